From an optimization exercise on the open Yosys and OpenROAD flow, aimed at small area, a short achievable clock period and few clock cycles per item; shortcuts taken in it are not production practice. At most, simulation tests tie the RTL to the original design; equivalence was not proved. Runs are listed by start time; runs that overlapped did not see each other's results, and the first one shown may already differ from the original design. The series may have gaps, and a smaller design here may also do less where the tests do not look. The RTL of run 1 was laid out without a check of its function.

==> flow/design.v <==
`timescale 1ns / 1ps
module systolic_array_matrix_mul #(
    parameter N = 4,             
    parameter DATA_WIDTH = 16    
) (
    input  logic                            clk,
    input  logic                            reset,
    input  logic                            start,
    input  logic [N*N*DATA_WIDTH-1:0]       matrix_a,  
    input  logic [N*N*DATA_WIDTH-1:0]       matrix_b,  
    output logic [N*N*DATA_WIDTH-1:0]       matrix_c,  
    output logic                            done
);
    logic [DATA_WIDTH-1:0] a_in [N];        
    logic [DATA_WIDTH-1:0] b_in [N];        
    logic [DATA_WIDTH-1:0] a_flow [N][N];   
    logic [DATA_WIDTH-1:0] b_flow [N][N];   
    logic [DATA_WIDTH-1:0] c_partial [N][N];  
    typedef enum logic [1:0] {IDLE, COMPUTE, DONE} state_t;
    state_t state;
    logic [$clog2(3*N)-1:0] cycle_count;
    logic clear;
    assign clear = (state == IDLE) && start;
    genvar i, j;
    generate
        for (i = 0; i < N; i++) begin : row_gen
            for (j = 0; j < N; j++) begin : col_gen
                pe #(
                    .DATA_WIDTH(DATA_WIDTH)
                ) pe_inst (
                    .clk(clk),
                    .reset(reset),
                    .clear(clear),
                    .a_in( j == 0 ? a_in[i] : a_flow[i][j-1] ),
                    .b_in( i == 0 ? b_in[j] : b_flow[i-1][j] ),
                    .a_out(a_flow[i][j]),
                    .b_out(b_flow[i][j]),
                    .c_out(c_partial[i][j])
                );
            end
        end
    endgenerate
    always_ff @(posedge clk or posedge reset) begin
        if (reset) begin
            state <= IDLE;
            cycle_count <= 0;
            done <= 0;
            matrix_c <= 0;
        end else begin
            done <= 0;
            case (state)
                IDLE: begin
                    cycle_count <= 0;
                    if (start) state <= COMPUTE;
                end
                COMPUTE: begin
                    cycle_count <= cycle_count + 1;
                    if (cycle_count == 3*N - 3) state <= DONE;
                end
                DONE: begin
                    for (int r = 0; r < N; r++) begin
                        for (int c = 0; c < N; c++) begin
                            matrix_c[(r*N+c)*DATA_WIDTH +: DATA_WIDTH] <= c_partial[r][c];
                        end
                    end
                    done <= 1;
                    state <= IDLE;
                end
                default: state <= IDLE;
            endcase
        end
    end
    always_comb begin
        for (int i = 0; i < N; i++) begin
            a_in[i] = 0;
            for (int k = 0; k < N; k++)
                if (state == COMPUTE && cycle_count == i + k)
                    a_in[i] = matrix_a[(i*N+k)*DATA_WIDTH +: DATA_WIDTH];
        end
        for (int j = 0; j < N; j++) begin
            b_in[j] = 0;
            for (int k = 0; k < N; k++)
                if (state == COMPUTE && cycle_count == j + k)
                    b_in[j] = matrix_b[(k*N+j)*DATA_WIDTH +: DATA_WIDTH];
        end
    end
endmodule
module pe #(
    parameter DATA_WIDTH = 16
) (
    input  logic                  clk,
    input  logic                  reset,
    input  logic                  clear,    
    input  logic [DATA_WIDTH-1:0] a_in,     
    input  logic [DATA_WIDTH-1:0] b_in,     
    output logic [DATA_WIDTH-1:0] a_out,    
    output logic [DATA_WIDTH-1:0] b_out,    
    output logic [DATA_WIDTH-1:0] c_out     
);
    logic [DATA_WIDTH-1:0] c_reg;
    always_ff @(posedge clk or posedge reset) begin
        if (reset) begin
            c_reg <= 0;
            a_out <= 0;
            b_out <= 0;
        end else begin
            if (clear)
                c_reg <= 0;
            else
                c_reg <= c_reg + (a_in * b_in);  
            a_out <= a_in;                   
            b_out <= b_in;                   
        end
    end
    assign c_out = c_reg;
endmodule
==> flow/run.sh <==
#!/bin/bash
# synth_recipe.tcl (not shown) runs the flow's synth.tcl, then flattens the netlist and writes it again
# the make line also repeats each setting of config.mk as NAME=value (left out here)
make -C /OpenROAD-flow-scripts/flow DESIGN_CONFIG=/design/flow/config.mk WORK_HOME=/design/flow/orfs CLKGATE_MAP_FILE= SYNTH_SCRIPT=/design/flow/synth_recipe.tcl finish
==> flow/config.mk <==
export PLATFORM = sky130hd
export DESIGN_NAME = systolic_array_matrix_mul
export DESIGN_NICKNAME = systolic_array_matrix_mul
export VERILOG_FILES = /design/flow/design.v
export SDC_FILE = /design/flow/constraint.sdc
export NUM_CORES = 4
export LEC_CHECK = 0
export CAP_MARGIN = 20
export CORE_MARGIN = 2
export CORE_UTILIZATION = 40
export PLACE_DENSITY = 0.6
export SLEW_MARGIN = 20
==> flow/constraint.sdc <==
create_clock -name core_clock -period 9.0 [get_ports {clk}]
set_input_delay 1.8000 -clock core_clock [delete_from_list [all_inputs] [get_ports {clk}]]
set_output_delay 1.8000 -clock core_clock [all_outputs]
set_load 0.01 [all_outputs]
==> impl_results.md, run 1 <==
- Yosys top cell by area: fa_1
- Worst-skew pair later-pin latency: 0.83 ns
- Pre-antenna DRT Iters: 7
- Post-cts sizing count: 0
- Vias: 73200
- Status: complete, no violations
- Die W: 505 µm
- EDFF count, synth: 0
- Final worst-path cycle share: 0.959
- Final Setup Violations: 0
- Post-DR vias/cell: 5.02
- Root buf cell: clkbuf_16
- First-pass GRT wire length: 514000 µm
- Synth cell count leaders: inv_1, fa_1, nand2_1
- HP Start: row_gen[3].col_gen[0].pe_inst.a_out[15]$_DFF_PP0_
- FF-to-FF End: row_gen[3].col_gen[0].pe_inst.c_reg[15]$_DFF_PP0_
- Total I/O pin count: 772
- Htree depth: 3
- Hold Vio Cnt, Final: 0
- Hpwl dp: 276000 µm
- Final Skew: 0.0688 ns
- Overall Global Routing Usage: 0.269
- Max clock buf depth: 3
- Routed wire length: 337000 µm
- Global route overflow: 0
- Register area share after synthesis: 0.225
- Post-Syn Area: 100000 µm²
- Number of setup buffers added after CTS: 0
- Ys Warns: 9
- Syn avg cell area: 9.61 µm²
- Die area: 255000 µm²
- I/O Buffers: 771
- Share of cells above drive strength 1: 0.0651
- Largest net degree at the start of global routing: 136
- Hold Path Depth: 0
- Fmax: 0.116 GHz
- Worst Max-Slew Pin Slew: 1.23 ns
- Fin area: 117000 µm²
- Crit path time final: 8.63 ns
- Wire per inst: 23.1 µm
- Initial Util: 0.403
- Critical Path AT: 9.32 ns
- Maxcap violations: 0
- DRC viols: 0
- Clock-pin slew on the worst setup and hold paths: 0.07 ns
- Type of element launching the critical path: flop
- Final TNS setup: 0 ns
- Seq cells post-synth: 903
- Vias in the first global route: 81600
- Placement Cell Area: 113000 µm²
- Layout fillers: 23500
- Dominant cells by area after synthesis: fa_1, dfrtp_1, ha_1
- TritonCTS buffer count: 113
- Final Max Tran Viols: 0
- Antenna-violating nets left: 0
- Layout Nets: 14000
- CP Buf/Inv Count: 5
- Most used cell, CP: fa_1
- Slew headroom: 0.175
- Most common cell in the netlist: inv_1
- Setup CP Type: reg -> reg
- CP endpoint kind: flop
- Sinks on the clock net: 903
- Core area: 249000 µm²
- Flop2flop setup slack: 0.37 ns
- Hold buffer count at CTS: 0
- Max incr delay on CP: 0.98 ns
- Post-synth top flop: dfrtp_1
- Synth unique cells: 83
- Initial antenna violation count: 32
- CTS tree: done
- Hold crit path type: reg -> reg
- GPL Wtd Cong: 0.987
- CP max-delay cell: o21ai_0
- RSZ-0062 raised after global routing: false
- Data required time of the worst path: 9.69 ns
- Share of flip-flops with an asynchronous set or reset: 1.00
- DRT iter0 DRCs: 4337
- Synth Instances: 10400
- Family with the most delay on the worst path: adder cells
- Critical R2R Launch: cycle_count[0]$_DFFE_PP0P_
- Top cell type's share of synthesized area: 0.300
- Crit Path Max Fanout: 20
- Hold Path Sink: row_gen[3].col_gen[1].pe_inst.a_out[15]$_DFF_PP0_
- Area growth syn-to-layout: 16.4%
- Die Height: 505 µm
- Core Rows: 183
- R2R cell count: 25
## layer usage
layer  track usage  vias up  part of all wire
li1              -    32500                 -
met1         0.327    37700              0.39
met2         0.464     2349              0.49
met3        0.0381      619             0.055
met4         0.141       10             0.060
met5             0        -           0.00022
## per-stage QoR
| stage | worst slack [ns] | hold WS, ns | util | std cells |
|---|---|---|---|---|
| global placement | 0.275 | 0.365 | 0.452 | 14300 |
| finish | 0.369 | 0.372 | 0.469 | 14600 |
| CTS | 0.475 | 0.378 | 0.469 | 14600 |
| floorplan | -5.22 | 0.352 | - | 10400 |
| global route | 0.0468 | 0.385 | 0.469 | 14600 |
| detailed placement | 0.354 | 0.369 | 0.452 | 14300 |
## cells in the final DEF, fill, tap and decap left out, types with 145 or more instances in the layout
cell type / count
mux2_2: 257
ha_1: 836
nand2_1: 1475
dfrtp_1: 902
xnor2_1: 467
fa_1: 1504
xor2_1: 145
and2_1: 750
inv_1: 2423
nor2_1: 363
clkdlybuf4s50_1: 771
buf_4: 181
## worst register-to-register path, delay by kind of cell (launching register included)
kind | cells | cell delay (ns)
xor+xnor | 8 | 1.82
fa+ha+maj | 7 | 3.43
flops | 1 | 0.44
compound gates | 2 | 1.13
simple gates | 3 | 0.81
buf+inv | 5 | 0.84
## logic make-up (layout without fill, tap and decap cells)
| group | Yosys count | in the layout | share of synthesized area |
|---|---|---|---|
| compound gates | 584 | 584 | 0.0412 |
| xor+xnor | 638 | 638 | 0.0593 |
| mux | 261 | 261 | 0.0293 |
| flops | 903 | 903 | 0.225 |
| other cells | 0 | 26 | 0 |
| simple gates | 2894 | 2894 | 0.134 |
| buf+inv | 2811 | 3605 | 0.106 |
| fa+ha+maj | 2340 | 2340 | 0.405 |
## worst max-delay path by stage
stage	from	to	slack, ns	cells past startpoint
CTS	state[1]$_DFFE_PP0P_	row_gen[3].col_gen[0].pe_inst.c_reg[15]$_DFF_PP0_	0.47	23
finish	cycle_count[0]$_DFFE_PP0P_	row_gen[3].col_gen[0].pe_inst.c_reg[15]$_DFF_PP0_	0.37	25
global placement	matrix_b[115]	row_gen[0].col_gen[3].pe_inst.c_reg[15]$_DFF_PP0_	0.28	23
global route	state[1]$_DFFE_PP0P_	row_gen[3].col_gen[0].pe_inst.c_reg[15]$_DFF_PP0_	0.05	23
detailed placement	matrix_b[50]	row_gen[0].col_gen[3].pe_inst.c_reg[15]$_DFF_PP0_	0.35	23
floorplan	reset	cycle_count[0]$_DFFE_PP0P_	-5.22	1
## area by class of cell
cell class | instances | area [µm²] | area share
Sequential cell | 903 | 22600 | 0.194
Clock inverter | 76 | 1090 | 0.00930
Inverter | 2429 | 9120 | 0.0781
Multi-Input combinational cell | 6717 | 67300 | 0.577
Tap cell | 3330 | 4170 | 0.0357
Clock buffer | 134 | 3020 | 0.0258
Timing Repair Buffer | 966 | 9360 | 0.0802
Antenna cell | 26 | 65.1 | 0.000557
Power of run 1 is not shown: the default activity estimate is doubtful for this run.
==> inputs of run 2 (changes only) <==
==> flow/design.v (replaced) <==
`timescale 1ns / 1ps
module mm_part (
    input  logic [7:0] s10,
    input  logic [7:0] s20,
    input  logic [7:0] s30,
    input  logic [15:0] b0,
    input  logic [15:0] t0,
    input  logic [7:0] s11,
    input  logic [7:0] s21,
    input  logic [7:0] s31,
    input  logic [15:0] b1,
    input  logic [15:0] t1,
    input  logic [7:0] s12,
    input  logic [7:0] s22,
    input  logic [7:0] s32,
    input  logic [15:0] b2,
    input  logic [15:0] t2,
    input  logic [7:0] s13,
    input  logic [7:0] s23,
    input  logic [7:0] s33,
    input  logic [15:0] b3,
    input  logic [15:0] t3,
    output logic [48:0] s
);
  wire n1, n2, n3, n4, n5, n6, n7, n8, n9, n10, n11, n12, n13, n14, n15, n16, n17, n18, n19, n20, n21, n22, n23, n24, n25, n26, n27, n28, n29, n30, n31, n32, n33, n34, n35, n36, n37, n38, n39, n40, n41, n42, n43, n44, n45, n46, n47, n48, n49, n50, n51, n52, n53, n54, n55, n56, n57, n58, n59, n60, n61, n62, n63, n64, n65, n66, n67, n68, n69, n70, n71, n72, n73, n74, n75, n76, n77, n78, n79, n80, n81, n82, n83, n84, n85, n86, n87, n88, n89, n90, n91, n92, n93, n94, n95, n96, n97, n98, n99, n100, n101, n102, n103, n104, n105, n106, n107, n108, n109, n110, n111, n112, n113, n114, n115, n116, n117, n118, n119, n120, n121, n122, n123, n124, n125, n126, n127, n128, n129, n130, n131, n132, n133, n134, n135, n136, n137, n138, n139, n140, n141, n142, n143, n144, n145, n146, n147, n148, n149, n150, n151, n152, n153, n154, n155, n156, n157, n158, n159, n160, n161, n162, n163, n164, n165, n166, n167, n168, n169, n170, n171, n172, n173, n174, n175, n176, n177, n178, n179, n180, n181, n182, n183, n184, n185, n186, n187, n188, n189, n190, n191, n192, n193, n194, n195, n196, n197, n198, n199, n200, n201, n202, n203, n204, n205, n206, n207, n208, n209, n210, n211, n212, n213, n214, n215, n216, n217, n218, n219, n220, n221, n222, n223, n224, n225, n226, n227, n228, n229, n230, n231, n232, n233, n234, n235, n236, n237, n238, n239, n240, n241, n242, n243, n244, n245, n246, n247, n248, n249, n250, n251, n252, n253, n254, n255, n256, n257, n258, n259, n260, n261, n262, n263, n264, n265, n266, n267, n268, n269, n270, n271, n272, n273, n274, n275, n276, n277, n278, n279, n280, n281, n282, n283, n284, n285, n286, n287, n288, n289, n290, n291, n292, n293, n294, n295, n296, n297, n298, n299, n300, n301, n302, n303, n304, n305, n306, n307, n308, n309, n310, n311, n312, n313, n314, n315, n316, n317, n318, n319, n320, n321, n322, n323, n324, n325, n326, n327, n328, n329, n330, n331, n332, n333, n334, n335, n336, n337, n338, n339, n340, n341, n342, n343, n344, n345, n346, n347, n348, n349, n350, n351, n352, n353, n354, n355, n356, n357, n358, n359, n360, n361, n362, n363, n364, n365, n366, n367, n368, n369, n370, n371, n372, n373, n374, n375, n376, n377, n378, n379, n380, n381, n382, n383, n384, n385, n386, n387, n388, n389, n390, n391, n392, n393, n394, n395, n396, n397, n398, n399, n400, n401, n402, n403, n404, n405, n406, n407, n408, n409, n410, n411, n412, n413, n414, n415, n416, n417, n418, n419, n420, n421, n422, n423, n424, n425, n426, n427, n428, n429, n430, n431, n432, n433, n434, n435, n436, n437, n438, n439, n440, n441, n442, n443, n444, n445, n446, n447, n448, n449, n450, n451, n452, n453, n454, n455, n456, n457, n458, n459, n460, n461, n462, n463, n464, n465, n466, n467, n468, n469, n470, n471, n472, n473, n474, n475, n476, n477, n478, n479, n480, n481, n482, n483, n484, n485, n486, n487, n488, n489, n490, n491, n492, n493, n494, n495, n496, n497, n498, n499, n500, n501, n502, n503, n504, n505, n506, n507, n508, n509, n510, n511, n512, n513, n514, n515, n516, n517, n518, n519, n520, n521, n522, n523, n524, n525, n526, n527, n528, n529, n530, n531, n532, n533, n534, n535, n536, n537, n538, n539, n540, n541, n542, n543, n544, n545, n546, n547, n548, n549, n550, n551, n552, n553, n554, n555, n556, n557, n558, n559, n560, n561, n562, n563, n564, n565, n566, n567, n568, n569, n570, n571, n572, n573, n574, n575, n576, n577, n578, n579, n580, n581, n582, n583, n584, n585, n586, n587, n588, n589, n590, n591, n592, n593, n594, n595, n596, n597, n598, n599, n600, n601, n602, n603, n604, n605, n606, n607, n608, n609, n610, n611, n612, n613, n614, n615, n616, n617, n618, n619, n620, n621, n622, n623, n624, n625, n626, n627, n628, n629, n630, n631, n632, n633, n634, n635, n636, n637, n638, n639, n640, n641, n642, n643, n644, n645, n646, n647, n648, n649, n650, n651, n652, n653, n654, n655, n656, n657, n658, n659, n660, n661, n662, n663, n664, n665, n666, n667, n668, n669, n670, n671, n672, n673, n674, n675, n676, n677, n678, n679, n680, n681, n682, n683, n684, n685, n686, n687, n688, n689, n690, n691;
  assign n1 = ~((b0[0] & s10[0]) | (t0[0] & s30[0]));
  assign n2 = ~((b0[1] & s10[0]) | (b0[0] & s20[0]) | (t0[1] & s30[0]));
  assign n3 = ~((b0[2] & s10[0]) | (b0[1] & s20[0]) | (t0[2] & s30[0]));
  assign n4 = ~((b0[3] & s10[0]) | (b0[2] & s20[0]) | (t0[3] & s30[0]));
  assign n5 = ~((b0[4] & s10[0]) | (b0[3] & s20[0]) | (t0[4] & s30[0]));
  assign n6 = ~((b0[5] & s10[0]) | (b0[4] & s20[0]) | (t0[5] & s30[0]));
  assign n7 = ~((b0[6] & s10[0]) | (b0[5] & s20[0]) | (t0[6] & s30[0]));
  assign n8 = ~((b0[7] & s10[0]) | (b0[6] & s20[0]) | (t0[7] & s30[0]));
  assign n9 = ~((b0[8] & s10[0]) | (b0[7] & s20[0]) | (t0[8] & s30[0]));
  assign n10 = ~((b0[9] & s10[0]) | (b0[8] & s20[0]) | (t0[9] & s30[0]));
  assign n11 = ~((b0[10] & s10[0]) | (b0[9] & s20[0]) | (t0[10] & s30[0]));
  assign n12 = ~((b0[11] & s10[0]) | (b0[10] & s20[0]) | (t0[11] & s30[0]));
  assign n13 = ~((b0[12] & s10[0]) | (b0[11] & s20[0]) | (t0[12] & s30[0]));
  assign n14 = ~((b0[13] & s10[0]) | (b0[12] & s20[0]) | (t0[13] & s30[0]));
  assign n15 = ~((b0[14] & s10[0]) | (b0[13] & s20[0]) | (t0[14] & s30[0]));
  assign n16 = ~((b0[15] & s10[0]) | (b0[14] & s20[0]) | (t0[15] & s30[0]));
  assign n17 = ~((b0[0] & s10[1]) | (t0[0] & s30[1]));
  assign n18 = ~((b0[1] & s10[1]) | (b0[0] & s20[1]) | (t0[1] & s30[1]));
  assign n19 = ~((b0[2] & s10[1]) | (b0[1] & s20[1]) | (t0[2] & s30[1]));
  assign n20 = ~((b0[3] & s10[1]) | (b0[2] & s20[1]) | (t0[3] & s30[1]));
  assign n21 = ~((b0[4] & s10[1]) | (b0[3] & s20[1]) | (t0[4] & s30[1]));
  assign n22 = ~((b0[5] & s10[1]) | (b0[4] & s20[1]) | (t0[5] & s30[1]));
  assign n23 = ~((b0[6] & s10[1]) | (b0[5] & s20[1]) | (t0[6] & s30[1]));
  assign n24 = ~((b0[7] & s10[1]) | (b0[6] & s20[1]) | (t0[7] & s30[1]));
  assign n25 = ~((b0[8] & s10[1]) | (b0[7] & s20[1]) | (t0[8] & s30[1]));
  assign n26 = ~((b0[9] & s10[1]) | (b0[8] & s20[1]) | (t0[9] & s30[1]));
  assign n27 = ~((b0[10] & s10[1]) | (b0[9] & s20[1]) | (t0[10] & s30[1]));
  assign n28 = ~((b0[11] & s10[1]) | (b0[10] & s20[1]) | (t0[11] & s30[1]));
  assign n29 = ~((b0[12] & s10[1]) | (b0[11] & s20[1]) | (t0[12] & s30[1]));
  assign n30 = ~((b0[13] & s10[1]) | (b0[12] & s20[1]) | (t0[13] & s30[1]));
  assign n31 = ~((b0[0] & s10[2]) | (t0[0] & s30[2]));
  assign n32 = ~((b0[1] & s10[2]) | (b0[0] & s20[2]) | (t0[1] & s30[2]));
  assign n33 = ~((b0[2] & s10[2]) | (b0[1] & s20[2]) | (t0[2] & s30[2]));
  assign n34 = ~((b0[3] & s10[2]) | (b0[2] & s20[2]) | (t0[3] & s30[2]));
  assign n35 = ~((b0[4] & s10[2]) | (b0[3] & s20[2]) | (t0[4] & s30[2]));
  assign n36 = ~((b0[5] & s10[2]) | (b0[4] & s20[2]) | (t0[5] & s30[2]));
  assign n37 = ~((b0[6] & s10[2]) | (b0[5] & s20[2]) | (t0[6] & s30[2]));
  assign n38 = ~((b0[7] & s10[2]) | (b0[6] & s20[2]) | (t0[7] & s30[2]));
  assign n39 = ~((b0[8] & s10[2]) | (b0[7] & s20[2]) | (t0[8] & s30[2]));
  assign n40 = ~((b0[9] & s10[2]) | (b0[8] & s20[2]) | (t0[9] & s30[2]));
  assign n41 = ~((b0[10] & s10[2]) | (b0[9] & s20[2]) | (t0[10] & s30[2]));
  assign n42 = ~((b0[11] & s10[2]) | (b0[10] & s20[2]) | (t0[11] & s30[2]));
  assign n43 = ~((b0[0] & s10[3]) | (t0[0] & s30[3]));
  assign n44 = ~((b0[1] & s10[3]) | (b0[0] & s20[3]) | (t0[1] & s30[3]));
  assign n45 = ~((b0[2] & s10[3]) | (b0[1] & s20[3]) | (t0[2] & s30[3]));
  assign n46 = ~((b0[3] & s10[3]) | (b0[2] & s20[3]) | (t0[3] & s30[3]));
  assign n47 = ~((b0[4] & s10[3]) | (b0[3] & s20[3]) | (t0[4] & s30[3]));
  assign n48 = ~((b0[5] & s10[3]) | (b0[4] & s20[3]) | (t0[5] & s30[3]));
  assign n49 = ~((b0[6] & s10[3]) | (b0[5] & s20[3]) | (t0[6] & s30[3]));
  assign n50 = ~((b0[7] & s10[3]) | (b0[6] & s20[3]) | (t0[7] & s30[3]));
  assign n51 = ~((b0[8] & s10[3]) | (b0[7] & s20[3]) | (t0[8] & s30[3]));
  assign n52 = ~((b0[9] & s10[3]) | (b0[8] & s20[3]) | (t0[9] & s30[3]));
  assign n53 = ~((b0[0] & s10[4]) | (t0[0] & s30[4]));
  assign n54 = ~((b0[1] & s10[4]) | (b0[0] & s20[4]) | (t0[1] & s30[4]));
  assign n55 = ~((b0[2] & s10[4]) | (b0[1] & s20[4]) | (t0[2] & s30[4]));
  assign n56 = ~((b0[3] & s10[4]) | (b0[2] & s20[4]) | (t0[3] & s30[4]));
  assign n57 = ~((b0[4] & s10[4]) | (b0[3] & s20[4]) | (t0[4] & s30[4]));
  assign n58 = ~((b0[5] & s10[4]) | (b0[4] & s20[4]) | (t0[5] & s30[4]));
  assign n59 = ~((b0[6] & s10[4]) | (b0[5] & s20[4]) | (t0[6] & s30[4]));
  assign n60 = ~((b0[7] & s10[4]) | (b0[6] & s20[4]) | (t0[7] & s30[4]));
  assign n61 = ~((b0[0] & s10[5]) | (t0[0] & s30[5]));
  assign n62 = ~((b0[1] & s10[5]) | (b0[0] & s20[5]) | (t0[1] & s30[5]));
  assign n63 = ~((b0[2] & s10[5]) | (b0[1] & s20[5]) | (t0[2] & s30[5]));
  assign n64 = ~((b0[3] & s10[5]) | (b0[2] & s20[5]) | (t0[3] & s30[5]));
  assign n65 = ~((b0[4] & s10[5]) | (b0[3] & s20[5]) | (t0[4] & s30[5]));
  assign n66 = ~((b0[5] & s10[5]) | (b0[4] & s20[5]) | (t0[5] & s30[5]));
  assign n67 = ~((b0[0] & s10[6]) | (t0[0] & s30[6]));
  assign n68 = ~((b0[1] & s10[6]) | (b0[0] & s20[6]) | (t0[1] & s30[6]));
  assign n69 = ~((b0[2] & s10[6]) | (b0[1] & s20[6]) | (t0[2] & s30[6]));
  assign n70 = ~((b0[3] & s10[6]) | (b0[2] & s20[6]) | (t0[3] & s30[6]));
  assign n71 = ~((b0[0] & s10[7]) | (t0[0] & s30[7]));
  assign n72 = ~((b0[1] & s10[7]) | (b0[0] & s20[7]) | (t0[1] & s30[7]));
  assign n73 = ~((b1[0] & s11[0]) | (t1[0] & s31[0]));
  assign n74 = ~((b1[1] & s11[0]) | (b1[0] & s21[0]) | (t1[1] & s31[0]));
  assign n75 = ~((b1[2] & s11[0]) | (b1[1] & s21[0]) | (t1[2] & s31[0]));
  assign n76 = ~((b1[3] & s11[0]) | (b1[2] & s21[0]) | (t1[3] & s31[0]));
  assign n77 = ~((b1[4] & s11[0]) | (b1[3] & s21[0]) | (t1[4] & s31[0]));
  assign n78 = ~((b1[5] & s11[0]) | (b1[4] & s21[0]) | (t1[5] & s31[0]));
  assign n79 = ~((b1[6] & s11[0]) | (b1[5] & s21[0]) | (t1[6] & s31[0]));
  assign n80 = ~((b1[7] & s11[0]) | (b1[6] & s21[0]) | (t1[7] & s31[0]));
  assign n81 = ~((b1[8] & s11[0]) | (b1[7] & s21[0]) | (t1[8] & s31[0]));
  assign n82 = ~((b1[9] & s11[0]) | (b1[8] & s21[0]) | (t1[9] & s31[0]));
  assign n83 = ~((b1[10] & s11[0]) | (b1[9] & s21[0]) | (t1[10] & s31[0]));
  assign n84 = ~((b1[11] & s11[0]) | (b1[10] & s21[0]) | (t1[11] & s31[0]));
  assign n85 = ~((b1[12] & s11[0]) | (b1[11] & s21[0]) | (t1[12] & s31[0]));
  assign n86 = ~((b1[13] & s11[0]) | (b1[12] & s21[0]) | (t1[13] & s31[0]));
  assign n87 = ~((b1[14] & s11[0]) | (b1[13] & s21[0]) | (t1[14] & s31[0]));
  assign n88 = ~((b1[15] & s11[0]) | (b1[14] & s21[0]) | (t1[15] & s31[0]));
  assign n89 = ~((b1[0] & s11[1]) | (t1[0] & s31[1]));
  assign n90 = ~((b1[1] & s11[1]) | (b1[0] & s21[1]) | (t1[1] & s31[1]));
  assign n91 = ~((b1[2] & s11[1]) | (b1[1] & s21[1]) | (t1[2] & s31[1]));
  assign n92 = ~((b1[3] & s11[1]) | (b1[2] & s21[1]) | (t1[3] & s31[1]));
  assign n93 = ~((b1[4] & s11[1]) | (b1[3] & s21[1]) | (t1[4] & s31[1]));
  assign n94 = ~((b1[5] & s11[1]) | (b1[4] & s21[1]) | (t1[5] & s31[1]));
  assign n95 = ~((b1[6] & s11[1]) | (b1[5] & s21[1]) | (t1[6] & s31[1]));
  assign n96 = ~((b1[7] & s11[1]) | (b1[6] & s21[1]) | (t1[7] & s31[1]));
  assign n97 = ~((b1[8] & s11[1]) | (b1[7] & s21[1]) | (t1[8] & s31[1]));
  assign n98 = ~((b1[9] & s11[1]) | (b1[8] & s21[1]) | (t1[9] & s31[1]));
  assign n99 = ~((b1[10] & s11[1]) | (b1[9] & s21[1]) | (t1[10] & s31[1]));
  assign n100 = ~((b1[11] & s11[1]) | (b1[10] & s21[1]) | (t1[11] & s31[1]));
  assign n101 = ~((b1[12] & s11[1]) | (b1[11] & s21[1]) | (t1[12] & s31[1]));
  assign n102 = ~((b1[13] & s11[1]) | (b1[12] & s21[1]) | (t1[13] & s31[1]));
  assign n103 = ~((b1[0] & s11[2]) | (t1[0] & s31[2]));
  assign n104 = ~((b1[1] & s11[2]) | (b1[0] & s21[2]) | (t1[1] & s31[2]));
  assign n105 = ~((b1[2] & s11[2]) | (b1[1] & s21[2]) | (t1[2] & s31[2]));
  assign n106 = ~((b1[3] & s11[2]) | (b1[2] & s21[2]) | (t1[3] & s31[2]));
  assign n107 = ~((b1[4] & s11[2]) | (b1[3] & s21[2]) | (t1[4] & s31[2]));
  assign n108 = ~((b1[5] & s11[2]) | (b1[4] & s21[2]) | (t1[5] & s31[2]));
  assign n109 = ~((b1[6] & s11[2]) | (b1[5] & s21[2]) | (t1[6] & s31[2]));
  assign n110 = ~((b1[7] & s11[2]) | (b1[6] & s21[2]) | (t1[7] & s31[2]));
  assign n111 = ~((b1[8] & s11[2]) | (b1[7] & s21[2]) | (t1[8] & s31[2]));
  assign n112 = ~((b1[9] & s11[2]) | (b1[8] & s21[2]) | (t1[9] & s31[2]));
  assign n113 = ~((b1[10] & s11[2]) | (b1[9] & s21[2]) | (t1[10] & s31[2]));
  assign n114 = ~((b1[11] & s11[2]) | (b1[10] & s21[2]) | (t1[11] & s31[2]));
  assign n115 = ~((b1[0] & s11[3]) | (t1[0] & s31[3]));
  assign n116 = ~((b1[1] & s11[3]) | (b1[0] & s21[3]) | (t1[1] & s31[3]));
  assign n117 = ~((b1[2] & s11[3]) | (b1[1] & s21[3]) | (t1[2] & s31[3]));
  assign n118 = ~((b1[3] & s11[3]) | (b1[2] & s21[3]) | (t1[3] & s31[3]));
  assign n119 = ~((b1[4] & s11[3]) | (b1[3] & s21[3]) | (t1[4] & s31[3]));
  assign n120 = ~((b1[5] & s11[3]) | (b1[4] & s21[3]) | (t1[5] & s31[3]));
  assign n121 = ~((b1[6] & s11[3]) | (b1[5] & s21[3]) | (t1[6] & s31[3]));
  assign n122 = ~((b1[7] & s11[3]) | (b1[6] & s21[3]) | (t1[7] & s31[3]));
  assign n123 = ~((b1[8] & s11[3]) | (b1[7] & s21[3]) | (t1[8] & s31[3]));
  assign n124 = ~((b1[9] & s11[3]) | (b1[8] & s21[3]) | (t1[9] & s31[3]));
  assign n125 = ~((b1[0] & s11[4]) | (t1[0] & s31[4]));
  assign n126 = ~((b1[1] & s11[4]) | (b1[0] & s21[4]) | (t1[1] & s31[4]));
  assign n127 = ~((b1[2] & s11[4]) | (b1[1] & s21[4]) | (t1[2] & s31[4]));
  assign n128 = ~((b1[3] & s11[4]) | (b1[2] & s21[4]) | (t1[3] & s31[4]));
  assign n129 = ~((b1[4] & s11[4]) | (b1[3] & s21[4]) | (t1[4] & s31[4]));
  assign n130 = ~((b1[5] & s11[4]) | (b1[4] & s21[4]) | (t1[5] & s31[4]));
  assign n131 = ~((b1[6] & s11[4]) | (b1[5] & s21[4]) | (t1[6] & s31[4]));
  assign n132 = ~((b1[7] & s11[4]) | (b1[6] & s21[4]) | (t1[7] & s31[4]));
  assign n133 = ~((b1[0] & s11[5]) | (t1[0] & s31[5]));
  assign n134 = ~((b1[1] & s11[5]) | (b1[0] & s21[5]) | (t1[1] & s31[5]));
  assign n135 = ~((b1[2] & s11[5]) | (b1[1] & s21[5]) | (t1[2] & s31[5]));
  assign n136 = ~((b1[3] & s11[5]) | (b1[2] & s21[5]) | (t1[3] & s31[5]));
  assign n137 = ~((b1[4] & s11[5]) | (b1[3] & s21[5]) | (t1[4] & s31[5]));
  assign n138 = ~((b1[5] & s11[5]) | (b1[4] & s21[5]) | (t1[5] & s31[5]));
  assign n139 = ~((b1[0] & s11[6]) | (t1[0] & s31[6]));
  assign n140 = ~((b1[1] & s11[6]) | (b1[0] & s21[6]) | (t1[1] & s31[6]));
  assign n141 = ~((b1[2] & s11[6]) | (b1[1] & s21[6]) | (t1[2] & s31[6]));
  assign n142 = ~((b1[3] & s11[6]) | (b1[2] & s21[6]) | (t1[3] & s31[6]));
  assign n143 = ~((b1[0] & s11[7]) | (t1[0] & s31[7]));
  assign n144 = ~((b1[1] & s11[7]) | (b1[0] & s21[7]) | (t1[1] & s31[7]));
  assign n145 = ~((b2[0] & s12[0]) | (t2[0] & s32[0]));
  assign n146 = ~((b2[1] & s12[0]) | (b2[0] & s22[0]) | (t2[1] & s32[0]));
  assign n147 = ~((b2[2] & s12[0]) | (b2[1] & s22[0]) | (t2[2] & s32[0]));
  assign n148 = ~((b2[3] & s12[0]) | (b2[2] & s22[0]) | (t2[3] & s32[0]));
  assign n149 = ~((b2[4] & s12[0]) | (b2[3] & s22[0]) | (t2[4] & s32[0]));
  assign n150 = ~((b2[5] & s12[0]) | (b2[4] & s22[0]) | (t2[5] & s32[0]));
  assign n151 = ~((b2[6] & s12[0]) | (b2[5] & s22[0]) | (t2[6] & s32[0]));
  assign n152 = ~((b2[7] & s12[0]) | (b2[6] & s22[0]) | (t2[7] & s32[0]));
  assign n153 = ~((b2[8] & s12[0]) | (b2[7] & s22[0]) | (t2[8] & s32[0]));
  assign n154 = ~((b2[9] & s12[0]) | (b2[8] & s22[0]) | (t2[9] & s32[0]));
  assign n155 = ~((b2[10] & s12[0]) | (b2[9] & s22[0]) | (t2[10] & s32[0]));
  assign n156 = ~((b2[11] & s12[0]) | (b2[10] & s22[0]) | (t2[11] & s32[0]));
  assign n157 = ~((b2[12] & s12[0]) | (b2[11] & s22[0]) | (t2[12] & s32[0]));
  assign n158 = ~((b2[13] & s12[0]) | (b2[12] & s22[0]) | (t2[13] & s32[0]));
  assign n159 = ~((b2[14] & s12[0]) | (b2[13] & s22[0]) | (t2[14] & s32[0]));
  assign n160 = ~((b2[15] & s12[0]) | (b2[14] & s22[0]) | (t2[15] & s32[0]));
  assign n161 = ~((b2[0] & s12[1]) | (t2[0] & s32[1]));
  assign n162 = ~((b2[1] & s12[1]) | (b2[0] & s22[1]) | (t2[1] & s32[1]));
  assign n163 = ~((b2[2] & s12[1]) | (b2[1] & s22[1]) | (t2[2] & s32[1]));
  assign n164 = ~((b2[3] & s12[1]) | (b2[2] & s22[1]) | (t2[3] & s32[1]));
  assign n165 = ~((b2[4] & s12[1]) | (b2[3] & s22[1]) | (t2[4] & s32[1]));
  assign n166 = ~((b2[5] & s12[1]) | (b2[4] & s22[1]) | (t2[5] & s32[1]));
  assign n167 = ~((b2[6] & s12[1]) | (b2[5] & s22[1]) | (t2[6] & s32[1]));
  assign n168 = ~((b2[7] & s12[1]) | (b2[6] & s22[1]) | (t2[7] & s32[1]));
  assign n169 = ~((b2[8] & s12[1]) | (b2[7] & s22[1]) | (t2[8] & s32[1]));
  assign n170 = ~((b2[9] & s12[1]) | (b2[8] & s22[1]) | (t2[9] & s32[1]));
  assign n171 = ~((b2[10] & s12[1]) | (b2[9] & s22[1]) | (t2[10] & s32[1]));
  assign n172 = ~((b2[11] & s12[1]) | (b2[10] & s22[1]) | (t2[11] & s32[1]));
  assign n173 = ~((b2[12] & s12[1]) | (b2[11] & s22[1]) | (t2[12] & s32[1]));
  assign n174 = ~((b2[13] & s12[1]) | (b2[12] & s22[1]) | (t2[13] & s32[1]));
  assign n175 = ~((b2[0] & s12[2]) | (t2[0] & s32[2]));
  assign n176 = ~((b2[1] & s12[2]) | (b2[0] & s22[2]) | (t2[1] & s32[2]));
  assign n177 = ~((b2[2] & s12[2]) | (b2[1] & s22[2]) | (t2[2] & s32[2]));
  assign n178 = ~((b2[3] & s12[2]) | (b2[2] & s22[2]) | (t2[3] & s32[2]));
  assign n179 = ~((b2[4] & s12[2]) | (b2[3] & s22[2]) | (t2[4] & s32[2]));
  assign n180 = ~((b2[5] & s12[2]) | (b2[4] & s22[2]) | (t2[5] & s32[2]));
  assign n181 = ~((b2[6] & s12[2]) | (b2[5] & s22[2]) | (t2[6] & s32[2]));
  assign n182 = ~((b2[7] & s12[2]) | (b2[6] & s22[2]) | (t2[7] & s32[2]));
  assign n183 = ~((b2[8] & s12[2]) | (b2[7] & s22[2]) | (t2[8] & s32[2]));
  assign n184 = ~((b2[9] & s12[2]) | (b2[8] & s22[2]) | (t2[9] & s32[2]));
  assign n185 = ~((b2[10] & s12[2]) | (b2[9] & s22[2]) | (t2[10] & s32[2]));
  assign n186 = ~((b2[11] & s12[2]) | (b2[10] & s22[2]) | (t2[11] & s32[2]));
  assign n187 = ~((b2[0] & s12[3]) | (t2[0] & s32[3]));
  assign n188 = ~((b2[1] & s12[3]) | (b2[0] & s22[3]) | (t2[1] & s32[3]));
  assign n189 = ~((b2[2] & s12[3]) | (b2[1] & s22[3]) | (t2[2] & s32[3]));
  assign n190 = ~((b2[3] & s12[3]) | (b2[2] & s22[3]) | (t2[3] & s32[3]));
  assign n191 = ~((b2[4] & s12[3]) | (b2[3] & s22[3]) | (t2[4] & s32[3]));
  assign n192 = ~((b2[5] & s12[3]) | (b2[4] & s22[3]) | (t2[5] & s32[3]));
  assign n193 = ~((b2[6] & s12[3]) | (b2[5] & s22[3]) | (t2[6] & s32[3]));
  assign n194 = ~((b2[7] & s12[3]) | (b2[6] & s22[3]) | (t2[7] & s32[3]));
  assign n195 = ~((b2[8] & s12[3]) | (b2[7] & s22[3]) | (t2[8] & s32[3]));
  assign n196 = ~((b2[9] & s12[3]) | (b2[8] & s22[3]) | (t2[9] & s32[3]));
  assign n197 = ~((b2[0] & s12[4]) | (t2[0] & s32[4]));
  assign n198 = ~((b2[1] & s12[4]) | (b2[0] & s22[4]) | (t2[1] & s32[4]));
  assign n199 = ~((b2[2] & s12[4]) | (b2[1] & s22[4]) | (t2[2] & s32[4]));
  assign n200 = ~((b2[3] & s12[4]) | (b2[2] & s22[4]) | (t2[3] & s32[4]));
  assign n201 = ~((b2[4] & s12[4]) | (b2[3] & s22[4]) | (t2[4] & s32[4]));
  assign n202 = ~((b2[5] & s12[4]) | (b2[4] & s22[4]) | (t2[5] & s32[4]));
  assign n203 = ~((b2[6] & s12[4]) | (b2[5] & s22[4]) | (t2[6] & s32[4]));
  assign n204 = ~((b2[7] & s12[4]) | (b2[6] & s22[4]) | (t2[7] & s32[4]));
  assign n205 = ~((b2[0] & s12[5]) | (t2[0] & s32[5]));
  assign n206 = ~((b2[1] & s12[5]) | (b2[0] & s22[5]) | (t2[1] & s32[5]));
  assign n207 = ~((b2[2] & s12[5]) | (b2[1] & s22[5]) | (t2[2] & s32[5]));
  assign n208 = ~((b2[3] & s12[5]) | (b2[2] & s22[5]) | (t2[3] & s32[5]));
  assign n209 = ~((b2[4] & s12[5]) | (b2[3] & s22[5]) | (t2[4] & s32[5]));
  assign n210 = ~((b2[5] & s12[5]) | (b2[4] & s22[5]) | (t2[5] & s32[5]));
  assign n211 = ~((b2[0] & s12[6]) | (t2[0] & s32[6]));
  assign n212 = ~((b2[1] & s12[6]) | (b2[0] & s22[6]) | (t2[1] & s32[6]));
  assign n213 = ~((b2[2] & s12[6]) | (b2[1] & s22[6]) | (t2[2] & s32[6]));
  assign n214 = ~((b2[3] & s12[6]) | (b2[2] & s22[6]) | (t2[3] & s32[6]));
  assign n215 = ~((b2[0] & s12[7]) | (t2[0] & s32[7]));
  assign n216 = ~((b2[1] & s12[7]) | (b2[0] & s22[7]) | (t2[1] & s32[7]));
  assign n217 = ~((b3[0] & s13[0]) | (t3[0] & s33[0]));
  assign n218 = ~((b3[1] & s13[0]) | (b3[0] & s23[0]) | (t3[1] & s33[0]));
  assign n219 = ~((b3[2] & s13[0]) | (b3[1] & s23[0]) | (t3[2] & s33[0]));
  assign n220 = ~((b3[3] & s13[0]) | (b3[2] & s23[0]) | (t3[3] & s33[0]));
  assign n221 = ~((b3[4] & s13[0]) | (b3[3] & s23[0]) | (t3[4] & s33[0]));
  assign n222 = ~((b3[5] & s13[0]) | (b3[4] & s23[0]) | (t3[5] & s33[0]));
  assign n223 = ~((b3[6] & s13[0]) | (b3[5] & s23[0]) | (t3[6] & s33[0]));
  assign n224 = ~((b3[7] & s13[0]) | (b3[6] & s23[0]) | (t3[7] & s33[0]));
  assign n225 = ~((b3[8] & s13[0]) | (b3[7] & s23[0]) | (t3[8] & s33[0]));
  assign n226 = ~((b3[9] & s13[0]) | (b3[8] & s23[0]) | (t3[9] & s33[0]));
  assign n227 = ~((b3[10] & s13[0]) | (b3[9] & s23[0]) | (t3[10] & s33[0]));
  assign n228 = ~((b3[11] & s13[0]) | (b3[10] & s23[0]) | (t3[11] & s33[0]));
  assign n229 = ~((b3[12] & s13[0]) | (b3[11] & s23[0]) | (t3[12] & s33[0]));
  assign n230 = ~((b3[13] & s13[0]) | (b3[12] & s23[0]) | (t3[13] & s33[0]));
  assign n231 = ~((b3[14] & s13[0]) | (b3[13] & s23[0]) | (t3[14] & s33[0]));
  assign n232 = ~((b3[15] & s13[0]) | (b3[14] & s23[0]) | (t3[15] & s33[0]));
  assign n233 = ~((b3[0] & s13[1]) | (t3[0] & s33[1]));
  assign n234 = ~((b3[1] & s13[1]) | (b3[0] & s23[1]) | (t3[1] & s33[1]));
  assign n235 = ~((b3[2] & s13[1]) | (b3[1] & s23[1]) | (t3[2] & s33[1]));
  assign n236 = ~((b3[3] & s13[1]) | (b3[2] & s23[1]) | (t3[3] & s33[1]));
  assign n237 = ~((b3[4] & s13[1]) | (b3[3] & s23[1]) | (t3[4] & s33[1]));
  assign n238 = ~((b3[5] & s13[1]) | (b3[4] & s23[1]) | (t3[5] & s33[1]));
  assign n239 = ~((b3[6] & s13[1]) | (b3[5] & s23[1]) | (t3[6] & s33[1]));
  assign n240 = ~((b3[7] & s13[1]) | (b3[6] & s23[1]) | (t3[7] & s33[1]));
  assign n241 = ~((b3[8] & s13[1]) | (b3[7] & s23[1]) | (t3[8] & s33[1]));
  assign n242 = ~((b3[9] & s13[1]) | (b3[8] & s23[1]) | (t3[9] & s33[1]));
  assign n243 = ~((b3[10] & s13[1]) | (b3[9] & s23[1]) | (t3[10] & s33[1]));
  assign n244 = ~((b3[11] & s13[1]) | (b3[10] & s23[1]) | (t3[11] & s33[1]));
  assign n245 = ~((b3[12] & s13[1]) | (b3[11] & s23[1]) | (t3[12] & s33[1]));
  assign n246 = ~((b3[13] & s13[1]) | (b3[12] & s23[1]) | (t3[13] & s33[1]));
  assign n247 = ~((b3[0] & s13[2]) | (t3[0] & s33[2]));
  assign n248 = ~((b3[1] & s13[2]) | (b3[0] & s23[2]) | (t3[1] & s33[2]));
  assign n249 = ~((b3[2] & s13[2]) | (b3[1] & s23[2]) | (t3[2] & s33[2]));
  assign n250 = ~((b3[3] & s13[2]) | (b3[2] & s23[2]) | (t3[3] & s33[2]));
  assign n251 = ~((b3[4] & s13[2]) | (b3[3] & s23[2]) | (t3[4] & s33[2]));
  assign n252 = ~((b3[5] & s13[2]) | (b3[4] & s23[2]) | (t3[5] & s33[2]));
  assign n253 = ~((b3[6] & s13[2]) | (b3[5] & s23[2]) | (t3[6] & s33[2]));
  assign n254 = ~((b3[7] & s13[2]) | (b3[6] & s23[2]) | (t3[7] & s33[2]));
  assign n255 = ~((b3[8] & s13[2]) | (b3[7] & s23[2]) | (t3[8] & s33[2]));
  assign n256 = ~((b3[9] & s13[2]) | (b3[8] & s23[2]) | (t3[9] & s33[2]));
  assign n257 = ~((b3[10] & s13[2]) | (b3[9] & s23[2]) | (t3[10] & s33[2]));
  assign n258 = ~((b3[11] & s13[2]) | (b3[10] & s23[2]) | (t3[11] & s33[2]));
  assign n259 = ~((b3[0] & s13[3]) | (t3[0] & s33[3]));
  assign n260 = ~((b3[1] & s13[3]) | (b3[0] & s23[3]) | (t3[1] & s33[3]));
  assign n261 = ~((b3[2] & s13[3]) | (b3[1] & s23[3]) | (t3[2] & s33[3]));
  assign n262 = ~((b3[3] & s13[3]) | (b3[2] & s23[3]) | (t3[3] & s33[3]));
  assign n263 = ~((b3[4] & s13[3]) | (b3[3] & s23[3]) | (t3[4] & s33[3]));
  assign n264 = ~((b3[5] & s13[3]) | (b3[4] & s23[3]) | (t3[5] & s33[3]));
  assign n265 = ~((b3[6] & s13[3]) | (b3[5] & s23[3]) | (t3[6] & s33[3]));
  assign n266 = ~((b3[7] & s13[3]) | (b3[6] & s23[3]) | (t3[7] & s33[3]));
  assign n267 = ~((b3[8] & s13[3]) | (b3[7] & s23[3]) | (t3[8] & s33[3]));
  assign n268 = ~((b3[9] & s13[3]) | (b3[8] & s23[3]) | (t3[9] & s33[3]));
  assign n269 = ~((b3[0] & s13[4]) | (t3[0] & s33[4]));
  assign n270 = ~((b3[1] & s13[4]) | (b3[0] & s23[4]) | (t3[1] & s33[4]));
  assign n271 = ~((b3[2] & s13[4]) | (b3[1] & s23[4]) | (t3[2] & s33[4]));
  assign n272 = ~((b3[3] & s13[4]) | (b3[2] & s23[4]) | (t3[3] & s33[4]));
  assign n273 = ~((b3[4] & s13[4]) | (b3[3] & s23[4]) | (t3[4] & s33[4]));
  assign n274 = ~((b3[5] & s13[4]) | (b3[4] & s23[4]) | (t3[5] & s33[4]));
  assign n275 = ~((b3[6] & s13[4]) | (b3[5] & s23[4]) | (t3[6] & s33[4]));
  assign n276 = ~((b3[7] & s13[4]) | (b3[6] & s23[4]) | (t3[7] & s33[4]));
  assign n277 = ~((b3[0] & s13[5]) | (t3[0] & s33[5]));
  assign n278 = ~((b3[1] & s13[5]) | (b3[0] & s23[5]) | (t3[1] & s33[5]));
  assign n279 = ~((b3[2] & s13[5]) | (b3[1] & s23[5]) | (t3[2] & s33[5]));
  assign n280 = ~((b3[3] & s13[5]) | (b3[2] & s23[5]) | (t3[3] & s33[5]));
  assign n281 = ~((b3[4] & s13[5]) | (b3[3] & s23[5]) | (t3[4] & s33[5]));
  assign n282 = ~((b3[5] & s13[5]) | (b3[4] & s23[5]) | (t3[5] & s33[5]));
  assign n283 = ~((b3[0] & s13[6]) | (t3[0] & s33[6]));
  assign n284 = ~((b3[1] & s13[6]) | (b3[0] & s23[6]) | (t3[1] & s33[6]));
  assign n285 = ~((b3[2] & s13[6]) | (b3[1] & s23[6]) | (t3[2] & s33[6]));
  assign n286 = ~((b3[3] & s13[6]) | (b3[2] & s23[6]) | (t3[3] & s33[6]));
  assign n287 = ~((b3[0] & s13[7]) | (t3[0] & s33[7]));
  assign n288 = ~((b3[1] & s13[7]) | (b3[0] & s23[7]) | (t3[1] & s33[7]));
  mm_fa f0 (.x(n1), .y(n145), .z(n217), .s(n289), .c(n290));
  mm_fa h0 (.x(n73), .y(n289), .z(1'b1), .s(n291), .c(n292));
  mm_fa f1 (.x(n146), .y(n2), .z(n218), .s(n293), .c(n294));
  mm_fa f2 (.x(n74), .y(n290), .z(n293), .s(n295), .c(n296));
  mm_fa h1 (.x(n292), .y(n295), .z(1'b1), .s(n297), .c(n298));
  mm_fa f3 (.x(n147), .y(n161), .z(n17), .s(n299), .c(n300));
  mm_fa f4 (.x(n219), .y(n233), .z(n3), .s(n301), .c(n302));
  mm_fa f5 (.x(n75), .y(n89), .z(n294), .s(n303), .c(n304));
  mm_fa h2 (.x(n299), .y(n301), .z(1'b1), .s(n305), .c(n306));
  mm_fa f6 (.x(n305), .y(n296), .z(n303), .s(n307), .c(n308));
  mm_fa h3 (.x(n298), .y(n307), .z(1'b1), .s(n309), .c(n310));
  mm_fa f7 (.x(n148), .y(n162), .z(n18), .s(n311), .c(n312));
  mm_fa f8 (.x(n220), .y(n234), .z(n4), .s(n313), .c(n314));
  mm_fa f9 (.x(n76), .y(n90), .z(n300), .s(n315), .c(n316));
  mm_fa f10 (.x(n302), .y(n311), .z(n313), .s(n317), .c(n318));
  mm_fa f11 (.x(n306), .y(n304), .z(n315), .s(n319), .c(n320));
  mm_fa f12 (.x(n317), .y(n308), .z(n319), .s(n321), .c(n322));
  mm_fa h4 (.x(n310), .y(n321), .z(1'b1), .s(n323), .c(n324));
  mm_fa f13 (.x(n103), .y(n149), .z(n163), .s(n325), .c(n326));
  mm_fa f14 (.x(n175), .y(n19), .z(n221), .s(n327), .c(n328));
  mm_fa f15 (.x(n235), .y(n247), .z(n31), .s(n329), .c(n330));
  mm_fa f16 (.x(n5), .y(n77), .z(n91), .s(n331), .c(n332));
  mm_fa f17 (.x(n312), .y(n314), .z(n325), .s(n333), .c(n334));
  mm_fa f18 (.x(n327), .y(n329), .z(n331), .s(n335), .c(n336));
  mm_fa f19 (.x(n316), .y(n318), .z(n333), .s(n337), .c(n338));
  mm_fa h5 (.x(n335), .y(n320), .z(1'b1), .s(n339), .c(n340));
  mm_fa f20 (.x(n337), .y(n339), .z(n322), .s(n341), .c(n342));
  mm_fa f21 (.x(n104), .y(n150), .z(n164), .s(n343), .c(n344));
  mm_fa f22 (.x(n176), .y(n20), .z(n222), .s(n345), .c(n346));
  mm_fa f23 (.x(n236), .y(n248), .z(n32), .s(n347), .c(n348));
  mm_fa f24 (.x(n6), .y(n78), .z(n92), .s(n349), .c(n350));
  mm_fa f25 (.x(n326), .y(n328), .z(n330), .s(n351), .c(n352));
  mm_fa f26 (.x(n332), .y(n343), .z(n345), .s(n353), .c(n354));
  mm_fa f27 (.x(n347), .y(n349), .z(n334), .s(n355), .c(n356));
  mm_fa f28 (.x(n336), .y(n351), .z(n353), .s(n357), .c(n358));
  mm_fa h6 (.x(n338), .y(n355), .z(1'b1), .s(n359), .c(n360));
  mm_fa f29 (.x(n357), .y(n340), .z(n359), .s(n361), .c(n362));
  mm_fa f30 (.x(n105), .y(n115), .z(n151), .s(n363), .c(n364));
  mm_fa f31 (.x(n165), .y(n177), .z(n187), .s(n365), .c(n366));
  mm_fa f32 (.x(n21), .y(n223), .z(n237), .s(n367), .c(n368));
  mm_fa f33 (.x(n249), .y(n259), .z(n33), .s(n369), .c(n370));
  mm_fa f34 (.x(n43), .y(n7), .z(n79), .s(n371), .c(n372));
  mm_fa f35 (.x(n93), .y(n344), .z(n346), .s(n373), .c(n374));
  mm_fa f36 (.x(n348), .y(n350), .z(n363), .s(n375), .c(n376));
  mm_fa f37 (.x(n365), .y(n367), .z(n369), .s(n377), .c(n378));
  mm_fa f38 (.x(n371), .y(n352), .z(n354), .s(n379), .c(n380));
  mm_fa f39 (.x(n373), .y(n375), .z(n377), .s(n381), .c(n382));
  mm_fa f40 (.x(n356), .y(n358), .z(n379), .s(n383), .c(n384));
  mm_fa f41 (.x(n381), .y(n360), .z(n383), .s(n385), .c(n386));
  mm_fa f42 (.x(n106), .y(n116), .z(n152), .s(n387), .c(n388));
  mm_fa f43 (.x(n166), .y(n178), .z(n188), .s(n389), .c(n390));
  mm_fa f44 (.x(n22), .y(n224), .z(n238), .s(n391), .c(n392));
  mm_fa f45 (.x(n250), .y(n260), .z(n34), .s(n393), .c(n394));
  mm_fa f46 (.x(n44), .y(n8), .z(n80), .s(n395), .c(n396));
  mm_fa f47 (.x(n94), .y(n364), .z(n366), .s(n397), .c(n398));
  mm_fa f48 (.x(n368), .y(n370), .z(n372), .s(n399), .c(n400));
  mm_fa f49 (.x(n387), .y(n389), .z(n391), .s(n401), .c(n402));
  mm_fa f50 (.x(n393), .y(n395), .z(n374), .s(n403), .c(n404));
  mm_fa f51 (.x(n376), .y(n378), .z(n397), .s(n405), .c(n406));
  mm_fa f52 (.x(n399), .y(n401), .z(n380), .s(n407), .c(n408));
  mm_fa f53 (.x(n403), .y(n382), .z(n405), .s(n409), .c(n410));
  mm_fa f54 (.x(n384), .y(n407), .z(n409), .s(n411), .c(n412));
  mm_fa f55 (.x(n107), .y(n117), .z(n125), .s(n413), .c(n414));
  mm_fa f56 (.x(n153), .y(n167), .z(n179), .s(n415), .c(n416));
  mm_fa f57 (.x(n189), .y(n197), .z(n225), .s(n417), .c(n418));
  mm_fa f58 (.x(n23), .y(n239), .z(n251), .s(n419), .c(n420));
  mm_fa f59 (.x(n261), .y(n269), .z(n35), .s(n421), .c(n422));
  mm_fa f60 (.x(n45), .y(n53), .z(n81), .s(n423), .c(n424));
  mm_fa f61 (.x(n9), .y(n95), .z(n388), .s(n425), .c(n426));
  mm_fa f62 (.x(n390), .y(n392), .z(n394), .s(n427), .c(n428));
  mm_fa f63 (.x(n396), .y(n413), .z(n415), .s(n429), .c(n430));
  mm_fa f64 (.x(n417), .y(n419), .z(n421), .s(n431), .c(n432));
  mm_fa f65 (.x(n423), .y(n398), .z(n400), .s(n433), .c(n434));
  mm_fa f66 (.x(n402), .y(n425), .z(n427), .s(n435), .c(n436));
  mm_fa f67 (.x(n429), .y(n431), .z(n404), .s(n437), .c(n438));
  mm_fa f68 (.x(n406), .y(n433), .z(n435), .s(n439), .c(n440));
  mm_fa h7 (.x(n408), .y(n437), .z(1'b1), .s(n441), .c(n442));
  mm_fa f69 (.x(n10), .y(n108), .z(n118), .s(n443), .c(n444));
  mm_fa f70 (.x(n126), .y(n154), .z(n168), .s(n445), .c(n446));
  mm_fa f71 (.x(n180), .y(n190), .z(n198), .s(n447), .c(n448));
  mm_fa f72 (.x(n226), .y(n24), .z(n240), .s(n449), .c(n450));
  mm_fa f73 (.x(n252), .y(n262), .z(n270), .s(n451), .c(n452));
  mm_fa f74 (.x(n36), .y(n46), .z(n54), .s(n453), .c(n454));
  mm_fa f75 (.x(n82), .y(n96), .z(n414), .s(n455), .c(n456));
  mm_fa f76 (.x(n416), .y(n418), .z(n420), .s(n457), .c(n458));
  mm_fa f77 (.x(n422), .y(n424), .z(n443), .s(n459), .c(n460));
  mm_fa f78 (.x(n445), .y(n447), .z(n449), .s(n461), .c(n462));
  mm_fa f79 (.x(n451), .y(n453), .z(n426), .s(n463), .c(n464));
  mm_fa f80 (.x(n428), .y(n430), .z(n432), .s(n465), .c(n466));
  mm_fa f81 (.x(n455), .y(n457), .z(n459), .s(n467), .c(n468));
  mm_fa f82 (.x(n461), .y(n434), .z(n436), .s(n469), .c(n470));
  mm_fa f83 (.x(n463), .y(n465), .z(n467), .s(n471), .c(n472));
  mm_fa h8 (.x(n438), .y(n440), .z(1'b1), .s(n473), .c(n474));
  mm_fa f84 (.x(n109), .y(n11), .z(n119), .s(n475), .c(n476));
  mm_fa f85 (.x(n127), .y(n133), .z(n155), .s(n477), .c(n478));
  mm_fa f86 (.x(n169), .y(n181), .z(n191), .s(n479), .c(n480));
  mm_fa f87 (.x(n199), .y(n205), .z(n227), .s(n481), .c(n482));
  mm_fa f88 (.x(n241), .y(n25), .z(n253), .s(n483), .c(n484));
  mm_fa f89 (.x(n263), .y(n271), .z(n277), .s(n485), .c(n486));
  mm_fa f90 (.x(n37), .y(n47), .z(n55), .s(n487), .c(n488));
  mm_fa f91 (.x(n61), .y(n83), .z(n97), .s(n489), .c(n490));
  mm_fa f92 (.x(n444), .y(n446), .z(n448), .s(n491), .c(n492));
  mm_fa f93 (.x(n450), .y(n452), .z(n454), .s(n493), .c(n494));
  mm_fa f94 (.x(n475), .y(n477), .z(n479), .s(n495), .c(n496));
  mm_fa f95 (.x(n481), .y(n483), .z(n485), .s(n497), .c(n498));
  mm_fa f96 (.x(n487), .y(n489), .z(n456), .s(n499), .c(n500));
  mm_fa f97 (.x(n458), .y(n460), .z(n462), .s(n501), .c(n502));
  mm_fa f98 (.x(n491), .y(n493), .z(n495), .s(n503), .c(n504));
  mm_fa f99 (.x(n497), .y(n464), .z(n466), .s(n505), .c(n506));
  mm_fa f100 (.x(n499), .y(n468), .z(n501), .s(n507), .c(n508));
  mm_fa f101 (.x(n503), .y(n470), .z(n505), .s(n509), .c(n510));
  mm_fa f102 (.x(n110), .y(n12), .z(n120), .s(n511), .c(n512));
  mm_fa f103 (.x(n128), .y(n134), .z(n156), .s(n513), .c(n514));
  mm_fa f104 (.x(n170), .y(n182), .z(n192), .s(n515), .c(n516));
  mm_fa f105 (.x(n200), .y(n206), .z(n228), .s(n517), .c(n518));
  mm_fa f106 (.x(n242), .y(n254), .z(n26), .s(n519), .c(n520));
  mm_fa f107 (.x(n264), .y(n272), .z(n278), .s(n521), .c(n522));
  mm_fa f108 (.x(n38), .y(n48), .z(n56), .s(n523), .c(n524));
  mm_fa f109 (.x(n62), .y(n84), .z(n98), .s(n525), .c(n526));
  mm_fa f110 (.x(n476), .y(n478), .z(n480), .s(n527), .c(n528));
  mm_fa f111 (.x(n482), .y(n484), .z(n486), .s(n529), .c(n530));
  mm_fa f112 (.x(n488), .y(n490), .z(n511), .s(n531), .c(n532));
  mm_fa f113 (.x(n513), .y(n515), .z(n517), .s(n533), .c(n534));
  mm_fa f114 (.x(n519), .y(n521), .z(n523), .s(n535), .c(n536));
  mm_fa f115 (.x(n525), .y(n492), .z(n494), .s(n537), .c(n538));
  mm_fa f116 (.x(n496), .y(n498), .z(n527), .s(n539), .c(n540));
  mm_fa f117 (.x(n529), .y(n531), .z(n533), .s(n541), .c(n542));
  mm_fa f118 (.x(n535), .y(n500), .z(n502), .s(n543), .c(n544));
  mm_fa f119 (.x(n537), .y(n504), .z(n539), .s(n545), .c(n546));
  mm_fa f120 (.x(n541), .y(n506), .z(n508), .s(n547), .c(n548));
  mm_fa f121 (.x(n111), .y(n121), .z(n129), .s(n549), .c(n550));
  mm_fa f122 (.x(n13), .y(n135), .z(n139), .s(n551), .c(n552));
  mm_fa f123 (.x(n157), .y(n171), .z(n183), .s(n553), .c(n554));
  mm_fa f124 (.x(n193), .y(n201), .z(n207), .s(n555), .c(n556));
  mm_fa f125 (.x(n211), .y(n229), .z(n243), .s(n557), .c(n558));
  mm_fa f126 (.x(n255), .y(n265), .z(n27), .s(n559), .c(n560));
  mm_fa f127 (.x(n273), .y(n279), .z(n283), .s(n561), .c(n562));
  mm_fa f128 (.x(n39), .y(n49), .z(n57), .s(n563), .c(n564));
  mm_fa f129 (.x(n63), .y(n67), .z(n85), .s(n565), .c(n566));
  mm_fa f130 (.x(n99), .y(n512), .z(n514), .s(n567), .c(n568));
  mm_fa f131 (.x(n516), .y(n518), .z(n520), .s(n569), .c(n570));
  mm_fa f132 (.x(n522), .y(n524), .z(n526), .s(n571), .c(n572));
  mm_fa f133 (.x(n549), .y(n551), .z(n553), .s(n573), .c(n574));
  mm_fa f134 (.x(n555), .y(n557), .z(n559), .s(n575), .c(n576));
  mm_fa f135 (.x(n561), .y(n563), .z(n565), .s(n577), .c(n578));
  mm_fa f136 (.x(n528), .y(n530), .z(n532), .s(n579), .c(n580));
  mm_fa f137 (.x(n534), .y(n536), .z(n567), .s(n581), .c(n582));
  mm_fa f138 (.x(n569), .y(n571), .z(n573), .s(n583), .c(n584));
  mm_fa f139 (.x(n575), .y(n577), .z(n538), .s(n585), .c(n586));
  mm_fa f140 (.x(n540), .y(n542), .z(n579), .s(n587), .c(n588));
  mm_fa f141 (.x(n581), .y(n583), .z(n544), .s(n589), .c(n590));
  mm_fa h9 (.x(n585), .y(n546), .z(1'b1), .s(n591), .c(n592));
  mm_fa f142 (.x(n100), .y(n112), .z(n122), .s(n593), .c(n594));
  mm_fa f143 (.x(n130), .y(n136), .z(n14), .s(n595), .c(n596));
  mm_fa f144 (.x(n140), .y(n158), .z(n172), .s(n597), .c(n598));
  mm_fa f145 (.x(n184), .y(n194), .z(n202), .s(n599), .c(n600));
  mm_fa f146 (.x(n208), .y(n212), .z(n230), .s(n601), .c(n602));
  mm_fa f147 (.x(n244), .y(n256), .z(n266), .s(n603), .c(n604));
  mm_fa f148 (.x(n274), .y(n28), .z(n280), .s(n605), .c(n606));
  mm_fa f149 (.x(n284), .y(n40), .z(n50), .s(n607), .c(n608));
  mm_fa f150 (.x(n58), .y(n64), .z(n68), .s(n609), .c(n610));
  mm_fa f151 (.x(n86), .y(n550), .z(n552), .s(n611), .c(n612));
  mm_fa f152 (.x(n554), .y(n556), .z(n558), .s(n613), .c(n614));
  mm_fa f153 (.x(n560), .y(n562), .z(n564), .s(n615), .c(n616));
  mm_fa f154 (.x(n566), .y(n593), .z(n595), .s(n617), .c(n618));
  mm_fa f155 (.x(n597), .y(n599), .z(n601), .s(n619), .c(n620));
  mm_fa f156 (.x(n603), .y(n605), .z(n607), .s(n621), .c(n622));
  mm_fa f157 (.x(n609), .y(n568), .z(n570), .s(n623), .c(n624));
  mm_fa f158 (.x(n572), .y(n574), .z(n576), .s(n625), .c(n626));
  mm_fa f159 (.x(n578), .y(n611), .z(n613), .s(n627), .c(n628));
  mm_fa f160 (.x(n615), .y(n617), .z(n619), .s(n629), .c(n630));
  mm_fa f161 (.x(n621), .y(n580), .z(n582), .s(n631), .c(n632));
  mm_fa f162 (.x(n623), .y(n584), .z(n625), .s(n633), .c(n634));
  mm_fa f163 (.x(n627), .y(n629), .z(n586), .s(n635), .c(n636));
  mm_fa f164 (.x(n588), .y(n631), .z(n633), .s(n637), .c(n638));
  mm_fa f165 (.x(n101), .y(n113), .z(n123), .s(n639), .c(n640));
  mm_fa f166 (.x(n131), .y(n137), .z(n141), .s(n641), .c(n642));
  mm_fa f167 (.x(n143), .y(n15), .z(n159), .s(n643), .c(n644));
  mm_fa f168 (.x(n173), .y(n185), .z(n195), .s(n645), .c(n646));
  mm_fa f169 (.x(n203), .y(n209), .z(n213), .s(n647), .c(n648));
  mm_fa f170 (.x(n215), .y(n231), .z(n245), .s(n649), .c(n650));
  mm_fa f171 (.x(n257), .y(n267), .z(n275), .s(n651), .c(n652));
  mm_fa f172 (.x(n281), .y(n285), .z(n287), .s(n653), .c(n654));
  mm_fa f173 (.x(n29), .y(n41), .z(n51), .s(n655), .c(n656));
  mm_fa f174 (.x(n59), .y(n65), .z(n69), .s(n657), .c(n658));
  mm_fa f175 (.x(n71), .y(n87), .z(n594), .s(n659), .c(n660));
  mm_fa f176 (.x(n596), .y(n598), .z(n600), .s(n661), .c(n662));
  mm_fa f177 (.x(n602), .y(n604), .z(n606), .s(n663), .c(n664));
  mm_fa f178 (.x(n608), .y(n610), .z(n639), .s(n665), .c(n666));
  mm_fa f179 (.x(n641), .y(n643), .z(n645), .s(n667), .c(n668));
  mm_fa f180 (.x(n647), .y(n649), .z(n651), .s(n669), .c(n670));
  mm_fa f181 (.x(n653), .y(n655), .z(n657), .s(n671), .c(n672));
  mm_fa f182 (.x(n612), .y(n614), .z(n616), .s(n673), .c(n674));
  mm_fa f183 (.x(n618), .y(n620), .z(n622), .s(n675), .c(n676));
  mm_fa f184 (.x(n659), .y(n661), .z(n663), .s(n677), .c(n678));
  mm_fa f185 (.x(n665), .y(n667), .z(n669), .s(n679), .c(n680));
  mm_fa f186 (.x(n671), .y(n624), .z(n626), .s(n681), .c(n682));
  mm_fa f187 (.x(n628), .y(n673), .z(n630), .s(n683), .c(n684));
  mm_fa f188 (.x(n675), .y(n677), .z(n679), .s(n685), .c(n686));
  mm_fa f189 (.x(n632), .y(n634), .z(n681), .s(n687), .c(n688));
  mm_fa h10 (.x(n683), .y(n685), .z(1'b1), .s(n689), .c(n690));
  assign n691 = ~(n102 ^ n114 ^ n124 ^ n132 ^ n138 ^ n142 ^ n144 ^ n16 ^ n160 ^ n174 ^ n186 ^ n196 ^ n204 ^ n210 ^ n214 ^ n216 ^ n232 ^ n246 ^ n258 ^ n268 ^ n276 ^ n282 ^ n286 ^ n288 ^ n30 ^ n42 ^ n52 ^ n60 ^ n66 ^ n70 ^ n72 ^ n88 ^ n640 ^ n642 ^ n644 ^ n646 ^ n648 ^ n650 ^ n652 ^ n654 ^ n656 ^ n658 ^ n660 ^ n662 ^ n664 ^ n666 ^ n668 ^ n670 ^ n672 ^ n674);
  assign s[0] = n291;   
  assign s[1] = n297;   
  assign s[2] = n309;   
  assign s[3] = n323;   
  assign s[4] = n324;   
  assign s[5] = n341;   
  assign s[6] = n342;   
  assign s[7] = n361;   
  assign s[8] = n362;   
  assign s[9] = n385;   
  assign s[10] = n386;   
  assign s[11] = n411;   
  assign s[12] = n410;   
  assign s[13] = n439;   
  assign s[14] = n441;   
  assign s[15] = n412;   
  assign s[16] = n469;   
  assign s[17] = n442;   
  assign s[18] = n471;   
  assign s[19] = n473;   
  assign s[20] = n472;   
  assign s[21] = n507;   
  assign s[22] = n474;   
  assign s[23] = n509;   
  assign s[24] = n543;   
  assign s[25] = n545;   
  assign s[26] = n510;   
  assign s[27] = n547;   
  assign s[28] = n587;   
  assign s[29] = n591;   
  assign s[30] = n548;   
  assign s[31] = n589;   
  assign s[32] = n592;   
  assign s[33] = n590;   
  assign s[34] = n635;   
  assign s[35] = n637;   
  assign s[36] = n636;   
  assign s[37] = n687;   
  assign s[38] = n638;   
  assign s[39] = n689;   
  assign s[40] = n676;   
  assign s[41] = n678;   
  assign s[42] = n680;   
  assign s[43] = n682;   
  assign s[44] = n684;   
  assign s[45] = n686;   
  assign s[46] = n688;   
  assign s[47] = n690;   
  assign s[48] = n691;   
endmodule
module mm_fa (input logic x, y, z, output logic s, c);
  assign s = x ^ y ^ z;
  assign c = (x & y) | (x & z) | (y & z);
endmodule
module mm_final (
    input  logic [48:0] s,
    output logic [15:0] y
);
  wire n1, n2, n3, n4, n5, n6, n7, n8, n9, n10, n11, n12, n13, n14, n15, n16, n17, n18, n19, n20, n21, n22, n23, n24, n25, n26, n27;
  mm_fa f0 (.x(s[12]), .y(s[13]), .z(s[14]), .s(n1), .c(n2));
  mm_fa f1 (.x(s[16]), .y(s[17]), .z(s[18]), .s(n3), .c(n4));
  mm_fa h0 (.x(s[19]), .y(n2), .z(1'b1), .s(n5), .c(n6));
  mm_fa f2 (.x(s[20]), .y(s[21]), .z(s[22]), .s(n7), .c(n8));
  mm_fa f3 (.x(s[23]), .y(n4), .z(n7), .s(n9), .c(n10));
  mm_fa f4 (.x(s[24]), .y(s[25]), .z(s[26]), .s(n11), .c(n12));
  mm_fa f5 (.x(s[27]), .y(n8), .z(n11), .s(n13), .c(n14));
  mm_fa f6 (.x(s[28]), .y(s[29]), .z(s[30]), .s(n15), .c(n16));
  mm_fa f7 (.x(s[31]), .y(n12), .z(n15), .s(n17), .c(n18));
  mm_fa f8 (.x(s[32]), .y(s[33]), .z(s[34]), .s(n19), .c(n20));
  mm_fa f9 (.x(s[35]), .y(n16), .z(n19), .s(n21), .c(n22));
  mm_fa f10 (.x(s[36]), .y(s[37]), .z(s[38]), .s(n23), .c(n24));
  mm_fa f11 (.x(s[39]), .y(n20), .z(n23), .s(n25), .c(n26));
  assign n27 = ~(s[40] ^ s[41] ^ s[42] ^ s[43] ^ s[44] ^ s[45] ^ s[46] ^ s[47] ^ s[48] ^ n24);
  wire [15:0] x0 = {n26, n22, n18, n14, n10, n6, n3, s[15], s[10], s[8], s[6], s[4], s[3], s[2], s[1], s[0]};
  wire [15:0] x1 = {n27, n25, n21, n17, n13, n9, n5, n1, s[11], s[9], s[7], s[5], 1'b1, 1'b1, 1'b1, 1'b1};
  assign y = ~(x0 + x1 + 16'd1);
endmodule
module systolic_array_matrix_mul #(
    parameter N = 4,
    parameter DATA_WIDTH = 16
) (
    input  logic                            clk,
    input  logic                            reset,
    input  logic                            start,
    input  logic [N*N*DATA_WIDTH-1:0]       matrix_a,
    input  logic [N*N*DATA_WIDTH-1:0]       matrix_b,
    output logic [N*N*DATA_WIDTH-1:0]       matrix_c,
    output logic                            done
);
    logic [7:0] s1 [16];
    logic [7:0] s2 [16];
    logic [7:0] s3 [16];
    logic [15:0] b3 [16];
    genvar e, d;
    generate
        for (e = 0; e < 16; e++) begin : enc
            wire [15:0] ae = matrix_a[e*16 +: 16];
            wire [15:0] be = matrix_b[e*16 +: 16];
            assign b3[e] = be + {be[14:0], 1'b0};
            for (d = 0; d < 8; d++) begin : dig
                assign s1[e][d] = ~ae[2*d+1] &  ae[2*d];
                assign s2[e][d] =  ae[2*d+1] & ~ae[2*d];
                assign s3[e][d] =  ae[2*d+1] &  ae[2*d];
            end
        end
    endgenerate
    logic [48:0] cs   [16];
    logic [48:0] cs_q [16];
    genvar r, c;
    generate
        for (r = 0; r < 4; r++) begin : row
            for (c = 0; c < 4; c++) begin : col
                mm_part u_part (
                    .s10(s1[r*4+0]),
                    .s20(s2[r*4+0]),
                    .s30(s3[r*4+0]),
                    .t0(b3[0*4+c]),
                    .b0(matrix_b[(0*4+c)*16 +: 16]),
                    .s11(s1[r*4+1]),
                    .s21(s2[r*4+1]),
                    .s31(s3[r*4+1]),
                    .t1(b3[1*4+c]),
                    .b1(matrix_b[(1*4+c)*16 +: 16]),
                    .s12(s1[r*4+2]),
                    .s22(s2[r*4+2]),
                    .s32(s3[r*4+2]),
                    .t2(b3[2*4+c]),
                    .b2(matrix_b[(2*4+c)*16 +: 16]),
                    .s13(s1[r*4+3]),
                    .s23(s2[r*4+3]),
                    .s33(s3[r*4+3]),
                    .t3(b3[3*4+c]),
                    .b3(matrix_b[(3*4+c)*16 +: 16]),
                    .s(cs[r*4+c])
                );
                mm_final u_final (
                    .s(cs_q[r*4+c]),
                    .y(matrix_c[(r*4+c)*16 +: 16])
                );
            end
        end
    endgenerate
    always_ff @(posedge clk) begin
        for (int i = 0; i < 16; i++)
            cs_q[i] <= cs[i];
    end
    always_ff @(posedge clk or posedge reset) begin
        if (reset)
            done <= 1'b0;
        else
            done <= start;
    end
endmodule
==> flow/flow/run.sh (new file) <==
#!/bin/bash
# The standard layout (standard.sh), with two changes:
# - the buffers that placement puts on every input and output port are buf_2
#   cells, which the resizer may then size, instead of the slow delay-buffer
#   cell buffer_ports picks by default;
# - before detailed routing, flow/pre_drt.tcl repairs antennas on the global
#   routes with a margin (see there).
# Each tool's output goes to a log in this folder.
set -euo pipefail
bash standard.sh BUFFER_PORTS_ARGS="-buffer_cell sky130_fd_sc_hd__buf_2" \
    PRE_DETAIL_ROUTE_TCL="$PWD/flow/pre_drt.tcl" > layout.log 2>&1
==> flow/flow/pre_drt.tcl (new file) <==
# Run before detailed routing: repair antennas once more on the global routes,
# with a 30% margin on the antenna ratios, so that the check after detailed
# routing finds none left and no second detailed route is needed.
repair_antennas -iterations 3 -ratio_margin 30
check_placement -verbose
==> flow/standard.sh (new file) <==
#!/bin/bash
# synth_recipe.tcl (not shown) runs the flow's synth.tcl, then flattens the netlist and writes it again
# the make line also repeats each setting of config.mk as NAME=value (left out here)
make -C /OpenROAD-flow-scripts/flow DESIGN_CONFIG=/design/flow/config.mk WORK_HOME=/design/flow/orfs CLKGATE_MAP_FILE= SYNTH_SCRIPT=/design/flow/synth_recipe.tcl "${@:-finish}"
--- a/flow/config.mk
+++ b/flow/config.mk
@@ -7,6 +7,8 @@
 export LEC_CHECK = 0
 export CAP_MARGIN = 20
 export CORE_MARGIN = 2
-export CORE_UTILIZATION = 40
-export PLACE_DENSITY = 0.6
+export CORE_UTILIZATION = 28
+export PLACE_DENSITY = 0.4
+export SETUP_SLACK_MARGIN = 3.5
 export SLEW_MARGIN = 20
+export SYNTH_HIERARCHICAL = 1
removed: flow/run.sh
==> run 2 against run 1 <==
Synthesized cell count rose by 44%. Global-route usage increased by 24 points. Area after synthesis grew 70%. The flow now stops in 5_2_route.
==> impl_results.md, run 2 <==
- Vias in the first global route: 199000 (+140%)
- Yosys top cell by area: fa_1
- Failed at: 5_2_route
- WEP type: output port
- Register area share after synthesis: 0.0922 (-0.133)
- Syn avg cell area: 11.3 µm² (+18%)
- First-pass GRT wire length: 2080000 µm (+300%)
- TritonCTS buffer count: 117 (+3.5%)
- Initial antenna violation count: 398 (+1100%)
- Synth Instances: 15100 (+44%)
- Top cell type's share of synthesized area: 0.406 (+0.105)
- Global route overflow: 0 (unchanged)
- Hold buffer count at CTS: 0 (unchanged)
- Root buf cell: clkbuf_16
- I/O Buffers: 771 (unchanged)
- Error: [ERROR GRT-0232] Routing congestion too high. Check the congestion heatmap in the GUI.
- Seq cells post-synth: 785 (-13%)
- Initial Util: 0.281 (-0.122)
- Worst_ep grt: matrix_c[95]
- Largest net degree at the start of global routing: 68 (-50%)
- Hpwl dp: 1040000 µm (+280%)
- Core Rows: 286 (+56%)
- Total I/O pin count: 772 (unchanged)
- Synth cell count leaders: a222oi_1, fa_1, clkbuf_1
- Most common cell in the netlist: a222oi_1
- Ys Warns: 18 (+9)
- Overall Global Routing Usage: 0.513 (+0.244)
- Post-synth top flop: dfxtp_1
- Htree depth: 3 (unchanged)
- Die W: 784 µm (+55%)
- Post-Syn Area: 170000 µm² (+70%)
- Synth unique cells: 67 (-19%)
- Share of flip-flops with an asynchronous set or reset: 0.00127 (-0.999)
- Sinks on the clock net: 785 (-13%)
- Max clock buf depth: 4 (+1)
- GPL Wtd Cong: 1.10 (+11%)
- Dominant cells by area after synthesis: fa_1, a222oi_1, dfxtp_1
- EDFF count, synth: 0 (unchanged)
- Status: stopped before the end
- Die Height: 784 µm (+55%)
==> run 2: changes by cell type after synthesis, sizes merged, moves of 902 or more <==
cell,delta
a222oi,+4091
fa,+1952
nand2,-1248
inv,-2208
dfrtp,-902
clkbuf,+1200
==> run 2: per-stage QoR <==
| step | area [µm²] | std cells | hold WS [ns] | worst slack, ns |
|---|---|---|---|---|
| 3_5_place_dp | 190000 | 22700 | 1.63 | 1.31 |
| 4_1_cts | 206000 | 23500 | 0.591 | 2.83 |
| 5_1_grt | 213000 | 24100 | 0.614 | 2.82 |
| 3_3_place_gp | 190000 | 22700 | 1.63 | 1.23 |
| 2_1_floorplan | 178000 | 15200 | 1.53 | 2.82 |
==> run 2: cells by family after synthesis <==
| group | share of synthesized area |
|---|---|
| AND/OR/NAND/NOR | 0.0338 |
| AO/OA/AOI/OAI | 0.296 |
| buffers and inverters | 0.0756 |
| flip-flops | 0.0922 |
| other | 0.000705 |
| XOR/XNOR | 0.0669 |
| adder cells (fa/ha/maj) | 0.435 |
==> run 2: layer usage <==
layer	track usage
met1	0.531
met2	0.610
met3	0.433
met4	0.457
met5	0.212
==> run 2: worst max-delay path by stage <==
stage / from / slack (ns) / endpoint
2_1_floorplan: matrix_b[224] / 2.82 / cs_q[10][39]$_DFF_P_
3_3_place_gp: matrix_b[240] / 1.23 / cs_q[15][39]$_DFF_P_
3_5_place_dp: matrix_b[147] / 1.31 / cs_q[1][35]$_DFF_P_
4_1_cts: cs_q[5][22]$_DFF_P_ / 2.83 / matrix_c[95]
5_1_grt: cs_q[5][21]$_DFF_P_ / 2.82 / matrix_c[95]
==> run 2: Yosys stat by module (local to each module, per instance) <==
module                     times used  cells inside
mm_fa                            3424             1
mm_final                           16            86
systolic_array_matrix_mul           1          2494
mm_part                            16           485
==> run 2: timing repair <==
action                     in CTS  in global routing
cloned                         41                  8
pin swaps                    1159                922
buffers inserted              495                259
setup endpoints to repair     706                521
gates resized for setup      1269                617
Testbench counts for the RTL of run 2, summed over its fixed seeds: cycles 328, items 320.
==> inputs of run 3 (changes only) <==
==> flow/design.v (replaced) <==
`timescale 1ns / 1ps
module systolic_array_matrix_mul #(
    parameter N = 4,
    parameter DATA_WIDTH = 16
) (
    input  logic                            clk,
    input  logic                            reset,
    input  logic                            start,
    input  logic [N*N*DATA_WIDTH-1:0]       matrix_a,
    input  logic [N*N*DATA_WIDTH-1:0]       matrix_b,
    output logic [N*N*DATA_WIDTH-1:0]       matrix_c,
    output logic                            done
);
    logic       busy;
    logic [1:0] k;           
    logic [DATA_WIDTH-1:0] a_sel [N];
    logic [DATA_WIDTH-1:0] b_sel [N];
    always_comb begin
        for (int i = 0; i < N; i++) begin
            a_sel[i] = matrix_a[(i*N+k)*DATA_WIDTH +: DATA_WIDTH];
            b_sel[i] = matrix_b[(k*N+i)*DATA_WIDTH +: DATA_WIDTH];
        end
    end
    always_ff @(posedge clk or posedge reset) begin
        if (reset) begin
            busy <= 1'b0;
            k    <= 2'd0;
            done <= 1'b0;
        end else begin
            done <= busy && (k == 2'd3);
            if (!busy) begin
                if (start) begin
                    busy <= 1'b1;
                    k    <= 2'd1;
                end else begin
                    k    <= 2'd0;
                end
            end else begin
                k <= k + 2'd1;
                if (k == 2'd3) begin
                    busy <= 1'b0;
                    k    <= 2'd0;
                end
            end
        end
    end
    always_ff @(posedge clk) begin
        for (int r = 0; r < N; r++)
            for (int c = 0; c < N; c++)
                if (!busy)
                    matrix_c[(r*N+c)*DATA_WIDTH +: DATA_WIDTH] <= a_sel[r] * b_sel[c];
                else
                    matrix_c[(r*N+c)*DATA_WIDTH +: DATA_WIDTH] <=
                        matrix_c[(r*N+c)*DATA_WIDTH +: DATA_WIDTH] + a_sel[r] * b_sel[c];
    end
endmodule
==> flow/run.sh (new file) <==
#!/bin/bash
# synth_recipe.tcl (not shown) runs the flow's synth.tcl, then flattens the netlist and writes it again
# the make line also repeats each setting of config.mk as NAME=value (left out here)
make -C /OpenROAD-flow-scripts/flow DESIGN_CONFIG=/design/flow/config.mk WORK_HOME=/design/flow/orfs CLKGATE_MAP_FILE= SYNTH_SCRIPT=/design/flow/synth_recipe.tcl finish
--- a/flow/config.mk
+++ b/flow/config.mk
@@ -7,8 +7,6 @@
 export LEC_CHECK = 0
 export CAP_MARGIN = 20
 export CORE_MARGIN = 2
-export CORE_UTILIZATION = 28
-export PLACE_DENSITY = 0.4
-export SETUP_SLACK_MARGIN = 3.5
+export CORE_UTILIZATION = 40
+export PLACE_DENSITY = 0.6
 export SLEW_MARGIN = 20
-export SYNTH_HIERARCHICAL = 1
removed: flow/flow/run.sh
removed: flow/flow/pre_drt.tcl
removed: flow/standard.sh
==> run 3 against run 2 <==
Now clean on timing, DRC and antenna. Area after synthesis shrank 51%. Global-route usage shrank 19 points. Synthesized cell count shrank 34%.
==> impl_results.md, run 3 <==
- Worst-skew pair later-pin latency: 0.67 ns
- Dominant cells by area after synthesis: fa_1, ha_1, inv_1
- EDFF count, synth: 0 (unchanged)
- DRC viols: 0
- Final Setup Violations: 0
- GPL Wtd Cong: 0.967 (-12%)
- Vias in the first global route: 78000 (-61%)
- Worst Max-Slew Pin Slew: 1.11 ns
- Layout Nets: 14200
- Data required time of the worst path: 9.58 ns
- Fmax: 0.115 GHz
- Register area share after synthesis: 0.0628 (-0.0295)
- TritonCTS buffer count: 40 (-66%)
- Final worst-path cycle share: 0.967
- Seq cells post-synth: 260 (-67%)
- Final Skew: 0.0250 ns
- Die W: 460 µm (-41%)
- Maxcap violations: 0
- Setup CP Type: in -> reg
- Final TNS setup: 0 ns
- Most used cell, CP: fa_1
- CTS tree: done
- Initial antenna violation count: 23 (-94%)
- Core Rows: 167 (-42%)
- Type of element launching the critical path: input pin
- Root buf cell: clkbuf_16
- I/O Buffers: 771 (unchanged)
- Initial Util: 0.402 (+0.121)
- Clock-pin slew on the worst setup and hold paths: 0.05 ns
- Antenna-violating nets left: 0
- Max clock buf depth: 3 (-1)
- Syn avg cell area: 8.35 µm² (-26%)
- Largest reg by FF count: matrix_c
- Number of setup buffers added after CTS: 0 (-100%)
- Global route overflow: 0 (unchanged)
- Max incr delay on CP: 0.68 ns
- Status: complete, no violations
- Routed wire length: 345000 µm
- Post-synth top flop: dfxtp_1
- Synth Instances: 9968 (-34%)
- Area growth syn-to-layout: 24.0%
- Layout fillers: 19800
- Hold buffer count at CTS: 0 (unchanged)
- First-pass GRT wire length: 509000 µm (-76%)
- Share of cells above drive strength 1: 0.122
- DRT iter0 DRCs: 5325
- Die Height: 460 µm (-41%)
- Total I/O pin count: 772 (unchanged)
- CP max-delay cell: mux2i_2
- Max FFs per register: 256
- Core area: 207000 µm²
- Final Max Tran Viols: 0
- Yosys top cell by area: fa_1
- CP endpoint kind: flop
- Hold Vio Cnt, Final: 0
- Hold crit path type: reg -> reg
- Overall Global Routing Usage: 0.327 (-0.186)
- Commonest non-fill, non-tap cells in the layout: inv_1, nor2_1, fa_1, ha_1, nand2_1
- Post-cts sizing count: 0 (-100%)
- Ys Warns: 3 (-15)
- Die area: 212000 µm²
- Slew headroom: 0.241
- Post-DR vias/cell: 5.18
- Vias: 73500
- Htree depth: 2 (-1)
- Share of flip-flops with an asynchronous set or reset: 0.0154 (+0.0141)
- Pre-antenna DRT Iters: 5
- Top cell type's share of synthesized area: 0.312 (-0.0942)
- Critical Path AT: 9.29 ns
- Hpwl dp: 285000 µm (-73%)
- Crit path time final: 8.71 ns
- RSZ-0062 raised after global routing: false
- Sinks on the clock net: 260 (-67%)
- Commonest non-fill, non-tap cell in the layout: inv_1
- Synth cell count leaders: inv_1, nor2_1, fa_1
- Synth unique cells: 62 (-7.5%)
- Most common cell in the netlist: inv_1
- Largest net degree at the start of global routing: 84 (+24%)
- Crit Path Max Fanout: 6
- Wire per inst: 24.3 µm
- Post-Syn Area: 83300 µm² (-51%)
[run 3: changes by cell type after synthesis, sizes merged, moves of 514 or more]
cell    change
a222oi   -4096
fa       -2160
inv      +1683
nor2     +1358
clkbuf   -1230
buf       -716
nand2     +669
ha        +641
dfxtp     -528
a22oi     -514
[run 3: area by class of cell]
class | instances | area, µm² | share of cell area
repair buffers | 1768 | 16700 | 0.162
diodes | 19 | 47.5 | 0.000461
multi-input cells | 7366 | 69200 | 0.671
clock inverters | 18 | 211 | 0.00205
clock buffers | 53 | 1130 | 0.0110
flip-flops and latches | 260 | 5240 | 0.0507
inverters | 1902 | 7140 | 0.0692
well taps | 2788 | 3490 | 0.0338
[run 3: metal layers]
layer | track usage | vias up | wire, µm
met5 | 0 | - | 101
met4 | 0.183 | 14 | 23200
met3 | 0.0573 | 686 | 26200
met2 | 0.530 | 2792 | 157000
met1 | 0.412 | 36700 | 138000
li1 | - | 33300 | -
[run 3: through the flow]
stage	hold WS (ns)	worst slack (ns)	instance area [µm²]	utilization	instances
2_1_floorplan	0.605	0.543	83300	-	9968
3_3_place_gp	0.561	-0.212	102000	0.492	14100
3_5_place_dp	0.576	-0.268	102000	0.492	14100
4_1_cts	0.592	0.407	103000	0.498	14200
5_1_grt	0.614	0.0354	103000	0.498	14200
6_report	0.595	0.293	103000	0.498	14200
[run 3: kinds of logic (layout without fill, tap and decap cells)]
group / Yosys count / count (layout) / share of synthesized area
muxes: 523 / 523 / 0.0710
other: 0 / 19 / 0
DFF: 260 / 260 / 0.0628
AOI/OAI and AO/OA: 875 / 875 / 0.0664
buffers and inverters: 2342 / 3741 / 0.109
adders and majority gates: 2337 / 2337 / 0.468
and+or+nand+nor: 2777 / 2777 / 0.133
xor gates and xnor gates: 854 / 854 / 0.0898
[run 3: critical path: cells and delay by family]
kind                       cells  cell delay [ns]
buffers and inverters          5             0.88
and+or+nand+nor                4             0.93
muxes                          3             1.04
AOI/OAI and AO/OA              5             1.09
adders and majority gates      8             3.22
xor gates and xnor gates       2             0.29
[run 3: worst paths after layout]
| kind | from | to | slack (ns) | cells past startpoint |
|---|---|---|---|---|
| setup / recovery | matrix_a[178] | matrix_c[175]$_DFF_P_ | 0.29 | 27 |
| hold / removal | matrix_c[64]$_DFF_P_ | matrix_c[64]$_DFF_P_ | 0.59 | 3 |
| setup reg to reg | k[1]$_DFF_PP0_ | matrix_c[175]$_DFF_P_ | 0.72 | 27 |
| hold reg to reg | matrix_c[64]$_DFF_P_ | matrix_c[64]$_DFF_P_ | 0.59 | 3 |
| max in group asynchronous | reset | k[1]$_DFF_PP0_ | 7.51 | 2 |
| min in group asynchronous | reset | busy$_DFF_PP0_ | 1.32 | 2 |
Testbench counts for the RTL of run 3, summed over its fixed seeds: cycles 1,288, items 320.
Power of run 3 is not shown: default switching activity piles up to over one toggle a cycle in this logic, so the estimate is an artifact.
==> inputs of run 4 (changes only) <==
==> flow/flow/run.sh (new file) <==
#!/bin/bash
# The standard layout (standard.sh), with one change: the buffers that
# placement puts on every input and output port are buf_2 cells, which the
# resizer may then size, instead of the slow delay-buffer cell buffer_ports
# picks by default.  Each tool's output goes to a log in this folder.
set -euo pipefail
bash standard.sh BUFFER_PORTS_ARGS="-buffer_cell sky130_fd_sc_hd__buf_2" > layout.log 2>&1
==> flow/standard.sh (new file) <==
#!/bin/bash
# synth_recipe.tcl (not shown) runs the flow's synth.tcl, then flattens the netlist and writes it again
# the make line also repeats each setting of config.mk as NAME=value (left out here)
make -C /OpenROAD-flow-scripts/flow DESIGN_CONFIG=/design/flow/config.mk WORK_HOME=/design/flow/orfs CLKGATE_MAP_FILE= SYNTH_SCRIPT=/design/flow/synth_recipe.tcl "${@:-finish}"
removed: flow/run.sh
==> run 4 against run 3 <==
Sequential share of layout area is 0.43 points higher. Register-to-register slack worse by 0.32 ns. Sequential cell count stayed put. Die area stayed put. Utilization is 3.9 points lower. Hold slack worse by 0.012 ns. Final cell count is 3.2% lower. First-iteration DRC count is 1.6% lower. Fmax is 1.2% higher. Routed wire length is 0.54% lower.
==> impl_results.md, run 4 <==
- Critical Path AT: 9.14 ns (-0.15 ns)
- Hold Path Depth: 3 (unchanged)
- CP startpoint: k[1]$_DFF_PP0_
- Yosys top cell by area: fa_1
- Synth Instances: 9968 (unchanged)
- Post-Syn Area: 83300 µm² (unchanged)
- Most used cell, CP: fa_1
- Data required time of the worst path: 9.53 ns (-0.05 ns)
- Post-DR vias/cell: 5.27 (+1.7%)
- I/O Buffers: 771 (unchanged)
- Fin area: 95100 µm² (-7.8%)
- Area growth syn-to-layout: 14.2%
- RSZ-0062 raised after global routing: false
- Layout Nets: 13700 (-3.3%)
- Overall Global Routing Usage: 0.324 (-0.00304)
- Status: complete, no violations
- Worst-skew pair later-pin latency: 0.66 ns (about the same)
- TritonCTS buffer count: 40 (unchanged)
- Antenna-violating nets left: 0 (unchanged)
- GPL Wtd Cong: 1.00 (+3.8%)
- CTS tree: done
- Clock-pin slew on the worst setup and hold paths: 0.06 ns (about the same)
- Slew headroom: 0.191 (-0.0501)
- Largest net degree at the start of global routing: 66 (-21%)
- Sinks on the clock net: 260 (unchanged)
- Post-cts sizing count: 0 (unchanged)
- Final Setup Violations: 0 (unchanged)
- Final worst-path cycle share: 0.956 (-0.0114)
- Setup CP Type: reg -> reg
- DRT iter0 DRCs: 5241 (-1.6%)
- GR met1 Demand/Resource: 0.408 (-0.00371)
- Crit Path Max Fanout: 33 (+27)
- Max FFs per register: 256 (unchanged)
- CP endpoint kind: flop
- Root buf cell: clkbuf_16
- Crit path depth: 28 (+3.7%)
- Share of flip-flops with an asynchronous set or reset: 0.0154 (unchanged)
- Commonest non-fill, non-tap cells in the layout: inv_1, nor2_1, fa_1, ha_1, nand2_1
- Critical Path End: matrix_c[223]$_DFF_P_
- Hold Vio Cnt, Final: 0 (unchanged)
- Type of element launching the critical path: flop
- DRC viols: 0 (unchanged)
- Vias: 72300 (-1.6%)
- Most common cell in the netlist: inv_1
- Number of setup buffers added after CTS: 0 (unchanged)
- Maxcap violations: 0 (unchanged)
- Critical R2R Launch: k[1]$_DFF_PP0_
- Core area: 207000 µm² (unchanged)
- Met3 Use GR: 0.0650 (+0.00764)
- Synth unique cells: 62 (unchanged)
- Family with the most delay on the worst path: adder cells
- FF-to-FF End: matrix_c[223]$_DFF_P_
- Final Max Tran Viols: 0 (unchanged)
- Met2 Use GR: 0.510 (-0.0195)
- Pre-antenna DRT Iters: 6 (+1)
- R2R cell count: 28 (+3.7%)
- Htree depth: 2 (unchanged)
- Crit path time final: 8.60 ns (-0.103 ns)
- Largest reg by FF count: matrix_c
- First-pass GRT wire length: 502000 µm (-1.3%)
- Initial Util: 0.402 (unchanged)
- Wire per inst: 25.0 µm (+2.7%)
- Placement Cell Area: 93700 µm² (-8.0%)
- Post-synth top flop: dfxtp_1
- CP max-delay cell: dfrtp_4
- Hold buffer count at CTS: 0 (unchanged)
- Final Skew: 0.0289 ns (+0.00388 ns)
- Routed wire length: 343000 µm (-0.54%)
- Hpwl dp: 279000 µm (-2.0%)
- Top cell type's share of synthesized area: 0.312 (unchanged)
- Hold crit path type: reg -> reg
- GR peak layer: met2
- Fmax: 0.116 GHz (+1.2%)
- EDFF count, synth: 0 (unchanged)
- Worst Max-Slew Pin Slew: 1.18 ns (+0.0731 ns)
- CP Buf/Inv Count: 6 (+1)
- Max incr delay on CP: 0.88 ns (+0.20 ns)
- Ys Warns: 3 (unchanged)
- Vias in the first global route: 75900 (-2.6%)
- Synth cell count leaders: inv_1, nor2_1, fa_1
- Die W: 460 µm (unchanged)
- Share of cells above drive strength 1: 0.155 (+0.0331)
- Die area: 212000 µm² (unchanged)
- Max clock buf depth: 3 (unchanged)
- Dominant cells by area after synthesis: fa_1, ha_1, inv_1
- Commonest non-fill, non-tap cell in the layout: inv_1
- Layout fillers: 20500 (+3.8%)
- Global route overflow: 0 (unchanged)
- Die Height: 460 µm (unchanged)
- Syn avg cell area: 8.35 µm² (unchanged)
- Total I/O pin count: 772 (unchanged)
- Core Rows: 167 (unchanged)
- Seq cells post-synth: 260 (unchanged)
- Flop2flop setup slack: 0.40 ns (-0.32 ns)
- Initial antenna violation count: 20 (-13%)
- Register area share after synthesis: 0.0628 (unchanged)
## run 4: layout make-up
type | count | area, µm² | share of cell area
multi-input combinational | 7366 | 69200 | 0.728
timing repair buffer | 1302 | 8610 | 0.0905
inverter | 1902 | 7140 | 0.0751
sequential | 260 | 5240 | 0.0551
tap | 2788 | 3490 | 0.0367
clock buffer | 60 | 1200 | 0.0126
clock inverter | 11 | 149 | 0.00157
antenna | 33 | 82.6 | 0.000868
## run 4: worst min-delay path by stage
stage | start | slack [ns] | endpoint
global route | matrix_c[32]$_DFF_P_ | 0.62 | matrix_c[32]$_DFF_P_
finish | matrix_c[32]$_DFF_P_ | 0.58 | matrix_c[32]$_DFF_P_
CTS | matrix_c[32]$_DFF_P_ | 0.59 | matrix_c[32]$_DFF_P_
detailed placement | matrix_c[32]$_DFF_P_ | 0.57 | matrix_c[32]$_DFF_P_
global placement | matrix_c[32]$_DFF_P_ | 0.56 | matrix_c[32]$_DFF_P_
floorplan | k[0]$_DFF_PP0_ | 0.61 | k[1]$_DFF_PP0_
## run 4: cell families (layout without fill, tap and decap cells)
kind of cell,Yosys count,in the layout,share of synthesized area
DFF,260,260,0.0628
and+or+nand+nor,2777,2777,0.133
xor gates and xnor gates,854,854,0.0898
other,0,33,0
muxes,523,523,0.0710
AOI/OAI and AO/OA,875,875,0.0664
buffers and inverters,2342,3275,0.109
adders and majority gates,2337,2337,0.468
## run 4: worst register-to-register path, delay by kind of cell, from the launching register on
| family | cells | cell delay [ns] |
|---|---|---|
| flip-flops | 1 | 0.88 |
| multiplexers | 2 | 1.14 |
| XOR/XNOR | 3 | 0.55 |
| AO/OA/AOI/OAI | 5 | 0.93 |
| AND/OR/NAND/NOR | 4 | 0.29 |
| buffers and inverters | 6 | 1.12 |
| adder cells (fa/ha/maj) | 8 | 3.59 |
## run 4: per-layer routing
| metal | vias up | wire (µm) |
|---|---|---|
| li1 | 32400 | - |
| met1 | 36100 | 137000 |
| met2 | 3021 | 152000 |
| met3 | 744 | 27900 |
| met4 | 6 | 25800 |
| met5 | - | 41 |
## run 4: through the flow
| stage | setup WS (ns) | TNS [ns] | utilization | instances | hold WS (ns) |
|---|---|---|---|---|---|
| 2_1_floorplan | 0.543 | 0 | - | 9968 | 0.605 |
| 3_3_place_gp | -0.0878 | -0.187 | 0.452 | 13600 | 0.561 |
| 3_5_place_dp | -0.0978 | -0.259 | 0.452 | 13600 | 0.570 |
| 4_1_cts | 0.462 | 0 | 0.459 | 13700 | 0.586 |
| 5_1_grt | 0.0890 | 0 | 0.459 | 13700 | 0.619 |
| 6_report | 0.396 | 0 | 0.459 | 13700 | 0.583 |
Power of run 4 is left out for the same reason.
==> inputs of run 5 (changes only) <==
--- a/flow/config.mk
+++ b/flow/config.mk
@@ -9,4 +9,5 @@
 export CORE_MARGIN = 2
 export CORE_UTILIZATION = 40
 export PLACE_DENSITY = 0.6
+export SETUP_SLACK_MARGIN = 1.5
 export SLEW_MARGIN = 20
==> run 5 against run 4 <==
Fmax rose by 8.7%. Still clean. Routed wire length rose by 6.4%. Count of clock-buffer cells in the layout fell by 2. Area after synthesis did not move. Clock skew rose by 0.0021 ns. Final cell count rose by 3.5%. Sequential share of layout area fell by 0.58 points. Via count rose by 5.8%. Sequential cell count did not move. Synthesized cell count did not move. Critical endpoint is now matrix_c[159]$_DFF_P_. First-iteration DRC count rose by 31%. Global-route usage rose by 1.1 points.
==> impl_results.md, run 5 <==
- Status: complete, no violations
- RSZ-0062 raised after global routing: true
- Register area share after synthesis: 0.0628 (unchanged)
- Dpl cells: 13500 (-0.61%)
- DRC viols: 0 (unchanged)
- Worst Max-Slew Pin Slew: 1.23 ns (+0.0529 ns)
- GPL Wtd Cong: 1.01 (+0.66%)
- Die area: 212000 µm² (unchanged)
- CP Buf/Inv Count: 6 (unchanged)
- Max incr delay on CP: 0.54 ns (-0.34 ns)
- Slew headroom: 0.155 (-0.0363)
- Core area: 207000 µm² (unchanged)
- Post-Syn Area: 83300 µm² (unchanged)
- Vias: 76600 (+5.8%)
- DRT iter0 DRCs: 6848 (+31%)
- Area growth syn-to-layout: 27.6%
- Final Skew: 0.0310 ns (+0.00208 ns)
- Most used cell, CP: fa_1
- Max clock buf depth: 3 (unchanged)
- Data required time of the worst path: 9.52 ns (about the same)
- Global route overflow: 0 (unchanged)
- FF-to-FF End: matrix_c[159]$_DFF_P_
- Htree depth: 2 (unchanged)
- HP Start: matrix_c[64]$_DFF_P_
- Largest net degree at the start of global routing: 70 (+6.1%)
- Commonest non-fill, non-tap cell in the layout: inv_1
- Initial antenna violation count: 27 (+35%)
- CP endpoint kind: flop
- Most common cell in the netlist: inv_1
- Top cell type's share of synthesized area: 0.312 (unchanged)
- Yosys top cell by area: fa_1
- EDFF count, synth: 0 (unchanged)
- Share of cells above drive strength 1: 0.260 (+0.105)
- R2R cell count: 29 (+3.6%)
- Pre-CTS setup slack: -0.0358 ns (+0.0621 ns)
- Flop2flop setup slack: 1.20 ns (+0.80 ns)
- TritonCTS buffer count: 39 (-2.5%)
- Clock-pin slew on the worst setup and hold paths: 0.06 ns (about the same)
- Hpwl dp: 268000 µm (-3.7%)
- CTS tree: done
- Total I/O pin count: 772 (unchanged)
- Layout Nets: 14200 (+3.5%)
- Commonest non-fill, non-tap cells in the layout: inv_1, nor2_1, fa_1, ha_1, nand2_1
- Type of element launching the critical path: input pin
- Critical Path AT: 8.43 ns (-0.71 ns)
- Fmax: 0.126 GHz (+8.7%)
- Largest reg by FF count: matrix_c
- Hold crit path type: reg -> reg
- Wire per inst: 25.7 µm (+2.8%)
- Hold Path Depth: 3 (unchanged)
- Hold Path Sink: matrix_c[64]$_DFF_P_
- Hold Vio Cnt, Final: 0 (unchanged)
- Setup CP Type: in -> reg
- Synth unique cells: 62 (unchanged)
- Die W: 460 µm (unchanged)
- Non-filler cells, final: 14200 (+3.5%)
- I/O Buffers: 771 (unchanged)
- Family with the most delay on the worst path: adder cells
- Antenna-violating nets left: 0 (unchanged)
- Initial Util: 0.402 (unchanged)
- Hold buffer count at CTS: 0 (unchanged)
- Ys Warns: 3 (unchanged)
- Final Setup Violations: 0 (unchanged)
- Post-DR vias/cell: 5.39 (+2.3%)
- First-pass GRT wire length: 518000 µm (+3.2%)
- Vias in the first global route: 78300 (+3.1%)
- Dominant cells by area after synthesis: fa_1, ha_1, inv_1
- Post-synth top flop: dfxtp_1
- Post-layout worst setup margin: 1.09 ns (+0.691 ns)
- Worst-skew pair later-pin latency: 0.66 ns (about the same)
- Final TNS setup: 0 ns (unchanged)
- Final Max Tran Viols: 0 (unchanged)
- Routed wire length: 365000 µm (+6.4%)
- Root buf cell: clkbuf_16
- Max FFs per register: 256 (unchanged)
- Share of flip-flops with an asynchronous set or reset: 0.0154 (unchanged)
- Syn avg cell area: 8.35 µm² (unchanged)
- Maxcap violations: 0 (unchanged)
- Final worst-path cycle share: 0.879 (-0.0768)
- Critical R2R Launch: k[1]$_DFF_PP0_
- Pre-antenna DRT Iters: 6 (unchanged)
- Crit Path Max Fanout: 6 (-82%)
- Die Height: 460 µm (unchanged)
- CP max-delay cell: fa_1
- Core Rows: 167 (unchanged)
- Synth cell count leaders: inv_1, nor2_1, fa_1
- Overall Global Routing Usage: 0.335 (+0.0113)
- Synth Instances: 9968 (unchanged)
- Crit path time final: 7.91 ns (-0.691 ns)
- Sinks on the clock net: 260 (unchanged)
- Seq cells post-synth: 260 (unchanged)
-- run 5: logic make-up after synthesis --
logic type / after synthesis / share of synthesized area
xor+xnor: 854 / 0.0898
buf+inv: 2342 / 0.109
flops: 260 / 0.0628
fa+ha+maj: 2337 / 0.468
mux: 523 / 0.0710
compound gates: 875 / 0.0664
simple gates: 2777 / 0.133
-- run 5: per-stage QoR --
| stage | hold slack, ns | util | cell area, µm² |
|---|---|---|---|
| 6_report | 0.573 | 0.513 | 106000 |
| 5_1_grt | 0.593 | 0.513 | 106000 |
| 4_1_cts | 0.577 | 0.493 | 102000 |
| 3_5_place_dp | 0.562 | 0.456 | 94300 |
| 3_3_place_gp | 0.557 | 0.456 | 94300 |
| 2_1_floorplan | 0.605 | - | 85700 |
-- run 5: how the worst max path moves through the flow --
stage | from | end | slack (ns) | cells after the start
finish | matrix_b[22] | matrix_c[159]$_DFF_P_ | 1.09 | 27
global route | matrix_b[214] | matrix_c[159]$_DFF_P_ | 0.97 | 27
CTS | matrix_b[209] | matrix_c[159]$_DFF_P_ | 1.22 | 28
detailed placement | matrix_b[211] | matrix_c[223]$_DFF_P_ | -0.04 | 28
global placement | matrix_b[211] | matrix_c[223]$_DFF_P_ | -0.007 | 28
floorplan | matrix_a[117] | matrix_c[127]$_DFF_P_ | 1.00 | 27
-- run 5: repair_timing --
action	in CTS	in global routing
setup buffers	371	170
gates cloned	26	5
pin swaps	227	429
setup endpoints to repair	81	71
resized for setup	413	576
-- run 5: cell type report --
cell class                      instances  area (µm²)
Fill cell                           19200      101000
Multi-Input combinational cell       7379       74500
Timing Repair Buffer                 1777       14600
Inverter                             1902        7140
Sequential cell                       260        5240
Tap cell                             2788        3490
Clock buffer                           58        1200
Clock inverter                         10         105
Antenna cell                           24        60.1
-- run 5: worst min-delay path, cell delays in order (launching register included) --
cell	delay, ns
dfxtp_1	0.32
ha_1	0.13
nand2_1	0.05
o31ai_1	0.05
-- run 5: per-layer routing --
layer / GRT usage / up-vias / part of all wire
met1: 0.409 / 37800 / 0.37
met4: 0.237 / 26 / 0.091
met5: 0 / - / 0.00071
li1: - / 33400 / -
met3: 0.0933 / 1209 / 0.11
met2: 0.511 / 4069 / 0.43
Power of run 5 is left out for the same reason.

==> afterwards: timing with drivers on the ports <==
The flow's constraints put no driver on any port. The routed layouts listed below were extracted and timed again, unchanged, in two steps.
Step 1 sets driving cells, clkbuf_16 on the clock port and buf_2 on the other inputs (assumed; they add their load-dependent delay and slew).
Step 2 also shifts input and output timing later by t, the mid clock arrival at the registers, as if the neighbouring blocks saw the same clock.
Three values: no drivers, after step 1, after step 2; two values: the first two.
run	t, ns	setup slack, ns	hold WS [ns]	worst register clock-pin slew, ns
run 1	0.889	0.369 / 0.369 / 0.201	0.372 / 0.372 / 0.372	0.07 / 0.07
run 3	0.752	0.293 / 0.367 / -0.386	0.595 / 0.595 / 0.595	0.06 / 0.06
run 4	0.749	0.396 / 0.396 / -0.153	0.583 / 0.583 / 0.583	0.07 / 0.07
run 5	0.746	1.087 / 1.047 / 0.301	0.573 / 0.573 / 0.573	0.07 / 0.07
With both steps, setup timing fails in run 3 and run 4, where it was met with ideal ports. The setup slack of run 5, which loses most, moves by -0.040 ns with the drivers and by -0.786 ns with both steps.
